Context: an optimization exercise on an open-source flow, tuned for small area. The choices shown serve that exercise and are no tape-out recipe.
RTL that was checked went through simulation tests only; none was proved equivalent to the original.
The runs stand in the order in which they began. Some may have run side by side, so a run need not build on the results above it, and the first need not be the original design.
The series may have gaps, and a smaller design here may also do less where the tests do not look.
Function not checked in runs 1 and 3: the RTL went through the layout flow alone.

$ cat flow/run.sh
#!/bin/bash
# synth_recipe.tcl (not shown) runs the flow's synth.tcl, then flattens the netlist and writes it again
# the make line also repeats each setting of config.mk as NAME=value (left out here)
make -C /OpenROAD-flow-scripts/flow DESIGN_CONFIG=/design/flow/config.mk WORK_HOME=/design/flow/orfs CLKGATE_MAP_FILE= SYNTH_SCRIPT=/design/flow/synth_recipe.tcl finish
$ cat flow/config.mk
export PLATFORM = sky130hd
export DESIGN_NAME = debug_uart
export DESIGN_NICKNAME = debug_uart
export VERILOG_FILES = /design/flow/design.v
export SDC_FILE = /design/flow/constraint.sdc
export NUM_CORES = 4
export LEC_CHECK = 0
export CAP_MARGIN = 20
export CORE_MARGIN = 2
export CORE_UTILIZATION = 40
export SLEW_MARGIN = 20
$ cat flow/constraint.sdc
create_clock -name core_clock -period 10.0 [get_ports {CLK}]
set_input_delay 2.0000 -clock core_clock [delete_from_list [all_inputs] [get_ports {CLK}]]
set_output_delay 2.0000 -clock core_clock [all_outputs]
set_load 0.01 [all_outputs]
$ cat flow/design.v
module fifo
#(
	parameter FIFO_DEPTH	= 8,
	parameter FIFO_WIDTH	= 32
)
(
	input							RST_N,
	input							FIFO_WR_CLK,
	input							FIFO_WR_CE,
	input							FIFO_WR_ENA,
	input [FIFO_WIDTH -1:0]		FIFO_WR_DATA,
	input							FIFO_WR_LAST,
	output 						FIFO_WR_FULL,
	output 						FIFO_WR_ALM_FULL,
	input [FIFO_DEPTH -1:0]		FIFO_WR_ALM_COUNT,
	input 							FIFO_RD_CLK,
	input 							FIFO_RD_CE,
	input 							FIFO_RD_ENA,
	output [FIFO_WIDTH -1:0]	FIFO_RD_DATA,
	output 						FIFO_RD_EMPTY,
	output 						FIFO_RD_ALM_EMPTY,
	input [FIFO_DEPTH -1:0]		FIFO_RD_ALM_COUNT
);
	reg [FIFO_DEPTH -1:0]	wr_adrs, wr_rd_count_d1r, wr_rd_count;
	reg 						wr_full, wr_alm_full;
	reg [FIFO_DEPTH -1:0]	rd_adrs, rd_wr_count_d1r, rd_wr_count;
	reg 						rd_empty, rd_alm_empty;
	wire 						wr_ena;
	reg 						wr_ena_req;
	reg [FIFO_DEPTH -1:0]	wr_adrs_req;
	wire 						rd_wr_ena, rd_wr_ena_ack;
	reg 						rd_wr_ena_d1r, rd_wr_ena_d2r, rd_wr_ena_d3r;
	reg							rd_wr_full_d1r, rd_wr_full;
	wire						rd_ena;
	reg 						rd_ena_req;
	reg [FIFO_DEPTH -1:0]	rd_adrs_req;
	wire 						wr_rd_ena, wr_rd_ena_ack;
	reg 						wr_rd_ena_d1r, wr_rd_ena_d2r, wr_rd_ena_d3r;
	reg							wr_rd_empty_d1r, wr_rd_empty;
	wire						reserve_ena;
	reg							reserve_empty, reserve_read;
	wire						reserve_alm_empty;
	reg [FIFO_WIDTH -1:0]	reserve_data;
	wire [FIFO_WIDTH -1:0]	rd_fifo;
	assign wr_ena = (!wr_full)?(FIFO_WR_ENA):1'b0;
	always @(posedge FIFO_WR_CLK or negedge RST_N) begin
		if(!RST_N) begin
			wr_adrs				<= 0;
		end else if(FIFO_WR_CE) begin
			if(wr_ena) wr_adrs	<= wr_adrs + 1;
		end
	end
	wire [FIFO_DEPTH -1:0] wr_adrs_s1, wr_adrs_s2;
	assign wr_adrs_s1 = wr_rd_count;
	assign wr_adrs_s2 = wr_rd_count -1;
	always @(posedge FIFO_WR_CLK or negedge RST_N) begin
		if(!RST_N) begin
			wr_full			<= 1'b0;
			wr_alm_full		<= 1'b0;
		end else if(FIFO_WR_CE) begin
			if(wr_ena & (wr_adrs == wr_adrs_s1)) begin
				wr_full		<= 1'b1;
			end else if(wr_rd_ena & !(wr_adrs == wr_adrs_s1)) begin
				wr_full		<= 1'b0;
			end
			if(wr_ena & ((wr_adrs == wr_adrs_s1) | (wr_adrs == wr_adrs_s2))) begin
				wr_alm_full	<= 1'b1;
			end else if(wr_rd_ena & !((wr_adrs == wr_adrs_s1) | (wr_adrs == wr_adrs_s2))) begin
				wr_alm_full	<= 1'b0;
			end
		end
	end
	always @(posedge FIFO_WR_CLK or negedge RST_N) begin
		if(!RST_N) begin
			wr_rd_count_d1r	<= {FIFO_DEPTH{1'b1}};
			wr_rd_count		<= {FIFO_DEPTH{1'b1}};
			wr_rd_ena_d1r		<= 1'b0;
			wr_rd_ena_d2r		<= 1'b0;
			wr_rd_ena_d3r		<= 1'b0;
		end else if(FIFO_WR_CE) begin
			wr_rd_ena_d1r		<= rd_ena_req;
			wr_rd_ena_d2r		<= wr_rd_ena_d1r;
			wr_rd_ena_d3r		<= wr_rd_ena_d2r;
			if(wr_rd_ena) begin
				wr_rd_count	<= rd_adrs_req;
				wr_rd_empty	<= rd_empty;
			end
		end
	end
	assign wr_rd_ena		= wr_rd_ena_d2r & ~wr_rd_ena_d3r;
	assign wr_rd_ena_ack	= wr_rd_ena_d2r & wr_rd_ena_d3r;
	wire [FIFO_DEPTH -1:0] wr_adrs_req_s1;
	assign wr_adrs_req_s1 = wr_adrs -1;
	reg [FIFO_DEPTH -1:0]	wr_last;
	always @(posedge FIFO_WR_CLK or negedge RST_N) begin
		if(!RST_N) begin
			wr_ena_req		<= 1'b0;
			wr_adrs_req		<= {FIFO_DEPTH{1'b1}};
			wr_last			<= {FIFO_DEPTH{1'b1}};
		end else if(FIFO_WR_CE) begin
			if(wr_ena & FIFO_WR_LAST) begin
				wr_last		<= wr_adrs;
			end
			if(~wr_ena_req & ~rd_wr_ena_ack & (wr_adrs_req != wr_last)) begin
				wr_ena_req	<= 1'b1;
				wr_adrs_req	<= wr_last;
			end else if(rd_wr_ena_ack) begin
				wr_ena_req	<= 1'b0;
			end
		end
	end
	always @(posedge FIFO_RD_CLK or negedge RST_N) begin
		if(!RST_N) begin
			rd_adrs		<= 0;
		end else if(FIFO_RD_CE) begin
			if(!rd_empty_d & rd_ena) begin
				rd_adrs	<= rd_adrs + 1;
			end
		end
	end
	wire [FIFO_DEPTH -1:0] rd_adrs_s1, rd_adrs_s2;
	assign rd_adrs_s1 = rd_wr_count;
	assign rd_adrs_s2 = rd_wr_count -1;
	reg rd_empty_d;
	always @(posedge FIFO_RD_CLK or negedge RST_N) begin
		if(!RST_N) begin
			rd_empty		<= 1'b1;
			rd_empty_d	<= 1'b1;
			rd_alm_empty	<= 1'b1;
		end else if(FIFO_RD_CE) begin
			if(rd_wr_ena) begin
				if(rd_ena & !rd_empty_d) begin
					rd_empty_d	<= (rd_adrs == wr_adrs_req);
				end else begin
					rd_empty_d	<= (rd_adrs == wr_adrs_req + 1'b1);
				end
			end else if(rd_ena & (rd_adrs == rd_adrs_s1)) begin
				rd_empty_d	<= 1'b1;
			end
			rd_empty <= rd_empty_d;
			if(rd_ena & ((rd_adrs == rd_adrs_s1) | (rd_adrs == rd_adrs_s2))) begin
				rd_alm_empty	<= 1'b1;
			end else if(rd_wr_ena & !((rd_adrs == rd_adrs_s1) | (rd_adrs == rd_adrs_s2))) begin
				rd_alm_empty	<= 1'b0;
			end
		end
	end
	always @(posedge FIFO_RD_CLK or negedge RST_N) begin
		if(!RST_N) begin
			rd_wr_ena_d1r		<= 1'b0;
			rd_wr_ena_d2r		<= 1'b0;
			rd_wr_ena_d3r		<= 1'b0;
			rd_wr_count_d1r	<= {FIFO_DEPTH{1'b1}};
			rd_wr_count		<= {FIFO_DEPTH{1'b1}};
		end else if(FIFO_RD_CE) begin
			rd_wr_ena_d1r		<= wr_ena_req;
			rd_wr_ena_d2r		<= rd_wr_ena_d1r;
			rd_wr_ena_d3r		<= rd_wr_ena_d2r;
			if(rd_wr_ena) begin
				rd_wr_count	<= wr_adrs_req;
				rd_wr_full	<= wr_full;
			end
		end
	end
	assign rd_wr_ena		= ~rd_wr_ena_d3r & rd_wr_ena_d2r;
	assign rd_wr_ena_ack	= rd_wr_ena_d3r & rd_wr_ena_d2r;
	wire [FIFO_DEPTH -1:0] rd_adrs_req_s1;
	assign rd_adrs_req_s1 = rd_adrs -1;
	always @(posedge FIFO_RD_CLK or negedge RST_N) begin
		if(!RST_N) begin
			rd_ena_req	<= 1'b0;
			rd_adrs_req	<= 0;
		end else if(FIFO_RD_CE) begin
			if(~rd_ena_req & (rd_adrs_req != rd_adrs_req_s1) & ~wr_rd_ena_ack) begin
				rd_ena_req	<= 1'b1;
				rd_adrs_req	<= rd_adrs_req_s1;
			end else if(wr_rd_ena_ack) begin
				rd_ena_req	<= 1'b0;
			end
		end
	end
	assign reserve_ena = reserve_empty_d & ~rd_empty & ~FIFO_RD_ENA;
   assign rd_ena = reserve_ena;
	reg reserve_rdena;
	reg reserve_empty_d;
	always @(posedge FIFO_RD_CLK or negedge RST_N) begin
		if(!RST_N) begin
			reserve_data			<= {FIFO_WIDTH{1'b0}};
			reserve_empty			<= 1'b1;
			reserve_rdena			<= 1'b0;
			reserve_empty_d		<= 1'b1;
		end else if(FIFO_RD_CE) begin
			if(rd_ena) begin
				reserve_data		<= rd_fifo;
			end
			if(reserve_ena) begin
				reserve_empty_d	<= 1'b0;
			end else if(FIFO_RD_ENA) begin
				reserve_empty_d	<= 1'b1;
			end
			if(FIFO_RD_ENA) begin
				reserve_empty		<= 1'b1;
			end else begin
				reserve_empty		<= reserve_empty_d;
			end
			reserve_rdena			<= FIFO_RD_ENA;
		end
	end
	assign reserve_alm_empty = (rd_empty & ~reserve_empty);
	assign FIFO_WR_FULL			= wr_full;
	assign FIFO_WR_ALM_FULL		= wr_alm_full;
	assign FIFO_RD_EMPTY			= (FIFO_RD_ENA)?rd_empty:reserve_empty;
	assign FIFO_RD_ALM_EMPTY	= (FIFO_RD_ENA)?rd_alm_empty:reserve_alm_empty;
	assign FIFO_RD_DATA			= (reserve_empty)?rd_fifo:reserve_data;
	fifo_ram #(FIFO_DEPTH,FIFO_WIDTH) u_fifo_ram(
		.WR_CLK  ( FIFO_WR_CLK  ),
		.WR_CE   ( FIFO_WR_CE   ),
		.WR_ENA  ( wr_ena  ),
		.WR_ADRS ( wr_adrs ),
		.WR_DATA ( FIFO_WR_DATA ),
		.RD_CLK  ( FIFO_RD_CLK  ),
		.RD_CE   ( FIFO_RD_CE   ),
		.RD_ADRS ( rd_adrs ),
		.RD_DATA ( rd_fifo )
		);
endmodule
module fifo_ram
#(
	parameter DEPTH	= 12,
	parameter WIDTH	= 32
)
(
	input					WR_CLK,
	input					WR_CE,
	input					WR_ENA,
	input [DEPTH -1:0] 	WR_ADRS,
	input [WIDTH -1:0]	WR_DATA,
	input 					RD_CLK,
	input 					RD_CE,
	input [DEPTH -1:0] 	RD_ADRS,
	output [WIDTH -1:0]	RD_DATA
);
	reg [WIDTH -1:0]		ram [0:(2**DEPTH) -1];
	reg [WIDTH -1:0]		rd_reg;
	always @(posedge WR_CLK) begin
		if(WR_CE & WR_ENA) ram[WR_ADRS] <= WR_DATA;
	end
	always @(posedge RD_CLK) begin
		if(RD_CE) rd_reg <= ram[RD_ADRS];
	end
	assign RD_DATA = rd_reg;
endmodule
module uartcon_clk
  (
   input  rst_n,
   input  clk,
   output reg out_clk,
   output tick
   );
   reg [7:0] count;
   parameter RESET_COUNT = 8'd7;
   always @(posedge clk or negedge rst_n) begin
      if(!rst_n) begin
         count[7:0]  <= 8'd0;
         out_clk     <= 1'b0;
      end else begin
         if(count[7:0] == RESET_COUNT) begin
            count[7:0]  <= 8'd0;
            out_clk     <= ~out_clk;
         end else begin
            count[7:0]  <= count[7:0] + 8'd1;
         end
      end
   end
   assign tick = (count[7:0] == RESET_COUNT) && (out_clk == 1'b0);
endmodule
module uartcon_rx
  (
   input            rst_n,
   input            clk,
   input            ce,
   input            rxd,
   output           valid,
   output reg [7:0] data
   );
   reg [2:0]    reg_rxd;
   reg [1:0]    sample_count;
   reg [2:0]    bit_count;
   reg [7:0]    rx_data;
   reg [3:0]    state;
   localparam S_IDLE    = 4'd0;
   localparam S_START   = 4'd1;
   localparam S_DATA    = 4'd2;
   localparam S_STOP    = 4'd3;
   localparam S_LAST    = 4'd4;
   wire         detect_startbit, sample_point;
   always @(posedge clk or negedge rst_n) begin
      if(!rst_n) begin
         reg_rxd[2:0] <= 3'd0;
      end else if(ce) begin
         reg_rxd[2:0] <= {reg_rxd[1:0], rxd};
      end
   end
   assign detect_startbit = (state == S_IDLE) && (reg_rxd[2] == 1'b1) && (reg_rxd[1] == 1'b0);
   always @(posedge clk or negedge rst_n) begin
      if(!rst_n) begin
         sample_count[1:0] <= 2'd0;
      end else if(ce) begin
         if(detect_startbit == 1'b1) begin
            sample_count[1:0] <= 2'd0;
         end else begin
            sample_count[1:0] <= sample_count[1:0] + 2'd1;
         end
      end
   end
   assign sample_point = (sample_count[1:0] == 2'd0)?1'b1:1'b0;
   always @(posedge clk or negedge rst_n) begin
      if(!rst_n) begin
         state <= S_IDLE;
         bit_count[2:0] <= 3'd0;
         rx_data[7:0] <= 8'd0;
      end else if(ce) begin
         case(state)
           S_IDLE: begin
              if(detect_startbit == 1'b1) begin
                 state <= S_START;
                 bit_count[2:0] <= 3'd0;
              end
           end
           S_START: begin
              if(sample_point == 1'b1) begin
                 if(reg_rxd[1] == 1'b0) begin
                    state <= S_DATA;
                 end else begin
                    state <= S_IDLE;
                 end
              end
           end
           S_DATA: begin
              if(sample_point == 1'b1) begin
                 data[7:0] <= {reg_rxd[1], data[7:1]};
                 if(bit_count[2:0] == 3'd7) begin
                    state <= S_STOP;
                 end else begin
                    bit_count[2:0] <= bit_count[2:0] + 3'd1;
                 end
              end
           end
           S_STOP: begin
              if(sample_point == 1'b1) begin
                 if(reg_rxd[1] == 1'b1) begin
                    state <= S_LAST;
                 end else begin
                    state <= S_IDLE;
                 end
              end
           end
           S_LAST: begin
              state <= S_IDLE;
           end
         endcase
      end
   end
   assign valid = (state == S_LAST)?1'b1:1'b0;
endmodule
module uartcon_tx
(
   input       rst_n,
   input       clk,
   input       ce,
   output reg  txd,
   input       valid,
   output reg  load,
   input [7:0] data
);
   reg [1:0]   sample_count;
   reg [2:0]   bit_count;
   reg [7:0]   tx_data;
   wire        sample_point;
   reg [3:0]   state;
   localparam S_IDLE    = 4'd0;
   localparam S_START   = 4'd1;
   localparam S_DATA    = 4'd2;
   localparam S_STOP    = 4'd3;
   localparam S_LAST    = 4'd4;
   always @(posedge clk or negedge rst_n) begin
      if(!rst_n) begin
         sample_count[1:0] <= 2'd0;
      end else if(ce) begin
         if(state != S_IDLE) begin
            sample_count[1:0] <= sample_count[1:0] + 2'd1;
         end else begin
            sample_count[1:0] <= 2'd0;
         end
      end
   end
   assign sample_point = (sample_count[1:0] == 2'd3)?1'b1:1'b0;
   always @(posedge clk or negedge rst_n) begin
      if(!rst_n) begin
         state          <= S_IDLE;
         tx_data[7:0]   <= 8'd0;
         load           <= 1'b0;
         txd            <= 1'b1;
         bit_count[2:0] <= 3'd0;
      end else if(ce) begin
         case(state)
           S_IDLE: begin
              if(valid == 1'b1) begin
                 state        <= S_START;
                 tx_data[7:0] <= data[7:0];
                 load         <= 1'b1;
              end
              bit_count[2:0]  <= 3'd0;
           end
           S_START: begin
              load     <= 1'b0;
              txd      <= 1'b0;
              if(sample_point == 1'b1) begin
                 state <= S_DATA;
              end
           end
           S_DATA: begin
              txd <= tx_data[0];
              if(sample_point == 1'b1) begin
                 tx_data[7:0]   <= {1'b0, tx_data[7:1]};
                 bit_count[2:0] <= bit_count[2:0] + 3'd1;
                 if(bit_count[2:0] == 3'd7) begin
                    state <= S_STOP;
                 end
              end
           end
           S_STOP: begin
              txd <= 1'b1;
              if(sample_point == 1'b1) begin
                 state <= S_LAST;
              end
           end
           S_LAST: begin
              txd <= 1'b1;
              if(sample_point == 1'b1) begin
                 state <= S_IDLE;
              end
           end
         endcase
      end
   end
endmodule
module uartcon_top
  (
   input        rst_n,
   input        clk,
   output       txd,
   input        rxd,
   input        write,
   input [7:0]  wdata,
   output       full,
   output       almost_full,
   output       wempty,
   input        read,
   output [7:0] rdata,
   output       empty,
   output       almost_empty
   );
   wire         uart_clk;
   wire         uart_ce;
   wire [7:0]   tx_data;
   wire         tx_empty, tx_almost_empty;
   wire         load;
   wire [7:0]   rx_data;
   wire         rx_full, rx_almost_full;
   wire         save;
   reg			tx_empty_reg;
   reg			tx_empty_d1, tx_empty_d2;
   always @(posedge clk or negedge rst_n) begin
	  if(!rst_n) begin
		 tx_empty_reg <= 1'b1;
		 tx_empty_d1 <= 1'b0;
		 tx_empty_d2 <= 1'b0;
	  end else begin
		 tx_empty_d1 <= tx_empty;
		 tx_empty_d2 <= tx_empty_d1;
		 if((tx_empty_d2 == 1'b0) && (tx_empty_d1 == 1'b1)) begin
			tx_empty_reg <= 1'b1;
		 end else if(write == 1'b1) begin
			tx_empty_reg <= 1'b0;
		 end
	  end
   end
   assign wempty = tx_empty_reg;
   uartcon_clk u_uartcon_clk
     (
      .rst_n      ( rst_n     ),
      .clk        ( clk       ),
      .out_clk    ( uart_clk  ),
      .tick       ( uart_ce   )
      );
   fifo
     #(
       .FIFO_DEPTH(7),  
       .FIFO_WIDTH(8)   
       )
   u_tx_fifo
     (
      .RST_N              ( rst_n             ),
      .FIFO_WR_CLK        ( clk               ),
      .FIFO_WR_CE         ( 1'b1              ),
      .FIFO_WR_ENA        ( write             ),
      .FIFO_WR_LAST       ( 1'b1              ),
      .FIFO_WR_DATA       ( wdata[7:0]        ),
      .FIFO_WR_FULL       ( full              ),
      .FIFO_WR_ALM_FULL   ( almost_full       ),
      .FIFO_WR_ALM_COUNT  ( 7'd1              ),
      .FIFO_RD_CLK        ( clk               ),
      .FIFO_RD_CE         ( uart_ce           ),
      .FIFO_RD_ENA        ( load              ),
      .FIFO_RD_DATA       ( tx_data[7:0]      ),
      .FIFO_RD_EMPTY      ( tx_empty          ),
      .FIFO_RD_ALM_EMPTY  ( tx_almost_empty   ),
      .FIFO_RD_ALM_COUNT  ( 7'd1              )
      );
   fifo
     #(
       .FIFO_DEPTH(7),  
       .FIFO_WIDTH(8)   
       )
   u_rx_fifo
     (
      .RST_N              ( rst_n             ),
      .FIFO_WR_CLK        ( clk               ),
      .FIFO_WR_CE         ( uart_ce           ),
      .FIFO_WR_ENA        ( save              ),
      .FIFO_WR_LAST       ( 1'b1              ),
      .FIFO_WR_DATA       ( rx_data[7:0]      ),
      .FIFO_WR_FULL       ( rx_full           ),
      .FIFO_WR_ALM_FULL   ( rx_almost_full    ),
      .FIFO_WR_ALM_COUNT  ( 7'd1              ),
      .FIFO_RD_CLK        ( clk               ),
      .FIFO_RD_CE         ( 1'b1              ),
      .FIFO_RD_ENA        ( read              ),
      .FIFO_RD_DATA       ( rdata[7:0]        ),
      .FIFO_RD_EMPTY      ( empty             ),
      .FIFO_RD_ALM_EMPTY  ( almost_empty      ),
      .FIFO_RD_ALM_COUNT  ( 7'd1              )
      );
    uartcon_tx u_uartcon_tx
      (
       .rst_n  ( rst_n         ),
       .clk    ( clk           ),
       .ce     ( uart_ce       ),
       .txd    ( txd           ),
       .valid  ( ~tx_empty     ),
       .load   ( load          ),
       .data   ( tx_data[7:0]  )
    );
    uartcon_rx u_uartcon_rx
      (
       .rst_n  ( rst_n         ),
       .clk    ( clk           ),
       .ce     ( uart_ce       ),
       .rxd    ( rxd           ),
       .valid  ( save          ),
       .data   ( rx_data[7:0]  )
       );
endmodule
module uartcon_ctrl
  (
   input         RST_N,
   input         CLK,
   input         EMPTY,
   input         AEMPTY,
   output        READ,
   input [7:0]   RDATA,
   output        WRITE,
   input         FULL,
   input         AFULL,
   input         WEMPTY,
   output [7:0]  WDATA,
   output        U_RUN,
   output        U_STOP,
   output        U_WRITE,
   output        U_READ,
   output [31:0] U_ADRS,
   input [31:0]  U_RDATA,
   output [31:0] U_WDATA
   );
   function [3:0] f_hex2bin;
	  input [7:0] data;
	  begin
		 if((data[7:0] >= 8'h30) && (data[7:0] <= 8'h39)) begin
			f_hex2bin[3:0] = data[7:0] - 8'h30;
		 end else if((data[7:0] >= 8'h41) && (data[7:0] <= 8'h46)) begin
			f_hex2bin[3:0] = data[7:0] - 8'h41 + 8'd10;
		 end else if((data[7:0] >= 8'h61) && (data[7:0] <= 8'h66)) begin
			f_hex2bin[3:0] = data[7:0] - 8'h61 + 8'd10;
		 end else begin
			f_hex2bin[3:0] = 8'd0;
		 end
	  end
   endfunction
   localparam [23:0]	P_CMD_GET	= "get";
   localparam [23:0]	P_CMD_SET	= "set";
   localparam [23:0]	P_CMD_RUN	= "run";
   localparam [23:0]	P_CMD_STP	= "stp";
   localparam S_INIT		= 6'd0;
   localparam S_PROMPT1		= 6'd1;
   localparam S_PROMPT2		= 6'd2;
   localparam S_IDLE		= 6'd3;
   localparam S_GETCHAR		= 6'd4;
   localparam S_GET_CMD		= 6'd5;
   localparam S_GET_SPACE1	= 6'd6;
   localparam S_GET_ADRS	= 6'd7;
   localparam S_GET_SPACE2	= 6'd8;
   localparam S_GET_DATA	= 6'd9;
   localparam S_DECODE1		= 6'd10;
   localparam S_EXECUTE		= 6'd11;
   localparam S_ERROR		= 6'd12;
   localparam S_WRITEBACK1	= 6'd13;
   localparam S_WRITEBACK2	= 6'd14;
   localparam S_WRITEBACK3	= 6'd15;
   localparam S_WRITEBACK4	= 6'd16;
   localparam S_WRITEBACK5	= 6'd17;
   localparam S_WRITEBACK6	= 6'd18;
   localparam S_FINISH		= 6'd19;
   localparam S_NEWLINE1	= 6'd20;
   localparam S_NEWLINE2	= 6'd21;
   localparam S_DECODE0		= 6'd22;
   reg [5:0]	ctrl_state;
   reg			uart_write;
   reg [7:0]    uart_wdata;
   reg [4:0]    buff_wp;
   reg [4:0]    buff_rp;
   reg [4:0]    buff_ct;
   reg [23:0]   buff_cmd;
   reg [23:0]   buff_rtn;
   reg [31:0]   buff_adrs;
   reg [31:0]   buff_rad;
   reg [31:0]   buff_data;
   reg [31:0]   buff_cnt;
   reg			user_write;
   reg			user_read;
   reg			user_run;
   reg			user_stop;
   reg [7:0]    uart_buff[0:31];
   always @(posedge CLK or negedge RST_N) begin
	  if(!RST_N) begin
		 ctrl_state		<= S_INIT;
		 uart_write		<= 1'b0;
		 uart_wdata[7:0]	<= 8'd0;
		 buff_wp[4:0]	<= 5'd0;
		 buff_rp[4:0]	<= 5'd0;
		 buff_ct[4:0]	<= 5'd0;
		 buff_cmd[23:0]	<= 24'd0;
		 buff_rtn[23:0]	<= 24'd0;
		 buff_adrs[31:0]	<= 32'd0;
		 buff_data[31:0]	<= 32'd0;
		 buff_cnt[31:0]	<= 32'd0;
		 buff_rad[31:0]	<= 32'd0;
		 user_write		<= 1'b0;
		 user_read		<= 1'b0;
		 user_run		<= 1'b0;
		 user_stop		<= 1'b0;
	  end else begin
		 case(ctrl_state)
		   S_INIT: begin
		     ctrl_state		<= S_PROMPT1;
			  uart_write		<= 1'b0;
			  uart_wdata[7:0]	<= 8'd0;
			  buff_wp[4:0]	<= 5'd0;
			  buff_rp[4:0]	<= 5'd0;
			  buff_ct[4:0]	<= 5'd0;
			  buff_cmd[23:0]	<= 24'd0;
			  buff_adrs[31:0]	<= 32'd0;
			  buff_data[31:0]	<= 32'd0;
			  buff_cnt[31:0]	<= 32'd0;
			  buff_rad[31:0]	<= 32'd0;
			  user_write		<= 1'b0;
			  user_read		<= 1'b0;
	       end
		   S_PROMPT1: begin
			  ctrl_state		<= S_PROMPT2;
			  uart_write		<= 1'b1;
			  uart_wdata[7:0]	<= 8'h3E;	 
		   end
		   S_PROMPT2: begin
			  ctrl_state <= S_IDLE;
			  uart_write		<= 1'b1;
			  uart_wdata[7:0]	<= 8'h20;	 
		   end
		   S_IDLE: begin
			  uart_write		<= 1'b0;
			  if(!EMPTY) begin
				 ctrl_state	<= S_GETCHAR;
			  end
		   end
		   S_GETCHAR: begin
			  uart_write		<= 1'b1;
			  uart_wdata[7:0]	<= RDATA[7:0];	 
			  buff_wp[4:0]	<= buff_wp[4:0] + 5'd1;
			  uart_buff[buff_wp[4:0]]	<= RDATA[7:0];
			  if(RDATA[7:0] == 8'h0D) begin
				 ctrl_state	<= S_NEWLINE1;
			  end else begin
				 ctrl_state	<= S_IDLE;
			  end
			  buff_rp[4:0]	<= 5'd0;
			  buff_ct[4:0]	<= 5'd0;
		   end
		   S_NEWLINE1: begin
			  ctrl_state	<= S_GET_CMD;
			  uart_wdata[7:0]	<= 8'h0A;	 
		   end
		   S_GET_CMD: begin
			  if(buff_rp[4:0] == buff_wp[4:0]) begin
				 ctrl_state	<= S_DECODE0;
			  end else if(uart_buff[buff_rp[4:0]] == 8'h0D) begin
				 ctrl_state	<= S_DECODE0;
			  end else if(uart_buff[buff_rp[4:0]] == 8'h20) begin
				 ctrl_state	<= S_GET_SPACE1;
			  end else begin
				 if(buff_ct[4:0] < 5'd3) begin
					buff_cmd[23:0] <= {buff_cmd[15:0], uart_buff[buff_rp[4:0]]};
					buff_ct[4:0] <= buff_ct[4:0] + 8'd1;
				 end
			  end
			  buff_rp[4:0] <= buff_rp[4:0] + 5'd1;
			  uart_write		<= 1'b0;
		   end
		   S_GET_SPACE1: begin
			  if(buff_rp[4:0] == buff_wp[4:0]) begin
				 ctrl_state	<= S_DECODE0;
			  end else if(uart_buff[buff_rp[4:0]] == 8'h0D) begin
				 ctrl_state	<= S_DECODE0;
			  end else if(uart_buff[buff_rp[4:0]] == 8'h20) begin
				 buff_rp[4:0] <= buff_rp[4:0] + 5'd1;
			  end else begin
				 ctrl_state	<= S_GET_ADRS;
			  end
			  buff_ct[4:0]	<= 5'd0;
		   end
		   S_GET_ADRS: begin
			  if(buff_rp[4:0] == buff_wp[4:0]) begin
				 ctrl_state	<= S_DECODE0;
			  end else if(uart_buff[buff_rp[4:0]] == 8'h0D) begin
				 ctrl_state	<= S_DECODE0;
			  end else if(uart_buff[buff_rp[4:0]] == 8'h20) begin
				 ctrl_state	<= S_GET_SPACE2;
			  end else begin
				 if(buff_ct[4:0] < 5'd8) begin
					buff_adrs[31:0] <= {buff_adrs[27:0], f_hex2bin(uart_buff[buff_rp[4:0]])};
					buff_ct[4:0] <= buff_ct[4:0] + 5'd1;
				 end
			  end
			  buff_rp[4:0] <= buff_rp[4:0] + 5'd1;
		   end
		   S_GET_SPACE2: begin
			  if(buff_rp[4:0] == buff_wp[4:0]) begin
				 ctrl_state	<= S_DECODE0;
			  end else if(uart_buff[buff_rp[4:0]] == 8'h0D) begin
				 ctrl_state	<= S_DECODE0;
			  end else if(uart_buff[buff_rp[4:0]] == 8'h20) begin
				 buff_rp[4:0] <= buff_rp[4:0] + 5'd1;
			  end else begin
				 ctrl_state	<= S_GET_DATA;
			  end
			  buff_ct[4:0]	<= 5'd0;
		   end
		   S_GET_DATA: begin
			  if(buff_rp[4:0] == buff_wp[4:0]) begin
				 ctrl_state	<= S_DECODE0;
			  end else if(uart_buff[buff_rp[4:0]] == 8'h0D) begin
				 ctrl_state	<= S_DECODE0;
			  end else begin
				 if(buff_ct[4:0] < 5'd8) begin
					buff_data[31:0] <= {buff_data[27:0], f_hex2bin(uart_buff[buff_rp[4:0]])};
					buff_ct[4:0] <= buff_ct[4:0] + 5'd1;
				 end
			  end
			  buff_rp[4:0] <= buff_rp[4:0] + 5'd1;
		   end
		   S_DECODE0: begin
			  ctrl_state	<= S_DECODE1;
			  case(buff_cmd[23:0])
				P_CMD_GET: begin
				   if(buff_data[31:0] == 32'd0) begin
					  buff_cnt[31:0]	<= 32'd1;
				   end else begin
					  buff_cnt[31:0]	<= buff_data[31:0];
				   end
				end
				default: begin
				   buff_cnt[31:0]	<= 32'd1;
				end
			  endcase
		   end
		   S_DECODE1: begin
			  case(buff_cmd[23:0])
				P_CMD_GET: begin
				   buff_data[31:0] <= U_RDATA[31:0];
				   user_read <= 1'b1;
				   ctrl_state	<= S_EXECUTE;
				end
				P_CMD_SET: begin
				   user_write <= 1'b1;
				   ctrl_state	<= S_EXECUTE;
				end
				P_CMD_RUN: begin
				   user_run <= 1'b1;
				   user_stop <= 1'b0;
				   ctrl_state	<= S_EXECUTE;
				end
				P_CMD_STP: begin
				   user_run <= 1'b0;
				   user_stop <= 1'b1;
				   ctrl_state	<= S_EXECUTE;
				end
				default: begin
				   ctrl_state	<= S_ERROR;
				end
			  endcase
			  uart_write	<= 1'b0;
			  buff_rad[31:0]	<= buff_adrs[31:0];
		   end
		   S_EXECUTE: begin
			  if(WEMPTY == 1'b1) begin
				 ctrl_state	<= S_WRITEBACK1;
			  end
			  user_read	<= 1'b0;
			  user_write	<= 1'b0;
			  buff_rtn[23:0]	<= "ACK";
			  buff_ct[4:0]	<= 5'd0;
		   end
		   S_ERROR: begin
			  ctrl_state	<= S_WRITEBACK1;
			  buff_rtn[23:0]	<= "ERR";
			  buff_ct[4:0]	<= 5'd0;
		   end
		   S_WRITEBACK1: begin
			  if(buff_ct[4:0] == 5'd2) begin
				 ctrl_state	<= S_WRITEBACK2;
			  end else begin
				 buff_ct[4:0]	<= buff_ct[4:0] + 5'd1;
			  end
			  uart_write		<= 1'b1;
			  uart_wdata[7:0]	<= buff_rtn[23:16];
			  buff_rtn[23:8]	<= buff_rtn[15:0];
		   end
		   S_WRITEBACK2: begin
			  ctrl_state	<= S_WRITEBACK3;
			  uart_wdata[7:0]	<= 8'h20;	 
			  buff_ct[4:0]	<= 5'd0;
			  uart_write		<= 1'b1;
		   end
		   S_WRITEBACK3: begin
			  if(buff_ct[4:0] == 5'd7) begin
				 ctrl_state	<= S_WRITEBACK4;
			  end else begin
				 buff_ct[4:0]	<= buff_ct[4:0] + 5'd1;
			  end
			  uart_write		<= 1'b1;
			  if(buff_rad[31:28] >= 4'd10) begin
				 uart_wdata[7:0]	<= {4'd0, buff_rad[31:28]} + 8'h41 - 8'd10;
			  end else begin
				 uart_wdata[7:0]	<= {4'd0, buff_rad[31:28]} + 8'h30;
			  end
			  buff_rad[31:4]	<= buff_rad[27:0];
		   end
		   S_WRITEBACK4: begin
			  ctrl_state	<= S_WRITEBACK5;
			  uart_wdata[7:0]	<= 8'h20;	 
			  buff_ct[4:0]	<= 5'd0;
			  uart_write		<= 1'b1;
		   end
		   S_WRITEBACK5: begin
			  if(buff_ct[4:0] == 5'd7) begin
				 ctrl_state	<= S_WRITEBACK6;
			  end else begin
				 buff_ct[4:0]	<= buff_ct[4:0] + 5'd1;
			  end
			  uart_write		<= 1'b1;
			  if(buff_data[31:28] >= 4'd10) begin
				 uart_wdata[7:0]	<= {4'd0, buff_data[31:28]} + 8'h41 - 8'd10;
			  end else begin
				 uart_wdata[7:0]	<= {4'd0, buff_data[31:28]} + 8'h30;
			  end
			  buff_data[31:4]	<= buff_data[27:0];
		   end
		   S_WRITEBACK6: begin
			  ctrl_state	<= S_NEWLINE2;
			  uart_wdata[7:0]	<= 8'h0D;	 
			  buff_ct[4:0]	<= 5'd0;
			  buff_adrs[31:0] <= buff_adrs[31:0] + 32'd1;
			  uart_write		<= 1'b1;
		   end
		   S_NEWLINE2: begin
			  if(buff_cnt[31:0] == 32'd1) begin
				 ctrl_state	<= S_FINISH;
			  end else begin
				 buff_cnt[31:0] <= buff_cnt[31:0] - 32'd1;
				 ctrl_state	<= S_DECODE1;
			  end
			  uart_wdata[7:0]	<= 8'h0A;	 
			  uart_write		<= 1'b1;
		   end
		   S_FINISH: begin
			  uart_write	<= 1'b0;
			  ctrl_state	<= S_INIT;
		   end
		 endcase
	  end
   end
   assign READ			= (ctrl_state == S_GETCHAR)?1'b1:1'b0;
   assign WRITE			= uart_write;
   assign WDATA[7:0]		= uart_wdata[7:0];
   assign U_RUN			= user_run;
   assign U_STOP			= user_stop;
   assign U_WRITE			= user_write;
   assign U_READ			= user_read;
   assign U_ADRS[31:0]	= buff_adrs[31:0];
   assign U_WDATA[31:0]	= buff_data[31:0];
endmodule
module debug_uart
  (
   input         RST_N,
   input         CLK,
   output        TXD,
   input         RXD,
   output reg [7:0]  LED,
   output        U_RUN,
   output        U_STOP,
   output        U_WRITE,
   output        U_READ,
   output [31:0] U_ADRS,
   input [31:0]  U_RDATA,
   output [31:0] U_WDATA
   );
   wire write;
   wire [7:0] wdata;
   wire       full, afull;
   wire       read;
   wire [7:0] rdata;
   wire       empty, aempty;
   wire       w_write;
   wire       w_read;
   wire [31:0] w_adrs;
   wire [31:0] w_rdata;
   wire [31:0] w_wdata;
   assign w_rdata = U_RDATA;
   assign U_WRITE = w_write;
   assign U_READ  = w_read;
   assign U_ADRS  = w_adrs;
   assign U_WDATA = w_wdata;
   uartcon_top u_uartcon_top
     (
	  .rst_n		( RST_N			),
	  .clk			( CLK    		),
	  .txd			( TXD			),
	  .rxd			( RXD			),
	  .write		( write			),
	  .wdata		( wdata[7:0]	),
	  .full			( full			),
	  .almost_full	( afull			),
	  .read			( read			),
	  .rdata		( rdata[7:0]	),
	  .empty		( empty			),
	  .almost_empty	( aempty		)
	  );
   uartcon_ctrl u_uartcon_ctrl
     (
	  .RST_N	( RST_N			),
	  .CLK		( CLK    		),
	  .EMPTY	( empty			),
	  .AEMPTY	( aempty		),
	  .READ		( read			),
	  .RDATA	( rdata[7:0]	),
	  .WRITE	( write			),
	  .FULL		( full			),
	  .AFULL	( afull			),
	  .WEMPTY	( 1'b1			),
	  .WDATA	( wdata[7:0]	),
	  .U_RUN	( U_RUN			),
	  .U_STOP	( U_STOP		),
	  .U_WRITE	( w_write		),
	  .U_READ	( w_read		),
	  .U_ADRS	( w_adrs[31:0]	),
	  .U_RDATA	( w_rdata[31:0]	),
	  .U_WDATA	( w_wdata[31:0]	)
      );
always @(posedge CLK or negedge RST_N) begin
  if(!RST_N) begin
    LED <= 0;
  end else begin
    if(w_write) begin
      case(w_adrs)
        32'h0000_0000: LED <= w_wdata[7:0];
      endcase
    end
  end
end
endmodule
==> impl_metrics.ini, run 1 <==
[outcome]
status = finished clean

[timing]
min_period_over_period = 0.560
hold_violations = 0
slew_headroom = 0.258
tightest_slew_ps = 1100
drv_slew = 0
skew_ps = 66.3
clock.fmax_ghz = 0.179
rsz0062_at_grt = false
period_minus_slack_ps = 5600
setup_viol = 0
setup_tns_ps = 0

[setup_path]
reg2reg_to = u_uartcon_ctrl.ctrl_state[0]
cp.required_ps = 10700
rrSetupSlack_ps = 4400
ff2ff_path_depth = 16
critPathCaptureType = flip-flop
critPathLaunchType = flip-flop
critical_path_class = reg -> reg
r2r_start = u_uartcon_ctrl.buff_rp[4]
critPathMaxFanout = 64
arrival_ps = 6290

[yosys]
yosysWarningCount = 9
syn_area_um2 = 111000
yosys.area.top_type = edfxtp_1
synth-edff-count = 2320
synthArstFlopShare = 0.142
synth_flop_cell = edfxtp_1
synth.top_cells.by_count = edfxtp_1 (2,320), mux4_2 (673), nor2_1 (478)
synth.distinct_cells = 101
synthTopCellsByArea = edfxtp_1 (63%), mux4_2 (14%), dfrtp_1 (7.2%)
synth_top_area_share = 0.630
synth_cells = 6101
synth_nets = 6177
postSynthAreaPerCell_um2 = 18.1
synth-seq-area-share = 0.719
yosys_register_bits = 2712
synth.most_common_cell = edfxtp_1

[worst_hold_path]
hp-start = u_uartcon_top.u_tx_fifo.wr_rd_ena_d1r
hold_depth = 0
hold_end = u_uartcon_top.u_tx_fifo.wr_rd_ena_d2r
min_path_type = reg -> reg

[cts]
cts_hold_buf = 0
clk_latency_ps = 860
cts_made_buffers = 297
cts_resized = 0
cts_tree = yes
h-tree-depth = 5
clkTransAtPathRegs_ps = 60
clock-sinks = 2712
postCtsSetupRepairBufs = 0
cts_root_buf = clkbuf_16
clockBufferDepth = 4

[route]
first_pass_iters = 7
wire_per_inst_um = 26.1
drtIter0Drc = 6160
vias = 57800
wl_mm = 266
postRouteAntennaNets = 0
drc_errors = 0
via_per_inst = 5.67

[die]
core_area_um2 = 276000
ios = 112
initial_core_util = 0.401
row_count = 193
die_w_um = 530
die_height_um = 530
dieArea_um2 = 281000

[final_layout]
final_nets = 6342
n_fill_cell = 23500
syn_to_final_growth_pct = 13.3
layout-drive-gt1-share = 0.225

[global_route]
grt_antenna_before_repair = 6
grt_pass1_vias = 58200
grt_use_total = 0.188
grt_pass1_wl_mm = 396
grt_max_degree = 135
overflow = 0

[place]
port_buffers = 111
dpl.hpwl_mm = 161
gp_congestion = 0.893

[flow_run]
maxCapViolCount = 0
## metal layers
metal  wire (um)  GRT usage
met1      114000      0.267
met2      131000      0.308
met3       14600     0.0247
met4        6070     0.0476
met5           0          0
## how the worst max path moves through the flow
| stage | from | endpoint | slack (ps) | cells after the start |
|---|---|---|---|---|
| floorplan | u_uartcon_ctrl.buff_rp[0] | u_uartcon_ctrl.ctrl_state[0] | 5280 | 20 |
| global placement | u_uartcon_ctrl.buff_rp[4] | u_uartcon_ctrl.ctrl_state[0] | 4530 | 16 |
| detailed placement | u_uartcon_ctrl.buff_rp[4] | u_uartcon_ctrl.ctrl_state[0] | 4390 | 16 |
| CTS | u_uartcon_ctrl.buff_rp[4] | u_uartcon_ctrl.ctrl_state[0] | 4380 | 16 |
| global route | u_uartcon_ctrl.buff_rp[4] | u_uartcon_ctrl.buff_adrs[16] | 3960 | 17 |
| finish | u_uartcon_ctrl.buff_rp[4] | u_uartcon_ctrl.ctrl_state[0] | 4400 | 16 |
## layout by cell type (no fill, tap or decap), types with 49 or more instances in the layout
cell             count
a21oi_1            152
a22oi_1             62
buf_4              101
clkbuf_1            57
clkbuf_16          301
clkdlybuf4s50_1    110
clkinv_1            55
clkinv_2            49
dfrtp_1            300
dfstp_2             65
edfxtp_1          2320
inv_1              121
mux2_2             118
mux2i_1             64
mux4_2             673
nand2_1            209
nand3_1            112
nor2_1             475
nor3_1              82
o21ai_0            192
xnor2_1             74
xor2_1              52
## critical path, cell delays in order (launching register included)
cell and delay [ps]:
dfrtp_2 430, buf_4 720, inv_1 460, ha_1 450, a22o_1 240, a31oi_1 170
a21boi_0 200, nand4_1 130, o31ai_2 510, ha_1 320, nand2b_1 90, nor4b_2 290
a31oi_1 100, nand2b_2 300, a2111oi_2 420, or2_1 300, mux2_4 330
## layout make-up
| class | count | area [um^2] | area share |
|---|---|---|---|
| well taps | 3705 | 4640 | 0.0370 |
| repair buffers | 220 | 2040 | 0.0163 |
| diodes | 4 | 10.0 | 0.0000799 |
| inverters | 122 | 458 | 0.00366 |
| clock buffers | 367 | 7870 | 0.0628 |
| clock inverters | 153 | 1470 | 0.0117 |
| flip-flops and latches | 2712 | 79600 | 0.635 |
| multi-input cells | 2913 | 29200 | 0.233 |
## logic make-up (layout without fill, tap and decap cells)
logic type | Yosys count | in the layout | share of synthesized area
multiplexers | 858 | 858 | 0.155
adder cells (fa/ha/maj) | 41 | 41 | 0.00464
other | 0 | 4 | 0
flip-flops | 2712 | 2712 | 0.719
XOR/XNOR | 126 | 126 | 0.00998
AO/OA/AOI/OAI | 697 | 697 | 0.0423
AND/OR/NAND/NOR | 1191 | 1191 | 0.0510
buffers and inverters | 476 | 862 | 0.0176
## through the flow
step / instance area (um^2) / setup WS, ps / instances / hold slack (ps) / util
final: 125000 / 4400 / 10200 / 351 / 0.454
after global routing: 125000 / 3960 / 10200 / 358 / 0.454
after CTS: 125000 / 4380 / 10200 / 351 / 0.454
after detailed placement: 116000 / 4390 / 9670 / 337 / 0.420
after global placement: 116000 / 4530 / 9666 / 334 / 0.420
after floorplan: 111000 / 5280 / 6101 / 331 / -
Power of run 1 is not shown: the default activity estimate is doubtful for this run.
==> run 2: changes to the inputs <==
==> flow/design.v (replaced) <==
module debug_uart
  (
   input         RST_N,
   input         CLK,
   output        TXD,
   input         RXD,
   output reg [7:0]  LED,
   output        U_RUN,
   output        U_STOP,
   output        U_WRITE,
   output        U_READ,
   output [31:0] U_ADRS,
   input [31:0]  U_RDATA,
   output [31:0] U_WDATA
   );
   reg [5:0] c6;                        
   wire [4:0] c   = c6[4:0];            
   wire       c0  = (c == 5'd0);
   wire       c31 = (c == 5'd31);
   wire       t64 = c0 & ~c6[5];
   always @(posedge CLK or negedge RST_N)
     if (!RST_N) c6 <= 6'd0;
     else        c6 <= c6 + 6'd1;
   reg       s1, s2;                    
   reg       rx_on;                     
   reg       ph;                        
   reg [8:0] rsr;                       
   reg       ebit;                      
   always @(posedge CLK or negedge RST_N)
     if (!RST_N) begin
        s1 <= 1'b1;
        s2 <= 1'b1;
     end else begin
        s1 <= RXD;
        s2 <= s1;
     end
   wire rx_start  = ~rx_on & c0 & ~s2;
   wire rx_sample = rx_on & c0 & (c6[5] == ph);
   always @(posedge CLK or negedge RST_N)
     if (!RST_N) begin
        rx_on <= 1'b0;
        ebit  <= 1'b1;
     end else if (rx_start) begin
        rx_on <= 1'b1;
        ebit  <= 1'b0;
     end else if (rx_sample) begin
        ebit  <= s2;
        if (rsr[0]) rx_on <= 1'b0;      
     end
   always @(posedge CLK)
     if (rx_start) begin
        ph  <= c6[5];
        rsr <= 9'h100;
     end else if (rx_sample & ~rsr[0]) begin
        rsr <= {s2, rsr[8:1]};
     end
   wire [7:0] ch     = rsr[8:1];
   wire       rx_evt = rx_on & rsr[0] & c31 & (c6[5] == ph);
   localparam F_CMD = 3'd0, F_SP1 = 3'd1, F_ADR = 3'd2, F_SP2 = 3'd3, F_DAT = 3'd4;
   reg       line;                      
   reg [2:0] field;
   reg [3:0] cnt;
   reg [3:0] alive;                     
   reg [4:0] pc;                        
   wire isget = alive[3];
   wire isset = alive[2];
   wire isrun = alive[1];
   wire isstp = alive[0];
   wire iserr = ~|alive;
   wire isCR = (ch == 8'h0D);
   wire isSP = (ch == 8'h20);
   reg [3:0] dig;
   always @(*) begin
      if (ch >= 8'h30 && ch <= 8'h39)      dig = ch[3:0];
      else if (ch >= 8'h41 && ch <= 8'h46) dig = ch[3:0] + 4'd9;
      else if (ch >= 8'h61 && ch <= 8'h66) dig = ch[3:0] + 4'd9;
      else                                 dig = 4'd0;
   end
   reg [3:0] m;
   always @(*) begin
      case (cnt[1:0])
        2'd0:    m = {ch == "g", ch == "s", ch == "r", ch == "s"};
        2'd1:    m = {ch == "e", ch == "e", ch == "u", ch == "t"};
        default: m = {ch == "t", ch == "t", ch == "n", ch == "p"};
      endcase
   end
   wire cnt_lt3 = (cnt < 4'd3);
   wire cnt_lt8 = ~cnt[3];
   wire ins_req = rx_evt & line & ~isCR &
                  (((field == F_SP1 || field == F_SP2) & ~isSP) |
                   ((field == F_ADR) & ~isSP & cnt_lt8) |
                   ((field == F_DAT) & cnt_lt8));
   reg [31:0] A, D;
   reg [3:0]  nib;                      
   reg        act;                      
   reg        cz;                       
   wire pc_d   = (pc >= 5'd13) && (pc <= 5'd20);
   wire dsel   = line ? (field == F_DAT) : pc_d;
   wire op_insA = act &  line & (field == F_ADR);
   wire op_insD = act &  line & (field == F_DAT);
   wire op_inc  = act & ~line & (pc == 5'd22);
   wire op_dec  = act & ~line & (pc == 5'd0);
   wire op_clr  = act & ~line & (pc == 5'd24);
   wire cy      = c0 | cz;
   wire ins_bit = (c < 5'd4) ? dig[c[1:0]] : nib[0];
   wire fA = op_clr ? 1'b0 : op_insA ? ins_bit : (A[0] ^ (op_inc & cy));
   wire fD = op_clr ? 1'b0 : op_insD ? ins_bit : (D[0] ^ (op_dec & cy));
   always @(posedge CLK) begin
      A   <= {fA, A[31:1]};
      D   <= {fD, D[31:1]};
      nib <= {dsel ? D[0] : A[0], nib[3:1]};
      cz  <= cy & (op_inc ? A[0] : op_dec ? ~D[0] : ~A[0]);
   end
   assign U_ADRS  = A;
   assign U_WDATA = D;
   reg [9:0] sr;
   reg       txd_r;
   wire      ready = (sr == 10'd0);
   reg       go;
   reg [7:0] tch;
   always @(posedge CLK or negedge RST_N)
     if (!RST_N) begin
        sr    <= 10'd0;
        txd_r <= 1'b1;
     end else begin
        if (go)       sr <= {1'b1, tch, 1'b0};
        else if (t64) sr <= {1'b0, sr[9:1]};
        if (t64) txd_r <= ebit & (ready | sr[0]);
     end
   assign TXD = txd_r;
   wire [2:0] kA = 3'd3 - pc[2:0];
   wire [2:0] kD = 3'd4 - pc[2:0];
   wire [2:0] k  = pc_d ? kD : kA;
   wire       c_dig = (c[1:0] == 2'd0) && (c[4:2] == k + 3'd1);
   reg [3:0] rnib;
   always @(*) begin
      case (kD)
        3'd0: rnib = U_RDATA[3:0];
        3'd1: rnib = U_RDATA[7:4];
        3'd2: rnib = U_RDATA[11:8];
        3'd3: rnib = U_RDATA[15:12];
        3'd4: rnib = U_RDATA[19:16];
        3'd5: rnib = U_RDATA[23:20];
        3'd6: rnib = U_RDATA[27:24];
        default: rnib = U_RDATA[31:28];
      endcase
   end
   wire [3:0] hn  = (pc_d & isget) ? rnib : nib;
   wire [7:0] hch = (hn < 4'd10) ? {4'h3, hn} : ({4'h0, hn} + 8'h37);
   reg ph_ok;
   always @(*) begin
      tch   = 8'h20;
      ph_ok = c31;
      case (pc)
        5'd0:  begin tch = iserr ? "E" : "A"; ph_ok = c0; end
        5'd1:  tch = iserr ? "R" : "C";
        5'd2:  tch = iserr ? "R" : "K";
        5'd21: tch = 8'h0D;
        5'd22: tch = 8'h0A;
        5'd23: tch = ">";
        5'd25: begin tch = 8'h0A; ph_ok = t64 & ~rx_on; end
        default: begin
           if ((pc >= 5'd4 && pc <= 5'd11) || pc_d) begin
              tch   = hch;
              ph_ok = (pc_d & isget) ? c0 : c_dig;
           end
        end
      endcase
      go = ~line & ready & ph_ok;
   end
   wire more = isget & (D[3] | D[2]);           
   always @(posedge CLK or negedge RST_N)
     if (!RST_N) begin
        line  <= 1'b0;
        pc    <= 5'd23;
        field <= F_CMD;
        cnt   <= 4'd0;
        alive <= 4'd0;
        act   <= 1'b0;
     end else begin
        if (c31)
          act <= ins_req | (go & ((pc == 5'd21) | (pc == 5'd22 & more) | (pc == 5'd23)));
        if (line) begin
           if (rx_evt) begin
              if (isCR) begin
                 line <= 1'b0;
                 pc   <= 5'd25;
                 if (field == F_CMD && cnt_lt3) alive <= 4'd0;
              end else begin
                 case (field)
                   F_CMD: begin
                      if (isSP) begin
                         field <= F_SP1;
                         cnt   <= 4'd0;
                         if (cnt_lt3) alive <= 4'd0;
                      end else if (cnt_lt3) begin
                         alive <= (cnt == 4'd0) ? m : (alive & m);
                         cnt   <= cnt + 4'd1;
                      end
                   end
                   F_SP1: if (!isSP) begin field <= F_ADR; cnt <= 4'd1; end
                   F_ADR: begin
                      if (isSP) begin
                         field <= F_SP2;
                         cnt   <= 4'd0;
                      end else if (cnt_lt8) cnt <= cnt + 4'd1;
                   end
                   F_SP2: if (!isSP) begin field <= F_DAT; cnt <= 4'd1; end
                   default: if (cnt_lt8) cnt <= cnt + 4'd1;
                 endcase
              end
           end
        end else if (go) begin
           case (pc)
             5'd22: pc <= more ? 5'd0 : 5'd23;
             5'd24: begin
                line  <= 1'b1;
                field <= F_CMD;
                cnt   <= 4'd0;
             end
             5'd25: pc <= 5'd0;
             default: pc <= pc + 5'd1;
           endcase
        end
     end
   reg user_run, user_stop;
   wire item = go & (pc == 5'd0);
   assign U_WRITE = item & isset;
   assign U_READ  = item & isget;
   assign U_RUN   = user_run;
   assign U_STOP  = user_stop;
   always @(posedge CLK or negedge RST_N)
     if (!RST_N) begin
        user_run  <= 1'b0;
        user_stop <= 1'b0;
        LED       <= 8'd0;
     end else begin
        if (item & isrun) begin user_run <= 1'b1; user_stop <= 1'b0; end
        if (item & isstp) begin user_run <= 1'b0; user_stop <= 1'b1; end
        if (~line & (pc == 5'd1) & c0 & isset & cz) LED <= D[7:0];
     end
endmodule
==> impl_metrics.ini, run 2 <==
[die]
die_height_um = 125
initial_core_util = 0.405
core_area_um2 = 14400
die_w_um = 125
ios = 112
dieArea_um2 = 15500
row_count = 44

[route]
wl_mm = 14.2
via_per_inst = 5.43
wire_per_inst_um = 16.1
vias = 4777
drtIter0Drc = 313
first_pass_iters = 8
drc_errors = 0
postRouteAntennaNets = 0

[timing]
tightest_slew_ps = 768
drv_slew = 0
period_minus_slack_ps = 6510
hold_violations = 0
skew_ps = 8.86
min_period_over_period = 0.651
setup_tns_ps = 0
clock.fmax_ghz = 0.154
rsz0062_at_grt = false
setup_viol = 0
slew_headroom = 0.485

[yosys]
synth-edff-count = 1
yosys.area.top_type = dfxtp_1
synthTopCellsByArea = dfxtp_1 (27%), dfrtp_1 (18%), ha_1 (4.9%)
yosys_register_bits = 128
synth_cells = 575
synth_top_area_share = 0.269
synthArstFlopShare = 0.383
syn_area_um2 = 5820
synth.top_cells.by_count = dfxtp_1 (78), nor2_1 (46), dfrtp_1 (41)
synth.distinct_cells = 81
postSynthAreaPerCell_um2 = 10.1
yosysWarningCount = 1
synth_flop_cell = dfxtp_1
synth-seq-area-share = 0.486
synth.most_common_cell = dfxtp_1
synth_nets = 633

[final_layout]
mostFrequentLayoutCells = clkdlybuf4s50_1 (110), dfxtp_1 (78), nor2_1 (45)
n_fill_cell = 1288
final_nets = 741
final_common_cell = clkdlybuf4s50_1
syn_to_final_growth_pct = 31.2
layout-drive-gt1-share = 0.114
diodes = 0

[cts]
cts_hold_buf = 0
clock-sinks = 128
cts_root_buf = clkbuf_16
cts_made_buffers = 17
cts_tree = yes
clk_latency_ps = 410
cts_resized = 0
clockBufferDepth = 2
h-tree-depth = 4
clkTransAtPathRegs_ps = 60
postCtsSetupRepairBufs = 0

[place]
port_buffers = 111
gp_congestion = 0.905
dpl.hpwl_mm = 10.5

[global_route]
grt_max_degree = 50
grt_antenna_before_repair = 0
overflow = 0
grt_pass1_wl_mm = 23.4
grt_pass1_vias = 4734
grt_use_total = 0.185

[outcome]
status = finished clean

[setup_path]
cp.required_ps = 8000
arrival_ps = 4510
critical_path_class = reg -> out
rrSetupSlack_ps = 6110
critPathCaptureType = primary output
critPathMaxFanout = 14
critPathLaunchType = flip-flop

[worst_hold_path]
min_path_type = reg -> reg

[flow_run]
maxCapViolCount = 0
[run 2: kinds of logic after synthesis]
| logic type | Yosys count | synth area share |
|---|---|---|
| flops | 128 | 0.486 |
| buf+inv | 50 | 0.0407 |
| xor+xnor | 21 | 0.0316 |
| compound gates | 154 | 0.183 |
| mux | 33 | 0.0602 |
| simple gates | 166 | 0.149 |
| fa+ha+maj | 23 | 0.0495 |
[run 2: layout make-up]
| class | count | area, um^2 | area share |
|---|---|---|---|
| clock buffers | 21 | 504 | 0.0661 |
| clock inverters | 10 | 96.3 | 0.0126 |
| inverters | 26 | 97.6 | 0.0128 |
| multi-input cells | 397 | 2750 | 0.361 |
| flip-flops and latches | 128 | 2830 | 0.371 |
| well taps | 184 | 230 | 0.0302 |
| repair buffers | 113 | 1120 | 0.147 |
[run 2: through the flow]
| stage | hold slack [ps] | setup WS [ps] | utilization | instances | area [um^2] |
|---|---|---|---|---|---|
| floorplan | 331 | 4990 | - | 575 | 5820 |
| global placement | 335 | 4110 | 0.489 | 848 | 7030 |
| detailed placement | 335 | 3910 | 0.489 | 848 | 7030 |
| CTS | 347 | 3470 | 0.531 | 879 | 7630 |
| global route | 353 | 3090 | 0.531 | 879 | 7630 |
| finish | 346 | 3490 | 0.531 | 879 | 7630 |
[run 2: critical path, cell delays in order, from the launching register on]
cell and delay [ps]:
dfstp_2 640, inv_1 140, ha_1 350, a22oi_1 230
nand3b_2 170, nand2_4 150, nor2_1 50, a21oi_1 130
ha_1 180, xnor2_1 130, xnor2_1 170, nand3b_1 90
o21ai_0 180, nor4b_4 260, o21ai_2 240, nor2_1 270
and2_1 190, clkdlybuf4s50_1 530
[run 2: layer usage]
metal / up-vias / part of all wire / GRT usage
li1: 2302 / - / -
met5: - / 0 / 0
met4: 0 / 0.020 / 0.0727
met3: 28 / 0.044 / 0.0391
met2: 138 / 0.47 / 0.296
met1: 2309 / 0.46 / 0.246
[run 2: worst paths after layout]
| check | endpoint | start | depth (start not counted) |
|---|---|---|---|
| worst max-delay path | U_WRITE | pc[1] | 17 |
| worst min-delay path | D[29] | D[30] | 0 |
| worst max register to register | cnt[3] | pc[1] | 16 |
| worst min register to register | D[29] | D[30] | 0 |
| max in group asynchronous | alive[1] | RST_N | 2 |
| min in group asynchronous | LED[0] | RST_N | 2 |
Power of run 2 is not shown: the default activity estimate is doubtful for this run.
==> run 3: changes to the inputs <==
==> flow/design.v (replaced) <==
module debug_uart
  (
   input         RST_N,
   input         CLK,
   output        TXD,
   input         RXD,
   output reg [7:0]  LED,
   output        U_RUN,
   output        U_STOP,
   output        U_WRITE,
   output        U_READ,
   output [31:0] U_ADRS,
   input [31:0]  U_RDATA,
   output [31:0] U_WDATA
   );
   reg [5:0] c6;                        
   wire [4:0] c   = c6[4:0];            
   wire       c0  = (c == 5'd0);
   wire       c31 = (c == 5'd31);
   wire       t64 = c0 & ~c6[5];
   always @(posedge CLK or negedge RST_N)
     if (!RST_N) c6 <= 6'd0;
     else        c6 <= c6 + 6'd1;
   reg       s1, s2;                    
   reg       rx_on;                     
   reg       ph;                        
   reg [8:0] rsr;                       
   always @(posedge CLK or negedge RST_N)
     if (!RST_N) begin
        s1 <= 1'b1;
        s2 <= 1'b1;
     end else begin
        s1 <= RXD;
        s2 <= s1;
     end
   wire rx_start  = ~rx_on & c0 & ~s2;
   wire rx_sample = rx_on & c0 & (c6[5] == ph);
   always @(posedge CLK or negedge RST_N)
     if (!RST_N)                      rx_on <= 1'b0;
     else if (rx_start)               rx_on <= 1'b1;
     else if (rx_sample & ~rsr[0])    rx_on <= 1'b0;    
   always @(posedge CLK)
     if (rx_start) begin
        ph  <= c6[5];
        rsr <= 9'h0FF;
     end else if (rx_sample & rsr[0]) begin
        rsr <= {s2, rsr[8:1]};
     end
   wire [7:0] ch     = rsr[8:1];
   wire       ebit   = ~rx_on | rsr[8];             
   wire       rx_evt = rx_on & ~rsr[0] & c31 & (c6[5] == ph);
   localparam F_CMD = 3'd0, F_SP1 = 3'd1, F_ADR = 3'd2, F_SP2 = 3'd3, F_DAT = 3'd4;
   reg       line;
   reg [4:0] pc;
   reg [3:0] tb;
   reg [3:0] alive;                     
   wire [2:0] field = pc[2:0];
   wire [3:0] cnt   = tb;
   wire isget = alive[3];
   wire isset = alive[2];
   wire isrun = alive[1];
   wire isstp = alive[0];
   wire iserr = ~|alive;
   wire isCR = (ch == 8'h0D);
   wire isSP = (ch == 8'h20);
   wire ch_num = (ch[7:4] == 4'h3) & ~(ch[3] & (ch[2] | ch[1]));
   wire ch_alp = (ch[7:4] == 4'h4 || ch[7:4] == 4'h6) & ~ch[3] &
                 (ch[2:0] != 3'd0) & (ch[2:0] != 3'd7);
   wire [3:0] dig = ch_num ? ch[3:0] :
                    ch_alp ? {1'b1, ch[2] ^ (ch[1] & ch[0]), ch[1] ^ ch[0], ~ch[0]} :
                    4'd0;
   reg [3:0] m;
   always @(*) begin
      case (cnt[1:0])
        2'd0:    m = {ch == "g", ch == "s", ch == "r", ch == "s"};
        2'd1:    m = {ch == "e", ch == "e", ch == "u", ch == "t"};
        default: m = {ch == "t", ch == "t", ch == "n", ch == "p"};
      endcase
   end
   wire [3:0] tb1 = tb + 4'd1;
   wire cnt_lt3 = ~(cnt[1] & cnt[0]);   
   wire cnt_lt8 = ~cnt[3];
   wire ins_req = rx_evt & line & ~isCR &
                  (((field == F_SP1 || field == F_SP2) & ~isSP) |
                   ((field == F_ADR) & ~isSP & cnt_lt8) |
                   ((field == F_DAT) & cnt_lt8));
   reg [31:0] A, D;
   reg [3:0]  nib;                      
   reg        act;                      
   reg        cz;                       
   reg pcA, pcD;                        
   always @(*) begin
      pcA = 1'b0;
      pcD = 1'b0;
      case (pc)
        5'd4, 5'd5, 5'd6, 5'd7, 5'd8, 5'd9, 5'd10, 5'd11:     pcA = 1'b1;
        5'd13, 5'd14, 5'd15, 5'd16, 5'd17, 5'd18, 5'd19, 5'd20: pcD = 1'b1;
        default: ;
      endcase
   end
   wire dsel   = line ? (field == F_DAT) : pcD;
   wire op_insA = act &  line & (field == F_ADR);
   wire op_insD = act &  line & (field == F_DAT);
   wire op_inc  = act & ~line & (pc == 5'd22);
   wire op_dec  = act & ~line & (pc == 5'd0);
   wire op_clr  = act & ~line & (pc == 5'd24);
   wire cy      = c0 | cz;
   wire ins_bit = (c[4:2] == 3'd0) ? dig[c[1:0]] : nib[0];
   wire fA = op_clr ? 1'b0 : op_insA ? ins_bit : (A[0] ^ (op_inc & cy));
   wire fD = op_clr ? 1'b0 : op_insD ? ins_bit : (D[0] ^ (op_dec & cy));
   always @(posedge CLK) begin
      A   <= {fA, A[31:1]};
      D   <= {fD, D[31:1]};
      nib <= {dsel ? D[0] : A[0], nib[3:1]};
      cz  <= cy & (op_inc ? A[0] : op_dec ? ~D[0] : ~A[0]);
   end
   assign U_ADRS  = A;
   assign U_WDATA = D;
   reg [2:0] kp;                        
   always @(*) begin
      case (pc)
        5'd4,  5'd13: kp = 3'd0;        
        5'd5,  5'd14: kp = 3'd7;
        5'd6,  5'd15: kp = 3'd6;
        5'd7,  5'd16: kp = 3'd5;
        5'd8,  5'd17: kp = 3'd4;
        5'd9,  5'd18: kp = 3'd3;
        5'd10, 5'd19: kp = 3'd2;
        default:      kp = 3'd1;        
      endcase
   end
   wire c_dig = (c[1:0] == 2'd0) && (c[4:2] == kp);
   reg [3:0] rnib;                      
   always @(*) begin
      case (pc[2:0])
        3'd5: rnib = U_RDATA[31:28];
        3'd6: rnib = U_RDATA[27:24];
        3'd7: rnib = U_RDATA[23:20];
        3'd0: rnib = U_RDATA[19:16];
        3'd1: rnib = U_RDATA[15:12];
        3'd2: rnib = U_RDATA[11:8];
        3'd3: rnib = U_RDATA[7:4];
        default: rnib = U_RDATA[3:0];
      endcase
   end
   wire       rdig = pcD & isget;       
   wire [3:0] hn   = rdig ? rnib : nib;
   wire       gt9  = hn[3] & (hn[2] | hn[1]);
   wire [7:0] hch  = gt9 ? {5'b01000, hn[2] & (hn[1] | hn[0]), ~(hn[1] ^ hn[0]), ~hn[0]}
                         : {4'h3, hn};
   reg       qe, qtx;                  
   reg [7:0] tch;
   reg       tgt;
   always @(*) begin
      tch = 8'h20;
      tgt = c0;
      case (pc)
        5'd0:  tch = iserr ? "E" : "A";
        5'd1:  tch = iserr ? "R" : "C";
        5'd2:  tch = iserr ? "R" : "K";
        5'd21: begin tch = 8'h0D; tgt = c31; end
        5'd22: begin tch = 8'h0A; tgt = c31; end
        5'd23: begin tch = ">";   tgt = c31; end
        5'd25: begin tch = 8'h0A; tgt = c0 & ~rx_on & qe; end
        default: begin
           if (pcA | pcD) begin
              tch = hch;
              tgt = rdig ? c0 : c_dig;
           end
        end
      endcase
   end
   wire hit = ~line & ~c6[5] & tgt;
   reg bitval;
   always @(*) begin
      case (tb)
        4'd0:    bitval = 1'b0;           
        4'd1:    bitval = tch[0];
        4'd2:    bitval = tch[1];
        4'd3:    bitval = tch[2];
        4'd4:    bitval = tch[3];
        4'd5:    bitval = tch[4];
        4'd6:    bitval = tch[5];
        4'd7:    bitval = tch[6];
        4'd8:    bitval = tch[7];
        default: bitval = 1'b1;           
      endcase
   end
   always @(posedge CLK or negedge RST_N)
     if (!RST_N) begin
        qe  <= 1'b1;
        qtx <= 1'b1;
     end else begin
        if (t64) qe  <= ebit;
        if (hit) qtx <= bitval;
     end
   assign TXD = qe & qtx;
   wire more = isget & (D[3] | D[2]);   
   wire send_end = hit & (tb == 4'd10);
   always @(posedge CLK or negedge RST_N)
     if (!RST_N) begin
        line  <= 1'b0;
        pc    <= 5'd23;
        tb    <= 4'd0;
        alive <= 4'd0;
        act   <= 1'b0;
     end else begin
        if (c31)
          act <= ins_req | (send_end & ((pc == 5'd21) | (pc == 5'd22 & more) | (pc == 5'd23)));
        if (line) begin
           if (rx_evt) begin
              if (isCR) begin
                 line <= 1'b0;
                 pc   <= 5'd25;
                 tb   <= 4'd0;
                 if (field == F_CMD && cnt_lt3) alive <= 4'd0;
              end else begin
                 case (field)
                   F_CMD: begin
                      if (isSP) begin
                         pc <= {2'b00, F_SP1};
                         tb <= 4'd0;
                         if (cnt_lt3) alive <= 4'd0;
                      end else if (cnt_lt3) begin
                         alive <= (cnt == 4'd0) ? m : (alive & m);
                         tb    <= tb1;
                      end
                   end
                   F_SP1: if (!isSP) begin pc <= {2'b00, F_ADR}; tb <= 4'd1; end
                   F_ADR: begin
                      if (isSP) begin
                         pc <= {2'b00, F_SP2};
                         tb <= 4'd0;
                      end else if (cnt_lt8) tb <= tb1;
                   end
                   F_SP2: if (!isSP) begin pc <= {2'b00, F_DAT}; tb <= 4'd1; end
                   default: if (cnt_lt8) tb <= tb1;
                 endcase
              end
           end
        end else if (hit) begin
           if (tb != 4'd10) tb <= tb1;
           else begin
              tb <= 4'd0;
              case (pc)
                5'd22: pc <= more ? 5'd0 : 5'd23;
                5'd24: begin
                   line <= 1'b1;
                   pc   <= {2'b00, F_CMD};
                end
                5'd25: pc <= 5'd0;
                default: pc <= pc + 5'd1;
              endcase
           end
        end
     end
   reg user_run, user_stop;
   wire item = hit & (tb == 4'd0) & (pc == 5'd0);    
   assign U_WRITE = item & isset;
   assign U_READ  = item & isget;
   assign U_RUN   = user_run;
   assign U_STOP  = user_stop;
   always @(posedge CLK or negedge RST_N)
     if (!RST_N) begin
        user_run  <= 1'b0;
        user_stop <= 1'b0;
        LED       <= 8'd0;
     end else begin
        if (item & isrun) begin user_run <= 1'b1; user_stop <= 1'b0; end
        if (item & isstp) begin user_run <= 1'b0; user_stop <= 1'b1; end
        if (hit & (tb == 4'd0) & (pc == 5'd1) & isset & cz) LED <= D[7:0];
     end
endmodule
==> flow/flow/run.sh (new file) <==
#!/bin/bash
set -euo pipefail
bash standard.sh "BUFFER_PORTS_ARGS=-buffer_cell sky130_fd_sc_hd__buf_1" \
  "CTS_ARGS=-sink_clustering_enable -repair_clock_nets -buf_list sky130_fd_sc_hd__clkbuf_4 -dont_use_dummy_load" \
  finish > standard_flow.log 2>&1
==> flow/standard.sh (new file) <==
#!/bin/bash
# synth_recipe.tcl (not shown) runs the flow's synth.tcl, then flattens the netlist and writes it again
# the make line also repeats each setting of config.mk as NAME=value (left out here)
make -C /OpenROAD-flow-scripts/flow DESIGN_CONFIG=/design/flow/config.mk WORK_HOME=/design/flow/orfs CLKGATE_MAP_FILE= SYNTH_SCRIPT=/design/flow/synth_recipe.tcl "${@:-finish}"
--- a/flow/config.mk
+++ b/flow/config.mk
@@ -7,5 +7,5 @@
 export LEC_CHECK = 0
 export CAP_MARGIN = 20
 export CORE_MARGIN = 2
-export CORE_UTILIZATION = 40
+export CORE_UTILIZATION = 50
 export SLEW_MARGIN = 20
removed: flow/run.sh
==> impl_metrics.ini, run 3 <==
[final_layout]
final_common_cell = buf_1
final_nets = 701
final_core_util = 0.572
final_cells = 772
diodes = 0
layout-drive-gt1-share = 0.0896
mostFrequentLayoutCells = buf_1 (110), dfxtp_1 (78), nand2_1 (41)
syn_to_final_growth_pct = 10.7

[die]
initial_core_util = 0.516
dieArea_um2 = 11600
row_count = 37
core_area_um2 = 10400
die_height_um = 107
die_w_um = 107
ios = 112

[yosys]
synth_flop_cell = dfxtp_1
yosys.area.top_type = dfxtp_1
synth_top_area_share = 0.292
syn_area_um2 = 5350
yosys_register_bits = 115
yosysWarningCount = 1
postSynthAreaPerCell_um2 = 10.0
synthArstFlopShare = 0.313
synthTopCellsByArea = dfxtp_1 (29%), dfrtp_1 (13%), ha_1 (6.5%)
synth_cells = 533
synth.distinct_cells = 76
synth.top_cells.by_count = dfxtp_1 (78), nand2_1 (41), a21oi_1 (36)
synth.most_common_cell = dfxtp_1
synth_nets = 596
synth-edff-count = 1
synth-seq-area-share = 0.467

[setup_path]
critical-path-max-stage-delay_ps = 880
critPathCaptureType = primary output
rrSetupSlack_ps = 6340
cp.required_ps = 8000
r2r_start = pc[2]
cp-startpoint = pc[2]
cp_num_buf_inv = 2
critPathMaxFanout = 29
arrival_ps = 4020
reg2reg_to = qtx
ff2ff_path_depth = 10
path_cells = inv_1 -> ha_1 -> mux2_1 -> o21ai_1 -> xnor2_1 -> and4_1 -> o221a_1 -> and3_1 -> and2_1 -> buf_1
crit_family = flip-flops
crit_slowest_cell = dfstp_2
critical_path_class = reg -> out
critPathLaunchType = flip-flop

[cts]
cts_made_buffers = 17
cts_hold_buf = 0
clkTransAtPathRegs_ps = 110
postCtsSetupRepairBufs = 0
cts_resized = 0
clock-sinks = 115
clockBufferDepth = 2
h-tree-depth = 4
cts_tree = yes
clk_latency_ps = 510
cts_root_buf = clkbuf_4

[timing]
hold_violations = 0
setup_viol = 0
min_period_over_period = 0.602
slew_headroom = 0.375
drv_slew = 0
rsz0062_at_grt = false
clock.fmax_ghz = 0.166
period_minus_slack_ps = 6020
hold-worst-slack_ps = 331
setup_tns_ps = 0
skew_ps = 29.8
tightest_slew_ps = 937

[route]
postRouteAntennaNets = 0
wire_per_inst_um = 17.6
vias = 4474
first_pass_iters = 6
via_per_inst = 5.80
drtIter0Drc = 325
wl_mm = 13.6
drc_errors = 0

[flow_run]
maxCapViolCount = 0

[global_route]
grt_antenna_before_repair = 0
grt_max_degree = 37
grt_use_total = 0.246
overflow = 0
grt_pass1_wl_mm = 21.9
grt_pass1_vias = 4269

[worst_hold_path]
hp-start = D[23]
hold_end = D[22]
hold_depth = 0
min_path_type = reg -> reg

[place]
gp_congestion = 0.914
dp.cells = 755
dpl.hpwl_mm = 9.93
port_buffers = 111

[outcome]
status = finished clean
==> run 3: changes by cell type in the layout (fill, tap and decap cells not counted), sizes merged, moves of 7 or more <==
cell	delta
o21ai	-7
buf	+107
clkdlybuf4s50	-110
nor2	-21
mux2i	-8
dfrtp	-13
==> run 3: final cells by class <==
cell class / count / area, um^2
clock buffers: 17 / 128
inverters: 24 / 90.1
fillers: 972 / 4440
well taps: 136 / 170
repair buffers: 111 / 418
multi-input cells: 369 / 2620
flip-flops and latches: 115 / 2500
==> run 3: routing by layer <==
layer  global-route usage  wire length (um)
met1                0.314              5870
met5                    0                 0
met3               0.0605               932
met4               0.0888               237
met2                0.405              6510
==> run 3: kinds of logic after synthesis <==
| family | synth area share |
|---|---|
| AO/OA/AOI/OAI | 0.178 |
| XOR/XNOR | 0.0229 |
| adder cells (fa/ha/maj) | 0.0654 |
| buffers and inverters | 0.0435 |
| flip-flops | 0.467 |
| multiplexers | 0.0533 |
| AND/OR/NAND/NOR | 0.169 |
==> run 3: how the worst max path moves through the flow <==
stage,depth (start not counted),endpoint
global route,10,U_WRITE
detailed placement,10,U_READ
finish,10,U_READ
CTS,10,U_READ
global placement,10,U_READ
floorplan,11,U_READ
==> run 3: worst reg2reg max path, cell delays in order, from the launching register on <==
cell      delay, ps
dfstp_2         880
inv_1           300
ha_1            390
nor4_1          540
and3_1          250
o311ai_2        100
a21o_2          220
o21ai_0         210
a41oi_1         200
o21ai_0         300
o221ai_1        180
==> run 3: metrics by stage <==
step,worst slack [ps],instance area (um^2)
global placement,4560,5800
finish,3980,5930
CTS,3940,5930
global route,3660,5930
detailed placement,4510,5800
floorplan,5230,5350
Power of run 3 is not shown: the default activity estimate is doubtful for this run.

-- what the ideal ports hide --
How much do the figures lean on ideal ports? The routed layouts below were timed once more, with nothing changed but the port constraints.
Step 1 sets driving cells, clkbuf_16 on the clock port and buf_2 on the other inputs (assumed; they add their load-dependent delay and slew).
Step 2 also shifts input and output timing later by t, the mid clock arrival at the registers, as if the neighbouring blocks saw the same clock.
Three values: no drivers, after step 1, after step 2; two values: the first two.
run	t, ns	setup slack, ns	worst setup path after step 2
run 1	0.921	4.404 / 4.404 / 4.404	register to register
run 2	0.449	3.487 / 3.447 / 3.895	register to output
run 3	0.541	3.982 / 3.948 / 4.489	register to output
After both steps every run listed still meets setup and hold.
